This is an optimization exercise on Yosys and OpenROAD, whose aim is small area, not a production implementation. RTL that was checked went through simulation tests only; none was proved equivalent to the original. The runs stand in the order in which they began. Some may have run side by side, so a run need not build on the results above it, and the first need not be the original design. Not every run is shown, and edits may drop behaviour that the tests do not exercise. No functional check of the RTL was part of runs 3 and 8. Power is estimated from default activity; no workload was simulated.

$ cat flow/run.sh
#!/bin/bash
# synth_recipe.tcl (not shown) runs the flow's synth.tcl, then flattens the netlist and writes it again
# the make line also repeats each setting of config.mk as NAME=value (left out here)
make -C /OpenROAD-flow-scripts/flow DESIGN_CONFIG=/design/flow/config.mk WORK_HOME=/design/flow/orfs CLKGATE_MAP_FILE= SYNTH_SCRIPT=/design/flow/synth_recipe.tcl finish
$ cat flow/config.mk
export PLATFORM = sky130hd
export DESIGN_NAME = SAL_ARBITER_RR_64TO1
export DESIGN_NICKNAME = SAL_ARBITER_RR_64TO1
export VERILOG_FILES = /design/flow/design.v
export SDC_FILE = /design/flow/constraint.sdc
export NUM_CORES = 4
export LEC_CHECK = 0
export CAP_MARGIN = 20
export CORE_AREA = 10 10 320 320
export DIE_AREA = 0 0 330 330
export SLEW_MARGIN = 20
$ cat flow/constraint.sdc
create_clock -name core_clock -period 5.5 [get_ports {clk}]
set_input_delay 1.1000 -clock core_clock [delete_from_list [all_inputs] [get_ports {clk}]]
set_output_delay 1.1000 -clock core_clock [all_outputs]
set_load 0.01 [all_outputs]
$ cat flow/design.v
module SAL_ARBITER_RR_4TO1
#(
    parameter   REQ_CNT                 = 4
  , parameter   REQ_CNT_LG2             = $clog2(REQ_CNT)
  , parameter   DATA_WIDTH              = 64
)
(
    input   wire                        clk
  , input   wire                        rst_n
  , input   wire    [REQ_CNT-1:0]       req_arr_i
  , input   wire    [REQ_CNT*DATA_WIDTH-1:0] data_arr_i   
  , output  logic   [REQ_CNT-1:0]       gnt_arr_o
  , output  logic                       req_o
  , output  logic   [DATA_WIDTH-1:0]    data_o   
  , input   wire                        gnt_i
);
    logic   [REQ_CNT_LG2-1:0]           prev_winner, prev_winner_n;
    logic   [REQ_CNT-1:0]               shift_valid;
    logic   [REQ_CNT-1:0]               shift_ready;
    logic   [REQ_CNT-1:0]               gnt_arr;
    always_ff @(posedge clk) begin
        if (!rst_n) begin
            prev_winner                 <= 'd3;
        end else begin
            prev_winner                 <= prev_winner_n;
        end
    end
    always_comb begin
        prev_winner_n                   = prev_winner;
        req_o                           = 'd0;
        data_o                          = 'd0;
        gnt_arr_o                       = 'h0;
        if (req_arr_i[0] & gnt_arr[0]) begin
            req_o                       = req_arr_i[0];
            data_o                      = data_arr_i[0*DATA_WIDTH +: DATA_WIDTH];
            if(gnt_i) begin
                prev_winner_n           = 2'd0;
                gnt_arr_o[0]            = 1'b1;
            end
        end else if (req_arr_i[1] & gnt_arr[1]) begin
            req_o                       = req_arr_i[1];
            data_o                      = data_arr_i[1*DATA_WIDTH +: DATA_WIDTH];
            if(gnt_i) begin
                prev_winner_n           = 2'd1;
                gnt_arr_o[1]            = 1'b1;
            end
        end else if (req_arr_i[2] & gnt_arr[2]) begin
            req_o                       = req_arr_i[2];
            data_o                      = data_arr_i[2*DATA_WIDTH +: DATA_WIDTH];
            if(gnt_i) begin
                prev_winner_n           = 2'd2;
                gnt_arr_o[2]            = 1'b1;
            end
        end else if (req_arr_i[3] & gnt_arr[3]) begin
            req_o                       = req_arr_i[3];
            data_o                      = data_arr_i[3*DATA_WIDTH +: DATA_WIDTH];
            if(gnt_i) begin
                prev_winner_n           = 2'd3;
                gnt_arr_o[3]            = 1'b1;
            end
        end
    end
    always_comb begin
        case(prev_winner)
            'd3: begin
                shift_valid             = {req_arr_i[3], req_arr_i[2], req_arr_i[1], req_arr_i[0]};
                gnt_arr                 = {shift_ready[3], shift_ready[2], shift_ready[1], shift_ready[0]};
            end
            'd0: begin
                shift_valid             = {req_arr_i[0], req_arr_i[3], req_arr_i[2], req_arr_i[1]};
                gnt_arr                 = {shift_ready[2], shift_ready[1], shift_ready[0], shift_ready[3]};
            end
            'd1: begin
                shift_valid             = {req_arr_i[1], req_arr_i[0], req_arr_i[3], req_arr_i[2]};
                gnt_arr                 = {shift_ready[1], shift_ready[0], shift_ready[3], shift_ready[2]};
            end
            'd2: begin
                shift_valid             = {req_arr_i[2], req_arr_i[1], req_arr_i[0], req_arr_i[3]};
                gnt_arr                 = {shift_ready[0], shift_ready[3], shift_ready[2], shift_ready[1]};
            end
        endcase
    end
    always_comb begin
        shift_ready                     = {REQ_CNT{1'b0}};
        if(shift_valid[0])              shift_ready[0] = 1'b1;
        else if(shift_valid[1])         shift_ready[1] = 1'b1;
        else if(shift_valid[2])         shift_ready[2] = 1'b1;
        else if(shift_valid[3])         shift_ready[3] = 1'b1;
    end
endmodule
module SAL_ARBITER_RR_64TO1
#(
    parameter   REQ_CNT                 = 64
  , parameter   REQ_CNT_LG2             = $clog2(REQ_CNT)
  , parameter	DATA_WIDTH	        = 12
)
(
    input   wire                        clk
  , input   wire                        rst_n
  , input   wire    [REQ_CNT-1:0]       req_arr_i
  , input   wire    [REQ_CNT*DATA_WIDTH-1:0] data_arr_i   
  , output  wire    [REQ_CNT-1:0]       gnt_arr_o
  , output  logic                       req_o
  , output  logic   [DATA_WIDTH-1:0]   	data_o 
  , input   wire                        gnt_i
);
    localparam	DEPTH1_REQ_CNT		= REQ_CNT >> 2;  
    localparam	DEPTH0_REQ_CNT		= REQ_CNT >> 4;  
    wire	[DEPTH1_REQ_CNT-1:0]	depth1_req_arr;
    wire	[DEPTH0_REQ_CNT-1:0]	depth0_req_arr;
    wire	[DEPTH1_REQ_CNT*DATA_WIDTH-1:0]	depth1_data_arr;
    wire	[DEPTH0_REQ_CNT*DATA_WIDTH-1:0]	depth0_data_arr;
    wire	[DEPTH1_REQ_CNT-1:0]	depth1_gnt_arr;
    wire	[DEPTH0_REQ_CNT-1:0]	depth0_gnt_arr;
    SAL_ARBITER_RR_4TO1
    #(
	.REQ_CNT                        (4)
      , .DATA_WIDTH			(DATA_WIDTH)
    ) 
    u_arbiter_depth0
    (
	.clk				(clk)
      , .rst_n				(rst_n)
      , .req_arr_i			(depth0_req_arr)
      , .data_arr_i			(depth0_data_arr)
      , .gnt_arr_o			(depth0_gnt_arr)
      , .req_o				(req_o)
      , .data_o				(data_o)
      , .gnt_i                          (gnt_i)
     );
    genvar j;
    generate
        for(j = 0; j < 4; j = j + 1) begin
            SAL_ARBITER_RR_4TO1 
            #(
                .REQ_CNT                (4)
              , .DATA_WIDTH		(DATA_WIDTH)
            ) 
            u_arbiter_depth1
            (
                .clk			(clk)
              , .rst_n			(rst_n)
              , .req_arr_i		(depth1_req_arr[(j*4)+:4])
              , .data_arr_i		(depth1_data_arr[(j*4*DATA_WIDTH) +: 4*DATA_WIDTH])
              , .gnt_arr_o		(depth1_gnt_arr[(j*4)+:4])
              , .req_o			(depth0_req_arr[j])
              , .data_o			(depth0_data_arr[j*DATA_WIDTH +: DATA_WIDTH])
              , .gnt_i                  (depth0_gnt_arr[j])
            );
        end
    endgenerate
    genvar i;
    generate
        for(i = 0; i < 16; i = i + 1) begin
            SAL_ARBITER_RR_4TO1 
            #(
                .REQ_CNT                (4)
              , .DATA_WIDTH		(DATA_WIDTH)
            ) 
            u_arbiter_depth2
            (
                .clk			(clk)
              , .rst_n			(rst_n)
              , .req_arr_i		(req_arr_i[(i*4)+:4])
              , .data_arr_i		(data_arr_i[(i*4*DATA_WIDTH) +: 4*DATA_WIDTH])
              , .gnt_arr_o		(gnt_arr_o[(i*4)+:4])
              , .req_o			(depth1_req_arr[i])
              , .data_o			(depth1_data_arr[i*DATA_WIDTH +: DATA_WIDTH])
              , .gnt_i                  (depth1_gnt_arr[i])
            );
        end
    endgenerate
endmodule
==> summary.txt, run 1 <==
Finish
  – Most frequent cells in the layout: clkdlybuf4s50_1, buf_4, a21oi_1
  – Final nets: 3564
  – Post-layout util: 25.5%
  – Most common cell after layout, fill and taps aside: clkdlybuf4s50_1
  – Layout fillers: 10478
  – Fin area: 24300 sq um
  – Share of cells above drive strength 1: between 10% and 20%
  – Area delta synth->final: 137%

Power and ir drop
  – Max VDD drop: 110 uV
  – P_leak: 9.32 nW
  – Int Power: 1.56 mW
  – Post-layout power: approximately 2.7 mW
  – Sw Pwr: between 1 and 1.5 mW
  – Pwr per Cell Area: 111 nW/um^2
  – Combinational Power Share: 73.9%
  – Sequential power share: 12.3%
  – Clock power share: 13.8%
  – Switching share of power: 42.1%

Placement
  – Final Wtd Congestion: 0.990
  – PortBufs: 911
  – Detailed placer's ending HPWL: 104000 um
  – Setup Slack @ Placement: -1.04 ns
  – Placed Area: 23400 sq um

STA
  – Worst hold slack: 0.552 ns
  – Hold Fails Final Rpt: 0
  – Worst Tran Pin Value: 0.965 ns
  – Clk_skew: around 0.015 ns
  – FMAX: 185 MHz
  – Tcrit/Tclk final: 98.1%
  – Final worst slack: roughly 0.10 ns
  – Period minus WS final: 5.40 ns
  – Final setup violating endpoints: 0
  – Final Max Tran Viols: 0
  – Slew headroom: 35.6%

Critical path
  – Required time of the critical path: 4.40 ns
  – Worst path top cell family by delay: simple AND/OR/NAND/NOR gates
  – Slowest cell delay on critical path: about 0.54 ns
  – WP depth: 13
  – Worst setup SP type: input pin
  – Cell mode on critical path: buf_4
  – CP Class: input pin to output pin
  – Crit. End Element: output pin
  – FF-to-FF path depth: 11
  – Max stage delay cell, worst path: or4_4
  – Worst Path Buf+Inv: 6
  – Data arrival time of the worst path: about 4.3 ns
  – Sequence of cells on the critical path: clkdlybuf4s50_1 -> or4_4 -> nor4_4 -> buf_4 -> nor2_1 -> a32oi_2 -> buf_12 -> buf_4 -> a21oi_1 -> nor4b_4 -> buf_4 -> or4_1 -> buf_4
  – CP max FO: 8

Global routing
  – Initial antenna violation count: 31
  – GRT overflow: 0
  – Number of global-route vias before repair: slightly below 20000
  – GRT Resource Usage Total: around a fifth
  – Largest net degree at the start of global routing: 43
  – First-pass GRT wire length: 156000 um

Detailed routing
  – DRC: 0
  – 1st-iter DRT viols: 2203
  – Vias: 19509
  – WL/cell: 29.5 um
  – Post-route ant nets: 0
  – Drt total wl: 118000 um
  – Vias per cell: 4.87
  – Initial DRT Pass Iterations: 9

Yosys
  – Synth Area per Inst: 6.52 sq um
  – Top cell type's share of synthesized area: 8.20%
  – Most area-consuming cells after synthesis: dfxtp_1, a221oi_1, o22ai_1
  – Number of synthesized flops with an enable pin: 0
  – Cell Area, Synth: 10300 sq um
  – Netlist cell types: 75
  – Yosys reg bits: 42
  – Syn Inst Count: 1574
  – Seq/Total Area, Yosys: 8.20%
  – Synth area leader: dfxtp_1
  – Post-synthesis async set-or-reset flop share: 0%
  – Yosys warns: 1
  – Post-synth top flop: dfxtp_1

Hold path
  – Hold Path Class: register to register
  – Hold Path Depth: 2

Floorplanning
  – Die Y: 330 um
  – FP Rows: between 100 and 150
  – Die area: between 100000 and 150000 sq um
  – IO Pins: 912
  – CORE AREA: approximately 95000 sq um
  – DIE WIDTH: 330 um
  – Starting density of the core: 10.8%

Clock network
  – Deepest clock path buffer count: 2
  – Insertion delay to the later sink of the worst-skew pair: 0.33 ns
  – Clock Pin Slew Worst Setup and Hold Paths: 0.07 ns
  – Clk root buf: clkbuf_16
  – TritonCTS Buffers: 5
  – TritonCTS clock tree: built
  – Clock sink total: 42
  – CTS H-tree lvls: 2

Job
  – Number of max-cap violations: 0

Status
  – Outcome: complete, no violations
## flip-flops by register name (all words and copies together) (netlist names)
register and count:
genblk1.u_arbiter_depth1.prev_winner 8, genblk2.u_arbiter_depth2.prev_winner 32, u_arbiter_depth0.prev_winner 2
## cell families after synthesis
kind of cell    share of synthesized area, %
compound gates                          57.2
buf+inv                                 7.54
flops                                   8.20
mux                                    0.683
simple gates                            26.4
## path summary, 6_finish.rpt
| path | start | to | slack [ns] |
|---|---|---|---|
| max | req_arr_i[50] | data_o[11] | 0.10 |
| min reg2reg | genblk2[11].u_arbiter_depth2.prev_winner[0]$_SDFFE_PN1P_ | genblk2[11].u_arbiter_depth2.prev_winner[0]$_SDFFE_PN1P_ | 0.55 |
| min | genblk2[11].u_arbiter_depth2.prev_winner[0]$_SDFFE_PN1P_ | genblk2[11].u_arbiter_depth2.prev_winner[0]$_SDFFE_PN1P_ | 0.55 |
| max reg2reg | u_arbiter_depth0.prev_winner[1]$_SDFFE_PN1P_ | genblk2[1].u_arbiter_depth2.prev_winner[1]$_SDFFE_PN1P_ | 2.76 |
## worst min-delay path, delay by kind of cell, from the launching register on
kind,cells,cell delay (ns)
and+or+nand+nor,1,0.07
AOI/OAI and AO/OA,1,0.08
DFF,1,0.35
## synth_stat cells, types with 7 or more instances
library cell,number
or3_1,21
o21a_1,25
and2_1,23
o211a_1,15
a21oi_1,134
nand2b_1,27
o22ai_1,109
or4_1,12
mux2i_1,7
o31ai_1,8
nand4_1,10
o22a_1,7
or2_2,23
nand2_1,118
a222oi_1,46
a221o_1,7
o21bai_1,19
a21o_1,15
a31oi_1,20
nor2_1,126
o221ai_1,33
a2bb2oi_1,8
o211ai_1,24
nor3b_1,13
o2bb2ai_1,8
nor2b_1,37
a221oi_1,81
o221a_2,7
o21ai_0,82
a211oi_1,19
a32oi_1,14
a22oi_1,17
inv_1,47
dfxtp_1,42
o311ai_0,14
clkbuf_1,141
o41ai_1,15
nor4_1,40
o311ai_1,8
o32ai_1,15
nor3_1,38
o21ai_1,7
## metal layers
metal / routed length (um) / global-route usage [%]
met1: 45400 / 24.1
met2: 55800 / 34.2
met3: 13300 / 6.81
met4: 3580 / 5.18
met5: 252 / 0
## area by class of cell
cell class	count	area [sq um]	share of cell area (%)
repair buffers	1301	12200	50.4
well taps	1265	1580	6.51
clock inverters	1	5.00	0.0206
flip-flops and latches	42	841	3.46
diodes	13	32.5	0.134
multi-input cells	1332	9270	38.1
clock buffers	7	143	0.587
inverters	47	176	0.726
## through the flow
| step | TNS (ns) | std cells |
|---|---|---|
| 3_5_place_dp | -31.14 | 3973 |
| 5_1_grt | -0.110 | 3997 |
| 3_3_place_gp | -31.40 | 3972 |
| 6_report | 0 | 4008 |
| 2_1_floorplan | 0 | 1574 |
| 4_1_cts | -0.176 | 3989 |
## repair_timing
| action | CTS | global route |
|---|---|---|
| endpoints found under the setup margin | 74 | 51 |
| hold buffers | 0 | 0 |
| gates resized for setup | 100 | 61 |
| buffers inserted | 10 | 5 |
| gates cloned | 1 | 1 |
| pin swaps | 20 | 13 |
## power by group through the flow
stage                     Sequential [mW]  Combinational [mW]  Clock (mW)
after floorplan                     0.326               0.533           0
after global placement              0.336                1.91           0
after detailed placement            0.336                1.91           0
after CTS                           0.330                1.97       0.404
after global routing                0.333                2.09       0.398
final                               0.331                1.99       0.370
==> inputs of run 2 (changes only) <==
==> flow/design.v (replaced) <==
module SAL_ARBITER_RR_4TO1
(
    input   wire    [3:0]               act_i    
  , input   wire    [1:0]               ptr_i    
  , output  logic   [3:0]               gnt_o    
);
    always_comb begin
        gnt_o = 4'b0000;
        case (ptr_i)
            2'd3: begin
                if      (act_i[0]) gnt_o[0] = 1'b1;
                else if (act_i[1]) gnt_o[1] = 1'b1;
                else if (act_i[2]) gnt_o[2] = 1'b1;
                else if (act_i[3]) gnt_o[3] = 1'b1;
            end
            2'd0: begin
                if      (act_i[1]) gnt_o[1] = 1'b1;
                else if (act_i[2]) gnt_o[2] = 1'b1;
                else if (act_i[3]) gnt_o[3] = 1'b1;
                else if (act_i[0]) gnt_o[0] = 1'b1;
            end
            2'd1: begin
                if      (act_i[2]) gnt_o[2] = 1'b1;
                else if (act_i[3]) gnt_o[3] = 1'b1;
                else if (act_i[0]) gnt_o[0] = 1'b1;
                else if (act_i[1]) gnt_o[1] = 1'b1;
            end
            default: begin
                if      (act_i[3]) gnt_o[3] = 1'b1;
                else if (act_i[0]) gnt_o[0] = 1'b1;
                else if (act_i[1]) gnt_o[1] = 1'b1;
                else if (act_i[2]) gnt_o[2] = 1'b1;
            end
        endcase
    end
endmodule
module SAL_ARBITER_RR_64TO1
#(
    parameter   REQ_CNT                 = 64
  , parameter   REQ_CNT_LG2             = $clog2(REQ_CNT)
  , parameter   DATA_WIDTH              = 12
)
(
    input   wire                        clk
  , input   wire                        rst_n
  , input   wire    [REQ_CNT-1:0]       req_arr_i
  , input   wire    [REQ_CNT*DATA_WIDTH-1:0] data_arr_i   
  , output  wire    [REQ_CNT-1:0]       gnt_arr_o
  , output  logic                       req_o
  , output  logic   [DATA_WIDTH-1:0]    data_o
  , input   wire                        gnt_i
);
    logic   [1:0]       leaf_ptr [16];
    logic   [1:0]       mid_ptr  [4];
    logic   [1:0]       root_ptr;
    logic   [15:0]      leaf_act;
    logic   [3:0]       mid_act;
    logic   [63:0]      leaf_pick;
    logic   [15:0]      mid_pick;
    logic   [3:0]       root_pick;
    logic   [15:0]      leaf_sel;        
    logic   [15:0]      leaf_gnt;        
    logic   [63:0]      sel;             
    logic   [3:0]       mid_gnt;
    genvar l, j;
    generate
        for (l = 0; l < 16; l = l + 1) begin : g_leaf
            assign leaf_act[l] = |req_arr_i[4*l +: 4];
            SAL_ARBITER_RR_4TO1 u_leaf (
                .act_i  (req_arr_i[4*l +: 4])
              , .ptr_i  (leaf_ptr[l])
              , .gnt_o  (leaf_pick[4*l +: 4])
            );
        end
        for (j = 0; j < 4; j = j + 1) begin : g_mid
            assign mid_act[j] = |leaf_act[4*j +: 4];
            SAL_ARBITER_RR_4TO1 u_mid (
                .act_i  (leaf_act[4*j +: 4])
              , .ptr_i  (mid_ptr[j])
              , .gnt_o  (mid_pick[4*j +: 4])
            );
        end
    endgenerate
    SAL_ARBITER_RR_4TO1 u_root (
        .act_i  (mid_act)
      , .ptr_i  (root_ptr)
      , .gnt_o  (root_pick)
    );
    assign req_o = |mid_act;
    always_comb begin
        for (int m = 0; m < 4; m++)
            mid_gnt[m] = root_pick[m] & gnt_i;
        for (int i = 0; i < 16; i++) begin
            leaf_sel[i] = mid_pick[i] & root_pick[i/4];
            leaf_gnt[i] = mid_pick[i] & mid_gnt[i/4];
        end
        for (int k = 0; k < 64; k++)
            sel[k] = leaf_pick[k] & leaf_sel[k/4];
    end
    assign gnt_arr_o = leaf_pick & {{4{leaf_gnt[15]}}, {4{leaf_gnt[14]}}, {4{leaf_gnt[13]}}, {4{leaf_gnt[12]}},
                                    {4{leaf_gnt[11]}}, {4{leaf_gnt[10]}}, {4{leaf_gnt[9]}},  {4{leaf_gnt[8]}},
                                    {4{leaf_gnt[7]}},  {4{leaf_gnt[6]}},  {4{leaf_gnt[5]}},  {4{leaf_gnt[4]}},
                                    {4{leaf_gnt[3]}},  {4{leaf_gnt[2]}},  {4{leaf_gnt[1]}},  {4{leaf_gnt[0]}}};
    always_comb begin
        data_o = '0;
        for (int k = 0; k < 64; k++)
            data_o = data_o | (data_arr_i[k*DATA_WIDTH +: DATA_WIDTH] & {DATA_WIDTH{sel[k]}});
    end
    function automatic [1:0] enc4(input [3:0] oh);
        enc4 = {oh[3] | oh[2], oh[3] | oh[1]};
    endfunction
    always_ff @(posedge clk) begin
        if (!rst_n) begin
            for (int i = 0; i < 16; i++) leaf_ptr[i] <= 2'd3;
            for (int m = 0; m < 4; m++)  mid_ptr[m]  <= 2'd3;
            root_ptr <= 2'd3;
        end else begin
            for (int i = 0; i < 16; i++)
                if (leaf_gnt[i]) leaf_ptr[i] <= enc4(leaf_pick[4*i +: 4]);
            for (int m = 0; m < 4; m++)
                if (mid_gnt[m])  mid_ptr[m]  <= enc4(mid_pick[4*m +: 4]);
            if (gnt_i & req_o) root_ptr <= enc4(root_pick);
        end
    end
endmodule
==> run 2 against run 1 <==
Against the previous run: now fails the layout checks on negative setup slack; first-iteration DRC count up 22%; maximum frequency shrank 8.1%; final cell count rose by 10%; register-to-register slack worse by 0.19 ns; flip-flop and latch count did not move; synthesized cell count down 1.7%; sequential power decreased by 1%; synthesized area up 2.8%; total power shrank 3.0%; core utilization grew 4.8 points; via count increased by 15%; critical path depth is 2 higher.
==> summary.txt, run 2 <==
Clock network
  – Deepest clock path buffer count: 2 (unchanged)
  – Clock Pin Slew Worst Setup and Hold Paths: 0.08 ns (about the same)
  – Clock sink total: 42 (unchanged)
  – Insertion delay to the later sink of the worst-skew pair: 0.35 ns (+0.02 ns)
  – CTS H-tree lvls: 2 (unchanged)
  – TritonCTS Buffers: 5 (unchanged)
  – Clk root buf: clkbuf_16
  – TritonCTS clock tree: built

Detailed routing
  – WL/cell: 39.5 um (+34%)
  – 1st-iter DRT viols: 2689 (+22%)
  – DRC: 0 (unchanged)
  – Vias per cell: 5.08 (+4.4%)
  – Initial DRT Pass Iterations: 10 (+1)
  – Post-route ant nets: 0 (unchanged)
  – Drt total wl: 175000 um (+48%)
  – Vias: 22442 (+15%)

STA
  – Hold Fails Final Rpt: 0 (unchanged)
  – Period minus WS final: 5.88 ns (+0.477 ns)
  – Worst Tran Pin Value: 0.825 ns (-0.140 ns)
  – RSZ-0062 raised after global routing: yes
  – Slew headroom: 44.5% (+8.9 points)
  – Final Max Tran Viols: 0 (unchanged)
  – Clk_skew: 0.0209 ns (+0.00569 ns)
  – FMAX: 170 MHz (-8.1%)
  – Tcrit/Tclk final: 107% (+8.7 points)
  – Final worst slack: -0.375 ns (-0.477 ns)
  – Final setup violating endpoints: 10 (+10)
  – Worst hold slack: 0.583 ns (+0.0312 ns)

Floorplanning
  – Starting density of the core: 11.1% (+0.30 points)
  – Die Y: 330 um (unchanged)
  – FP Rows: 113 (unchanged)
  – Die area: 109000 sq um (unchanged)
  – IO Pins: 912 (unchanged)
  – DIE WIDTH: 330 um (unchanged)
  – CORE AREA: 95200 sq um (unchanged)

Finish
  – Final nets: 3952 (+11%)
  – Most common cell after layout, fill and taps aside: clkdlybuf4s50_1
  – Post-layout util: 30.3% (+4.8 points)
  – Max reg flops: 32 (unchanged)
  – Share of cells above drive strength 1: 34.6% (+15 points)
  – Top Registers: leaf_ptr x32, mid_ptr x8, root_ptr x2
  – Layout fillers: 10400 (-0.74%)
  – Fin area: 28800 sq um (+19%)
  – Area delta synth->final: 173%
  – Register with the most flip-flops: leaf_ptr
  – Most frequent cells in the layout: clkdlybuf4s50_1, buf_4, a22oi_1

Power and ir drop
  – Pwr per Cell Area: 90.4 nW/um^2 (-18%)
  – Clock power share: 16.2% (+2.4 points)
  – Int Power: 1.54 mW (-1.2%)
  – Max VDD drop: 109 uV (-0.91%)
  – Sw Pwr: 1.07 mW (-5.5%)
  – Sequential power share: 12.5% (+0.2 points)
  – Switching share of power: 41.0% (-1.1 points)
  – Combinational Power Share: 71.3% (-2.6 points)
  – P_leak: 11.8 nW (+27%)

Yosys
  – Cell Area, Synth: 10500 sq um (+2.8%)
  – Yosys warns: 6 (+5)
  – Number of synthesized flops with an enable pin: 0 (unchanged)
  – Synth Area per Inst: 6.81 sq um (+4.5%)
  – Syn Inst Count: 1548 (-1.7%)
  – Most numerous cell in the Yosys netlist: a22oi_1
  – Netlist cell types: 89 (+19%)
  – Yosys reg bits: 42 (unchanged)
  – Post-synthesis async set-or-reset flop share: 0% (unchanged)
  – Synth area leader: a22oi_1
  – Seq/Total Area, Yosys: 7.98% (-0.22 points)
  – Top cell type's share of synthesized area: 9.54% (+1.3 points)
  – Most area-consuming cells after synthesis: a22oi_1, dfxtp_1, a22o_1
  – Post-synth top flop: dfxtp_1
  – Synth top cells by count: a22oi_1, nand2_1, nor2_1

Placement
  – Detailed placer's ending HPWL: 157000 um (+51%)
  – PortBufs: 911 (unchanged)
  – Final Wtd Congestion: 1.04 (+5.4%)
  – Placed Area: 26500 sq um (+13%)

Global routing
  – Largest net degree at the start of global routing: 30 (-30%)
  – Number of global-route vias before repair: 22527 (+17%)
  – Initial antenna violation count: 85 (+170%)
  – GRT overflow: 0 (unchanged)
  – First-pass GRT wire length: 221000 um (+42%)
  – GRT Resource Usage Total: 30.3% (+10 points)

Hold path
  – Hold EP: leaf_ptr[3][1]$_SDFFE_PN1P_
  – Hold Path Class: register to register
  – Hold_sp: leaf_ptr[3][1]$_SDFFE_PN1P_
  – Hold Path Depth: 2 (unchanged)

Status
  – Outcome: failed layout checks
  – SO Viols: negative setup slack

Critical path
  – FF-to-FF path depth: 15 (+4)
  – Sequence of cells on the critical path: buf_6 -> or4_4 -> nor4_4 -> buf_6 -> a2111o_1 -> buf_12 -> buf_6 -> nor2_4 -> buf_6 -> buf_6 -> a22oi_2 -> nand3_2 -> or4_4 -> or4_4 -> buf_6
  – Worst flop-to-flop path startpoint: root_ptr[1]$_SDFFE_PN1P_
  – Worst r2r dst: leaf_ptr[10][0]$_SDFFE_PN1P_
  – R2r setup slk: 2.57 ns (-0.19 ns)
  – CP Class: input pin to output pin
  – Worst setup SP type: input pin
  – Max stage delay cell, worst path: or4_4
  – Crit. End Element: output pin
  – CP max FO: 4 (-4)
  – Slowest cell delay on critical path: 0.59 ns (+0.05 ns)
  – Data arrival time of the worst path: 4.78 ns (+0.48 ns)
  – Required time of the critical path: 4.40 ns (about the same)
  – Cell mode on critical path: buf_6

Job
  – Number of max-cap violations: 0 (unchanged)
run 2: layer usage:
layer | global-route usage (%) | routed length (um) | vias to the layer above
met5 | 0 | 360 | -
met3 | 8.20 | 15900 | 318
met2 | 52.4 | 84400 | 1457
met4 | 11.4 | 7610 | 56
li1 | - | - | 9601
met1 | 35.2 | 66400 | 11010
run 2: layout make-up:
cell class | count | area, sq um | area share (%)
diodes | 35 | 87.6 | 0.304
clock buffers | 5 | 125 | 0.434
clock inverters | 3 | 40.0 | 0.139
inverters | 47 | 176 | 0.612
multi-input cells | 1351 | 10500 | 36.3
flip-flops and latches | 42 | 841 | 2.92
well taps | 1265 | 1580 | 5.49
repair buffers | 1670 | 15500 | 53.8
run 2: through the flow:
step                instances  power [mW]  setup slack, ns  TNS (ns)
CTS                      4368        2.58           -0.304    -0.912
finish                   4418        2.61           -0.375     -1.22
detailed placement       4294        2.03            -1.53    -34.67
global route             4405        2.67           -0.381     -1.81
global placement         4293        2.04            -1.55    -34.17
floorplan                1548       0.678            0.641         0
run 2: what timing repair did:
item | in CTS | in global routing
cloned | 2 | 0
buffers inserted | 73 | 22
endpoints found under the setup margin | 72 | 27
hold buffers | 0 | 0
pin swaps | 102 | 51
gates resized for setup | 418 | 135
run 2: worst max path at each step:
stage	from	end	slack, ns	cells after the start
finish	req_arr_i[47]	data_o[3]	-0.38	15
CTS	req_arr_i[46]	data_o[3]	-0.30	15
global placement	req_arr_i[32]	data_o[3]	-1.55	13
detailed placement	req_arr_i[32]	data_o[3]	-1.53	13
floorplan	req_arr_i[39]	data_o[11]	0.64	10
global route	req_arr_i[47]	data_o[3]	-0.38	15
run 2: power by group through the flow:
stage               Combinational [mW]  Sequential (mW)  Clock [mW]
finish                            1.86            0.327       0.422
global route                      1.91            0.328       0.438
CTS                               1.81            0.326       0.436
detailed placement                1.70            0.333           0
global placement                  1.71            0.332           0
floorplan                        0.354            0.325           0
run 2: cell families after synthesis:
logic type	synth area share, %
flops	7.98
mux	0.190
simple gates	37.3
buf+inv	6.41
compound gates	48.1
run 2: worst max-delay path: cells and delay by family:
family          cells  cell delay [ns]
compound gates      2             0.53
buf+inv             7             0.88
simple gates        6             2.25
==> inputs of run 3 (changes only) <==
==> flow/design.v (replaced) <==
module SAL_ARBITER_RR_4TO1
(
    input   wire    [3:0]               act_i
  , input   wire    [1:0]               ptr_i
  , output  logic   [3:0]               pick_o
);
    always_comb begin
        pick_o = 4'b0000;
        case (ptr_i)
            2'd3: begin
                if      (act_i[0]) pick_o[0] = 1'b1;
                else if (act_i[1]) pick_o[1] = 1'b1;
                else if (act_i[2]) pick_o[2] = 1'b1;
                else if (act_i[3]) pick_o[3] = 1'b1;
            end
            2'd0: begin
                if      (act_i[1]) pick_o[1] = 1'b1;
                else if (act_i[2]) pick_o[2] = 1'b1;
                else if (act_i[3]) pick_o[3] = 1'b1;
                else if (act_i[0]) pick_o[0] = 1'b1;
            end
            2'd1: begin
                if      (act_i[2]) pick_o[2] = 1'b1;
                else if (act_i[3]) pick_o[3] = 1'b1;
                else if (act_i[0]) pick_o[0] = 1'b1;
                else if (act_i[1]) pick_o[1] = 1'b1;
            end
            default: begin
                if      (act_i[3]) pick_o[3] = 1'b1;
                else if (act_i[0]) pick_o[0] = 1'b1;
                else if (act_i[1]) pick_o[1] = 1'b1;
                else if (act_i[2]) pick_o[2] = 1'b1;
            end
        endcase
    end
endmodule
module SAL_ARBITER_RR_PTR_NEXT
(
    input   wire                        rst_n
  , input   wire                        upd_i
  , input   wire    [3:0]               pick_i
  , input   wire    [1:0]               ptr_i
  , output  logic   [1:0]               ptr_o
);
    always_comb begin
        if (!rst_n)     ptr_o = 2'd3;
        else if (upd_i) ptr_o = {pick_i[3] | pick_i[2], pick_i[3] | pick_i[1]};
        else            ptr_o = ptr_i;
    end
endmodule
module SAL_ARBITER_RR_LEAF
(
    input   wire                        rst_n
  , input   wire    [3:0]               req_i
  , input   wire    [1:0]               ptr_i
  , input   wire                        sel_i
  , input   wire                        gnt_i
  , output  logic   [3:0]               sel_n_o
  , output  logic   [3:0]               gnt_o
  , output  logic   [1:0]               ptr_o
  , output  logic                       act_o
);
    logic   [3:0]   pick;
    SAL_ARBITER_RR_4TO1 u_pick (.act_i(req_i), .ptr_i(ptr_i), .pick_o(pick));
    assign act_o   = |req_i;
    assign sel_n_o = ~(pick & {4{sel_i}});
    assign gnt_o   = pick & {4{sel_i & gnt_i}};
    SAL_ARBITER_RR_PTR_NEXT u_ptr (.rst_n(rst_n), .upd_i(sel_i & gnt_i), .pick_i(pick), .ptr_i(ptr_i), .ptr_o(ptr_o));
endmodule
module SAL_ARBITER_RR_NODE
(
    input   wire                        rst_n
  , input   wire    [3:0]               act_i
  , input   wire    [1:0]               ptr_i
  , input   wire                        sel_i
  , input   wire                        gnt_i
  , output  logic   [3:0]               sel_o
  , output  logic   [1:0]               ptr_o
  , output  logic                       act_o
);
    logic   [3:0]   pick;
    SAL_ARBITER_RR_4TO1 u_pick (.act_i(act_i), .ptr_i(ptr_i), .pick_o(pick));
    assign act_o = |act_i;
    assign sel_o = pick & {4{sel_i}};
    SAL_ARBITER_RR_PTR_NEXT u_ptr (.rst_n(rst_n), .upd_i(sel_i & gnt_i & act_o), .pick_i(pick), .ptr_i(ptr_i), .ptr_o(ptr_o));
endmodule
module SAL_ARBITER_RR_DMUX
(
    input   wire    [63:0]              d_i
  , input   wire    [63:0]              sel_n_i
  , output  logic                       d_o
);
    assign d_o = &(d_i | sel_n_i);
endmodule
module SAL_ARBITER_RR_64TO1
#(
    parameter   REQ_CNT                 = 64
  , parameter   REQ_CNT_LG2             = $clog2(REQ_CNT)
  , parameter   DATA_WIDTH              = 12
)
(
    input   wire                        clk
  , input   wire                        rst_n
  , input   wire    [REQ_CNT-1:0]       req_arr_i
  , input   wire    [REQ_CNT*DATA_WIDTH-1:0] data_arr_i   
  , output  wire    [REQ_CNT-1:0]       gnt_arr_o
  , output  logic                       req_o
  , output  logic   [DATA_WIDTH-1:0]    data_o
  , input   wire                        gnt_i
);
    logic   [31:0]      leaf_ptr, leaf_ptr_n;    
    logic   [7:0]       mid_ptr, mid_ptr_n;      
    logic   [1:0]       root_ptr, root_ptr_n;
    logic   [15:0]      leaf_act;                
    logic   [3:0]       mid_act;                 
    logic   [3:0]       mid_sel;                 
    logic   [15:0]      leaf_sel;                
    logic   [63:0]      sel_n;                   
    SAL_ARBITER_RR_NODE u_root (
        .rst_n(rst_n), .act_i(mid_act), .ptr_i(root_ptr), .sel_i(1'b1), .gnt_i(gnt_i)
      , .sel_o(mid_sel), .ptr_o(root_ptr_n), .act_o(req_o)
    );
    genvar j, l, b;
    generate
        for (j = 0; j < 4; j = j + 1) begin : g_mid
            SAL_ARBITER_RR_NODE u_mid (
                .rst_n(rst_n), .act_i(leaf_act[4*j +: 4]), .ptr_i(mid_ptr[2*j +: 2])
              , .sel_i(mid_sel[j]), .gnt_i(gnt_i)
              , .sel_o(leaf_sel[4*j +: 4]), .ptr_o(mid_ptr_n[2*j +: 2]), .act_o(mid_act[j])
            );
        end
        for (l = 0; l < 16; l = l + 1) begin : g_leaf
            SAL_ARBITER_RR_LEAF u_leaf (
                .rst_n(rst_n), .req_i(req_arr_i[4*l +: 4]), .ptr_i(leaf_ptr[2*l +: 2])
              , .sel_i(leaf_sel[l]), .gnt_i(gnt_i)
              , .sel_n_o(sel_n[4*l +: 4]), .gnt_o(gnt_arr_o[4*l +: 4])
              , .ptr_o(leaf_ptr_n[2*l +: 2]), .act_o(leaf_act[l])
            );
        end
        for (b = 0; b < DATA_WIDTH; b = b + 1) begin : g_data
            logic [63:0] d;
            for (genvar k = 0; k < 64; k = k + 1) begin : g_k
                assign d[k] = data_arr_i[k*DATA_WIDTH + b];
            end
            SAL_ARBITER_RR_DMUX u_dmux (.d_i(d), .sel_n_i(sel_n), .d_o(data_o[b]));
        end
    endgenerate
    always_ff @(posedge clk) begin
        leaf_ptr <= leaf_ptr_n;
        mid_ptr  <= mid_ptr_n;
        root_ptr <= root_ptr_n;
    end
endmodule
==> flow/flow/run.sh (new file) <==
#!/bin/bash
# The standard layout, with every port buffered by the smallest buffer cell
# (buf_1) instead of the cell buffer_ports picks by default.
set -euo pipefail
export BUFFER_PORTS_ARGS="-buffer_cell sky130_fd_sc_hd__buf_1"
bash standard.sh > standard_flow.log 2>&1
==> flow/standard.sh (new file) <==
#!/bin/bash
# synth_recipe.tcl (not shown) runs the flow's synth.tcl, then flattens the netlist and writes it again
# the make line also repeats each setting of config.mk as NAME=value (left out here)
make -C /OpenROAD-flow-scripts/flow DESIGN_CONFIG=/design/flow/config.mk WORK_HOME=/design/flow/orfs CLKGATE_MAP_FILE= SYNTH_SCRIPT=/design/flow/synth_recipe.tcl "${@:-finish}"
--- a/flow/config.mk
+++ b/flow/config.mk
@@ -7,5 +7,6 @@
 export LEC_CHECK = 0
 export CAP_MARGIN = 20
-export CORE_AREA = 10 10 320 320
-export DIE_AREA = 0 0 330 330
+export CORE_AREA = 10 10 260 260
+export DIE_AREA = 0 0 270 270
 export SLEW_MARGIN = 20
+export SYNTH_HIERARCHICAL = 1
removed: flow/run.sh
==> run 3 against run 2 <==
Against the previous run: still fails the layout checks on negative setup slack; via count fell by 18%; first-iteration DRC count fell by 32%; non-clock buffer count shrank 403; combinational power shrank 59%; final cell count down 20%; die area decreased by 33%; final area down 37%; worst hold slack better by 0.0076 ns; synthesized area shrank 20%; critical endpoint is now data_o[11]; highest routed layer unchanged.
==> summary.txt, run 3 <==
STA
  – Clk_skew: 0.0130 ns (-0.00793 ns)
  – Worst hold slack: 0.591 ns (+0.00756 ns)
  – FMAX: 178 MHz (+4.5%)
  – RSZ-0062 raised after global routing: yes
  – Hold Fails Final Rpt: 0 (unchanged)
  – Final Max Tran Viols: 0 (unchanged)
  – Final setup violating endpoints: 12 (+2)
  – Slew headroom: 62.3% (+18 points)
  – Final worst slack: -0.125 ns (+0.251 ns)
  – Tcrit/Tclk final: 102% (-4.6 points)
  – Period minus WS final: 5.62 ns (-0.251 ns)
  – Worst Tran Pin Value: 0.566 ns (-0.259 ns)
  – Setup TNS: -0.826 ns (+0.391 ns)

Detailed routing
  – Vias per cell: 5.20 (+2.3%)
  – Post-route ant nets: 0 (unchanged)
  – Drt total wl: 113000 um (-35%)
  – WL/cell: 32.1 um (-19%)
  – 1st-iter DRT viols: 1821 (-32%)
  – Vias: 18295 (-18%)
  – Initial DRT Pass Iterations: 5 (-5)
  – DRC: 0 (unchanged)

Global routing
  – GRT overflow: 0 (unchanged)
  – First-pass GRT wire length: 148000 um (-33%)
  – Initial antenna violation count: 43 (-49%)
  – Largest net degree at the start of global routing: 43 (+43%)
  – Number of global-route vias before repair: 17916 (-20%)
  – GRT Resource Usage Total: 28.8% (-1.5 points)

Yosys
  – Cell Area, Synth: 8460 sq um (-20%)
  – Synth top cells by count: o22ai_1, nor2_1, nand2_1
  – Most numerous cell in the Yosys netlist: o22ai_1
  – Most area-consuming cells after synthesis: o22ai_1, nor2_1, dfxtp_1
  – Netlist cell types: 24 (-73%)
  – Syn Inst Count: 1382 (-11%)
  – Top cell type's share of synthesized area: 28.4% (+19 points)
  – Synth area leader: o22ai_1
  – Post-synth top flop: dfxtp_1
  – Seq/Total Area, Yosys: 9.94% (+2.0 points)
  – Number of synthesized flops with an enable pin: 0 (unchanged)
  – Yosys warns: 9 (+3)
  – Synth Area per Inst: 6.12 sq um (-10%)
  – Yosys reg bits: 42 (unchanged)
  – Post-synthesis async set-or-reset flop share: 0% (unchanged)

Clock network
  – Clock sink total: 42 (unchanged)
  – TritonCTS clock tree: built
  – Clk root buf: clkbuf_16
  – Deepest clock path buffer count: 2 (unchanged)
  – CTS H-tree lvls: 2 (unchanged)
  – Clock Pin Slew Worst Setup and Hold Paths: 0.08 ns (about the same)
  – Insertion delay to the later sink of the worst-skew pair: 0.33 ns (-0.02 ns)
  – TritonCTS Buffers: 5 (unchanged)
  – Hold_buf cts: 0 (unchanged)

Finish
  – Register with the most flip-flops: leaf_ptr
  – Max reg flops: 32 (unchanged)
  – Layout fillers: 6987 (-33%)
  – Share of cells above drive strength 1: 24.6% (-10 points)
  – Most common cell after layout, fill and taps aside: buf_1
  – Most frequent cells in the layout: buf_1, o22ai_1, nor2_1
  – Area delta synth->final: 113%
  – Final nets: 3495 (-12%)
  – Fin area: 18000 sq um (-37%)
  – Top Registers: leaf_ptr x32, mid_ptr x8, root_ptr x2

Hold path
  – Hold_sp: leaf_ptr[19]$_DFF_P_
  – Hold Path Depth: 2 (unchanged)
  – Hold EP: leaf_ptr[19]$_DFF_P_
  – Hold Path Class: register to register

Critical path
  – Worst path top cell family by delay: simple AND/OR/NAND/NOR gates
  – FF-to-FF path depth: 26 (+11)
  – Worst setup SP type: input pin
  – R2r setup slk: 1.46 ns (-1.11 ns)
  – Max stage delay cell, worst path: or4_4
  – Sequence of cells on the critical path: buf_6 -> or4_4 -> or4_4 -> buf_6 -> a211oi_2 -> o31a_1 -> and2_4 -> and2_4 -> buf_6 -> nand2_4 -> buf_8 -> o22ai_4 -> nor2_4 -> nand4_1 -> buf_6 -> nor4_2 -> buf_4
  – Cell mode on critical path: buf_6
  – Required time of the critical path: 4.40 ns (about the same)
  – Slowest cell delay on critical path: 0.63 ns (+0.04 ns)
  – Crit. End Element: output pin
  – Data arrival time of the worst path: 4.52 ns (-0.26 ns)
  – CP Class: input pin to output pin
  – CP max FO: 6 (+2)
  – Worst Path Buf+Inv: 6 (-1)
  – Worst r2r dst: root_ptr[0]$_DFF_P_
  – Worst flop-to-flop path startpoint: root_ptr[0]$_DFF_P_
  – CP startpoint: req_arr_i[13]

Placement
  – Final Wtd Congestion: 1.03 (-0.94%)
  – PortBufs: 911 (unchanged)
  – Detailed placer's ending HPWL: 99000 um (-37%)
  – Placed Area: 16000 sq um (-40%)

Floorplanning
  – DIE WIDTH: 270 um (-18%)
  – Die Y: 270 um (-18%)
  – Starting density of the core: 13.7% (+2.6 points)
  – IO Pins: 912 (unchanged)
  – Die area: 72900 sq um (-33%)
  – FP Rows: 91 (-19%)
  – CORE AREA: 61800 sq um (-35%)

Status
  – SO Viols: negative setup slack
  – Outcome: failed layout checks

Job
  – Number of max-cap violations: 0 (unchanged)

Power and ir drop
  – Max VDD drop: 104 uV (-4.5%)
  – P_leak: 7.21 nW (-39%)
  – Post-layout power: 1.43 mW (-45%)
  – Pwr per Cell Area: 79.4 nW/um^2 (-12%)
==> run 3: cell types whose count changed in the layout (fill, tap and decap cells not counted), sizes merged, moves of 39 or more <==
| cell | previous run | this run |
|---|---|---|
| nor2 | 106 | 273 |
| clkdlybuf4s50 | 815 | 0 |
| nand3 | 51 | 12 |
| a22o | 64 | 0 |
| a221oi | 43 | 0 |
| and3 | 56 | 111 |
| buf | 789 | 1261 |
| nor3 | 81 | 0 |
| a21oi | 86 | 21 |
| a22oi | 134 | 0 |
| o22ai | 22 | 384 |
==> run 3: per-stage QoR <==
step           std cells  setup slack [ns]  util, %
3_5_place_dp        3440            -0.935     25.8
5_1_grt             3511            -0.206     29.2
2_1_floorplan       1386             0.620        -
4_1_cts             3495            -0.156     28.0
6_report            3520            -0.125     29.2
3_3_place_gp        3440            -0.966     25.8
==> run 3: report_power, final <==
part	internal, mW	switching (mW)
combinational	0.356	0.409
sequential	0.309	0.0104
clock	0.170	0.177
==> run 3: what timing repair did <==
action	in CTS	in global routing
buffers inserted	48	7
cloned	4	3
resized for setup	207	127
setup endpoints to repair	21	13
pin swaps	65	67
==> run 3: worst min-delay path, cell delays in order (launching register included) <==
cell	delay (ns)
dfxtp_1	0.38
nor2_1	0.10
o21ai_1	0.07
==> run 3: logic make-up after synthesis <==
family | after synthesis | synth area share (%)
AO/OA/AOI/OAI | 573 | 43.9
buffers and inverters | 21 | 0.932
flip-flops | 42 | 9.94
other | 1 | 0.0443
AND/OR/NAND/NOR | 745 | 45.1
==> run 3: layout make-up <==
| class | instances | area, sq um | area share [%] |
|---|---|---|---|
| Clock buffer | 6 | 129 | 0.714 |
| Timing Repair Buffer | 1267 | 7190 | 39.9 |
| Inverter | 21 | 78.8 | 0.437 |
| Sequential cell | 42 | 841 | 4.66 |
| Tap cell | 837 | 1050 | 5.80 |
| Multi-Input combinational cell | 1323 | 8690 | 48.2 |
| Antenna cell | 22 | 55.1 | 0.305 |
| Clock inverter | 2 | 13.8 | 0.0763 |
==> run 3: routing by layer <==
| metal | global-route usage (%) | vias up | part of all wire (%) |
|---|---|---|---|
| met1 | 33.6 | 8654 | 37 |
| met4 | 11.3 | 10 | 4.1 |
| met3 | 7.17 | 217 | 10 |
| met5 | 0 | - | 0.058 |
| li1 | - | 8096 | - |
| met2 | 49.8 | 1318 | 49 |
==> run 3: worst max-delay path by stage <==
| stage | endpoint | slack (ns) | cells past startpoint |
|---|---|---|---|
| finish | data_o[11] | -0.12 | 17 |
| CTS | data_o[0] | -0.16 | 14 |
| global placement | data_o[2] | -0.97 | 14 |
| global route | data_o[11] | -0.21 | 17 |
| detailed placement | data_o[2] | -0.93 | 14 |
| floorplan | data_o[0] | 0.62 | 10 |
==> run 3: Yosys stat by module, one instance, submodules excluded <==
module,cell area [sq um],times used
SAL_ARBITER_RR_NODE,42.5,5
SAL_ARBITER_RR_64TO1,845,1
SAL_ARBITER_RR_LEAF,53.8,16
SAL_ARBITER_RR_4TO1,110,21
SAL_ARBITER_RR_PTR_NEXT,32.5,21
SAL_ARBITER_RR_DMUX,295,12
==> inputs of run 4 (changes only) <==
==> flow/design.v (replaced) <==
module SAL_RR_INV    (input wire a, output wire y); assign y = ~a; endmodule
module SAL_RR_NAND2  (input wire a, b, output wire y); assign y = ~(a & b); endmodule
module SAL_RR_NOR2   (input wire a, b, output wire y); assign y = ~(a | b); endmodule
module SAL_RR_NAND3  (input wire a, b, c, output wire y); assign y = ~(a & b & c); endmodule
module SAL_RR_AND2   (input wire a, b, output wire y); assign y = a & b; endmodule
module SAL_RR_AND3   (input wire a, b, c, output wire y); assign y = a & b & c; endmodule
module SAL_RR_NAND4  (input wire a, b, c, d, output wire y); assign y = ~(a & b & c & d); endmodule
module SAL_RR_NOR4   (input wire a, b, c, d, output wire y); assign y = ~(a | b | c | d); endmodule
module SAL_RR_OR4    (input wire a, b, c, d, output wire y); assign y = a | b | c | d; endmodule
module SAL_RR_O22AI  (input wire a1, a2, b1, b2, output wire y); assign y = ~((a1 | a2) & (b1 | b2)); endmodule
module SAL_RR_A222OI (input wire a1, a2, b1, b2, c1, c2, output wire y);
    assign y = ~((a1 & a2) | (b1 & b2) | (c1 & c2));
endmodule
module SAL_RR_A2111OI (input wire a1, a2, b1, c1, d1, output wire y);
    assign y = ~((a1 & a2) | b1 | c1 | d1);
endmodule
module SAL_RR_O2111AI (input wire a1, a2, b1, c1, d1, output wire y);
    assign y = ~((a1 | a2) & b1 & c1 & d1);
endmodule
module SAL_ARBITER_RR_4TO1
(
    input   wire    [3:0]               act_i
  , input   wire    [1:0]               b_i
  , input   wire    [1:0]               nb_i
  , output  wire    [3:0]               nblk_o
);
    wire    eq0, eq1, eq2, eq3, ne0, ne1, ne2, ne3;
    SAL_RR_NOR2  u_eq0 (.a(nb_i[1]), .b(b_i[0]),  .y(eq0));
    SAL_RR_NOR2  u_eq1 (.a(b_i[1]),  .b(b_i[0]),  .y(eq1));
    SAL_RR_NOR2  u_eq2 (.a(b_i[1]),  .b(nb_i[0]), .y(eq2));
    SAL_RR_NOR2  u_eq3 (.a(nb_i[1]), .b(nb_i[0]), .y(eq3));
    SAL_RR_NAND2 u_ne0 (.a(b_i[1]),  .b(nb_i[0]), .y(ne0));
    SAL_RR_NAND2 u_ne1 (.a(nb_i[1]), .b(nb_i[0]), .y(ne1));
    SAL_RR_NAND2 u_ne2 (.a(nb_i[1]), .b(b_i[0]),  .y(ne2));
    SAL_RR_NAND2 u_ne3 (.a(b_i[1]),  .b(b_i[0]),  .y(ne3));
    SAL_RR_A222OI u_blk0 (.a1(act_i[3]), .a2(ne3), .b1(act_i[2]), .b2(nb_i[0]), .c1(act_i[1]), .c2(eq0), .y(nblk_o[0]));
    SAL_RR_A222OI u_blk1 (.a1(act_i[0]), .a2(ne0), .b1(act_i[3]), .b2(nb_i[1]), .c1(act_i[2]), .c2(eq1), .y(nblk_o[1]));
    SAL_RR_A222OI u_blk2 (.a1(act_i[1]), .a2(ne1), .b1(act_i[0]), .b2(b_i[0]),  .c1(act_i[3]), .c2(eq2), .y(nblk_o[2]));
    SAL_RR_A222OI u_blk3 (.a1(act_i[2]), .a2(ne2), .b1(act_i[1]), .b2(b_i[1]),  .c1(act_i[0]), .c2(eq3), .y(nblk_o[3]));
endmodule
module SAL_ARBITER_RR_LEAF
(
    input   wire                        rst
  , input   wire    [3:0]               req_i
  , input   wire    [1:0]               nb_i
  , input   wire                        sel_i
  , input   wire                        upd_i
  , output  wire    [3:0]               sel_n_o
  , output  wire    [3:0]               gnt_o
  , output  wire    [1:0]               nb_o
  , output  wire                        act_o
  , output  wire                        ng_o
);
    wire    [1:0]   b;
    wire    [3:0]   nblk;
    wire            ng, n01, n23;
    SAL_RR_INV u_b1 (.a(nb_i[1]), .y(b[1]));
    SAL_RR_INV u_b0 (.a(nb_i[0]), .y(b[0]));
    SAL_ARBITER_RR_4TO1 u_blk (.act_i(req_i), .b_i(b), .nb_i(nb_i), .nblk_o(nblk));
    SAL_RR_NAND2 u_ng (.a(sel_i), .b(upd_i), .y(ng));
    assign ng_o = ng;
    genvar x;
    for (x = 0; x < 4; x = x + 1) begin : g_x
        SAL_RR_NAND3 u_sel (.a(req_i[x]), .b(sel_i), .c(nblk[x]), .y(sel_n_o[x]));
        SAL_RR_NOR2  u_gnt (.a(sel_n_o[x]), .b(ng), .y(gnt_o[x]));
    end
    SAL_RR_A2111OI u_nx1 (.a1(b[1]), .a2(ng), .b1(gnt_o[0]), .c1(gnt_o[3]), .d1(rst), .y(nb_o[1]));
    SAL_RR_A2111OI u_nx0 (.a1(b[0]), .a2(ng), .b1(gnt_o[2]), .c1(gnt_o[3]), .d1(rst), .y(nb_o[0]));
    SAL_RR_NOR2  u_n01 (.a(req_i[0]), .b(req_i[1]), .y(n01));
    SAL_RR_NOR2  u_n23 (.a(req_i[2]), .b(req_i[3]), .y(n23));
    SAL_RR_NAND2 u_act (.a(n01), .b(n23), .y(act_o));
endmodule
module SAL_ARBITER_RR_MID
(
    input   wire                        rst_n
  , input   wire    [3:0]               act_i
  , input   wire    [1:0]               b_i
  , input   wire                        sel_i
  , input   wire                        gnt_i
  , input   wire    [3:0]               ng_i
  , output  wire    [3:0]               sel_o
  , output  wire    [1:0]               b_o
  , output  wire                        act_o
  , output  wire                        upd_o
);
    wire    [1:0]   nb;
    wire    [3:0]   nblk;
    wire            n01, n23;
    SAL_RR_INV u_nb1 (.a(b_i[1]), .y(nb[1]));
    SAL_RR_INV u_nb0 (.a(b_i[0]), .y(nb[0]));
    SAL_ARBITER_RR_4TO1 u_blk (.act_i(act_i), .b_i(b_i), .nb_i(nb), .nblk_o(nblk));
    genvar x;
    for (x = 0; x < 4; x = x + 1) begin : g_x
        SAL_RR_AND2 u_sel (.a(act_i[x]), .b(nblk[x]), .y(sel_o[x]));
    end
    SAL_RR_AND2 u_upd (.a(sel_i), .b(gnt_i), .y(upd_o));
    SAL_RR_O2111AI u_nx1 (.a1(nb[1]), .a2(upd_o), .b1(rst_n), .c1(ng_i[0]), .d1(ng_i[3]), .y(b_o[1]));
    SAL_RR_O2111AI u_nx0 (.a1(nb[0]), .a2(upd_o), .b1(rst_n), .c1(ng_i[2]), .d1(ng_i[3]), .y(b_o[0]));
    SAL_RR_NOR2  u_n01 (.a(act_i[0]), .b(act_i[1]), .y(n01));
    SAL_RR_NOR2  u_n23 (.a(act_i[2]), .b(act_i[3]), .y(n23));
    SAL_RR_NAND2 u_act (.a(n01), .b(n23), .y(act_o));
endmodule
module SAL_ARBITER_RR_ROOT
(
    input   wire                        rst
  , input   wire    [3:0]               act_i
  , input   wire    [1:0]               nb_i
  , input   wire                        gnt_i
  , input   wire    [3:0]               upd_i
  , output  wire    [3:0]               sel_o
  , output  wire    [1:0]               nb_o
  , output  wire                        act_o
);
    wire    [1:0]   b;
    wire    [3:0]   nblk;
    wire            ng, n01, n23;
    SAL_RR_INV u_b1 (.a(nb_i[1]), .y(b[1]));
    SAL_RR_INV u_b0 (.a(nb_i[0]), .y(b[0]));
    SAL_ARBITER_RR_4TO1 u_blk (.act_i(act_i), .b_i(b), .nb_i(nb_i), .nblk_o(nblk));
    genvar x;
    for (x = 0; x < 4; x = x + 1) begin : g_x
        SAL_RR_AND2 u_sel (.a(act_i[x]), .b(nblk[x]), .y(sel_o[x]));
    end
    SAL_RR_NOR2  u_n01 (.a(act_i[0]), .b(act_i[1]), .y(n01));
    SAL_RR_NOR2  u_n23 (.a(act_i[2]), .b(act_i[3]), .y(n23));
    SAL_RR_NAND2 u_act (.a(n01), .b(n23), .y(act_o));
    SAL_RR_NAND2 u_ng (.a(act_o), .b(gnt_i), .y(ng));
    SAL_RR_A2111OI u_nx1 (.a1(b[1]), .a2(ng), .b1(upd_i[0]), .c1(upd_i[3]), .d1(rst), .y(nb_o[1]));
    SAL_RR_A2111OI u_nx0 (.a1(b[0]), .a2(ng), .b1(upd_i[2]), .c1(upd_i[3]), .d1(rst), .y(nb_o[0]));
endmodule
module SAL_ARBITER_RR_DMUX
(
    input   wire    [63:0]              d_i
  , input   wire    [63:0]              sel_n_i
  , input   wire    [3:0]               sel_i
  , output  wire                        d_o
);
    wire    [31:0]  u;
    wire    [7:0]   v;
    wire    [3:0]   w;
    genvar i;
    for (i = 0; i < 32; i = i + 1) begin : g_u
        SAL_RR_O22AI u_o (.a1(d_i[2*i]), .a2(sel_n_i[2*i]), .b1(d_i[2*i+1]), .b2(sel_n_i[2*i+1]), .y(u[i]));
    end
    for (i = 0; i < 8; i = i + 1) begin : g_v
        SAL_RR_NOR4 u_n (.a(u[4*i]), .b(u[4*i+1]), .c(u[4*i+2]), .d(u[4*i+3]), .y(v[i]));
    end
    for (i = 0; i < 4; i = i + 1) begin : g_w
        SAL_RR_NAND3 u_n (.a(sel_i[i]), .b(v[2*i]), .c(v[2*i+1]), .y(w[i]));
    end
    SAL_RR_NAND4 u_o (.a(w[0]), .b(w[1]), .c(w[2]), .d(w[3]), .y(d_o));
endmodule
module SAL_ARBITER_RR_64TO1
#(
    parameter   REQ_CNT                 = 64
  , parameter   REQ_CNT_LG2             = $clog2(REQ_CNT)
  , parameter   DATA_WIDTH              = 12
)
(
    input   wire                        clk
  , input   wire                        rst_n
  , input   wire    [REQ_CNT-1:0]       req_arr_i
  , input   wire    [REQ_CNT*DATA_WIDTH-1:0] data_arr_i   
  , output  wire    [REQ_CNT-1:0]       gnt_arr_o
  , output  logic                       req_o
  , output  logic   [DATA_WIDTH-1:0]    data_o
  , input   wire                        gnt_i
);
    logic   [31:0]      leaf_nb, leaf_nb_n;      
    logic   [7:0]       mid_b, mid_b_n;          
    logic   [1:0]       root_nb, root_nb_n;      
    wire                rst;
    wire    [15:0]      leaf_act;                
    wire    [3:0]       mid_act;                 
    wire    [3:0]       mid_sel;                 
    wire    [3:0]       mid_upd;                 
    wire    [15:0]      leaf_sel;                
    wire    [15:0]      leaf_ng;                 
    wire    [63:0]      sel_n;                   
    SAL_RR_INV u_rst (.a(rst_n), .y(rst));
    SAL_ARBITER_RR_ROOT u_root (
        .rst(rst), .act_i(mid_act), .nb_i(root_nb), .gnt_i(gnt_i), .upd_i(mid_upd)
      , .sel_o(mid_sel), .nb_o(root_nb_n), .act_o(req_o)
    );
    genvar j, l, b, k;
    generate
        for (j = 0; j < 4; j = j + 1) begin : g_mid
            SAL_ARBITER_RR_MID u_mid (
                .rst_n(rst_n), .act_i(leaf_act[4*j +: 4]), .b_i(mid_b[2*j +: 2])
              , .sel_i(mid_sel[j]), .gnt_i(gnt_i), .ng_i(leaf_ng[4*j +: 4])
              , .sel_o(leaf_sel[4*j +: 4]), .b_o(mid_b_n[2*j +: 2]), .act_o(mid_act[j])
              , .upd_o(mid_upd[j])
            );
        end
        for (l = 0; l < 16; l = l + 1) begin : g_leaf
            SAL_ARBITER_RR_LEAF u_leaf (
                .rst(rst), .req_i(req_arr_i[4*l +: 4]), .nb_i(leaf_nb[2*l +: 2])
              , .sel_i(leaf_sel[l]), .upd_i(mid_upd[l/4])
              , .sel_n_o(sel_n[4*l +: 4]), .gnt_o(gnt_arr_o[4*l +: 4])
              , .nb_o(leaf_nb_n[2*l +: 2]), .act_o(leaf_act[l]), .ng_o(leaf_ng[l])
            );
        end
        for (b = 0; b < DATA_WIDTH; b = b + 1) begin : g_data
            wire [63:0] d;
            for (k = 0; k < 64; k = k + 1) begin : g_k
                assign d[k] = data_arr_i[k*DATA_WIDTH + b];
            end
            SAL_ARBITER_RR_DMUX u_dmux (.d_i(d), .sel_n_i(sel_n), .sel_i(mid_sel), .d_o(data_o[b]));
        end
    endgenerate
    always_ff @(posedge clk) begin
        leaf_nb <= leaf_nb_n;
        mid_b   <= mid_b_n;
        root_nb <= root_nb_n;
    end
endmodule
==> flow/flow/run.sh (replaced) <==
#!/bin/bash
# The standard layout, with two changes:
#  - every combinational cell of the synthesized netlist starts at the
#    smallest-area variant of its type (downsize.tcl); timing repair in the
#    placement sizes up the ones the timing needs;
#  - every port is buffered by the smallest buffer cell (buf_1) instead of the
#    cell buffer_ports picks by default.
set -euo pipefail
export BUFFER_PORTS_ARGS="-buffer_cell sky130_fd_sc_hd__buf_1"
R=orfs/results/$FLOW_PLATFORM/SAL_ARBITER_RR_64TO1/base
bash standard.sh synth > synth.log 2>&1
ODB_IN=$R/1_synth.odb ODB_OUT=$R/1_synth.odb DONT_USE_CELLS="" \
  openroad -no_init -exit flow/downsize.tcl > downsize.log 2>&1
bash standard.sh > layout.log 2>&1
==> flow/flow/downsize.tcl (new file) <==
# Give every combinational cell of the synthesized netlist the smallest-area
# variant of its cell type (for example nor4_2 -> nor4_1); the placement's
# timing repair sizes up the ones the timing needs. Flip-flops are left as
# synthesis made them.
read_db $::env(ODB_IN)
set db [ord::get_db]
set smallest [dict create]
foreach lib [$db getLibs] {
  foreach m [$lib getMasters] {
    set n [$m getName]
    if {![regexp {^(sky130_fd_sc_hd__[a-z0-9]+)_([0-9]+)$} $n -> base drive]} { continue }
    set area [expr {[$m getWidth] * [$m getHeight]}]
    # the smallest area; among equal areas the strongest drive
    if {![dict exists $smallest $base] || $area < [lindex [dict get $smallest $base] 1]
        || ($area == [lindex [dict get $smallest $base] 1] && $drive > [lindex [dict get $smallest $base] 2])} {
      dict set smallest $base [list $m $area $drive]
    }
  }
}
set dont_use {}
foreach c $::env(DONT_USE_CELLS) { lappend dont_use $c }
set n 0
set swaps [dict create]
foreach inst [[[$db getChip] getBlock] getInsts] {
  set m [$inst getMaster]
  set name [$m getName]
  if {![regexp {^(sky130_fd_sc_hd__[a-z0-9]+)_([0-9]+)$} $name -> base drive]} { continue }
  if {[regexp {__(df|ed|sd|dl|clk|conb|tap|fill|decap|diode)} $name]} { continue }
  if {![dict exists $smallest $base]} { continue }
  set sm [lindex [dict get $smallest $base] 0]
  if {[$sm getName] eq $name || [lsearch -exact $dont_use [$sm getName]] >= 0} { continue }
  if {[$inst swapMaster $sm]} { incr n; dict incr swaps "$name -> [$sm getName]" }
}
puts "resized $n cells"
dict for {k v} $swaps { puts "  $v x $k" }
write_db $::env(ODB_OUT)
==> run 4 against run 3 <==
Against the previous run: the run now finishes clean; combinational power fell by 1%; first-iteration DRC count rose by 26%; core utilization fell by 8.5 points; clock power rose by 11%.
==> summary.txt, run 4 <==
Critical path
  – Worst Path Buf+Inv: 2 (-4)
  – Max stage delay cell, worst path: nor4_1
  – CP max FO: 13 (+7)
  – Slowest cell delay on critical path: 0.71 ns (+0.08 ns)
  – Required time of the critical path: 4.40 ns (about the same)
  – Data arrival time of the worst path: 4.19 ns (-0.33 ns)
  – Crit. End Element: output pin
  – Worst setup SP type: input pin
  – CP Class: input pin to output pin
  – Sequence of cells on the critical path: buf_1 -> nor2_1 -> nand2_1 -> a222oi_1 -> and2_1 -> nand3_1 -> o22ai_1 -> nor4_1 -> nand3_1 -> nand4_1 -> buf_1
  – Worst path top cell family by delay: simple AND/OR/NAND/NOR gates

Finish
  – Register area: 841 sq um (unchanged)
  – Register with the most flip-flops: leaf_nb
  – Most frequent cells in the layout: buf_1, o22ai_1, nor2_1
  – Fin area: 12800 sq um (-29%)
  – Final nets: 3016 (-14%)
  – Area delta synth->final: 78.1%
  – Layout fillers: 7262 (+3.9%)
  – Max reg flops: 32 (unchanged)
  – Post-route insts no fill: 3035 (-14%)
  – Top Registers: leaf_nb x32, mid_b x8, root_nb x2
  – Multi-input logic area: 6170 sq um (-29%)
  – Post-layout util: 20.7% (-8.5 points)
  – Share of cells above drive strength 1: 7.79% (-17 points)
  – Most common cell after layout, fill and taps aside: buf_1

Placement
  – Setup Slack @ Placement: 0.280 ns (+1.21 ns)
  – PortBufs: 911 (unchanged)
  – Placed Area: 12600 sq um (-21%)
  – Placed cells: 3011 (-12%)
  – Final Wtd Congestion: 1.10 (+6.2%)
  – Detailed placer's ending HPWL: 82400 um (-17%)

Floorplanning
  – IO Pins: 912 (unchanged)
  – Die area: 72900 sq um (unchanged)
  – Starting density of the core: 11.6% (-2.1 points)
  – CORE AREA: 61800 sq um (unchanged)
  – Die Y: 270 um (unchanged)
  – FP Rows: 91 (unchanged)
  – DIE WIDTH: 270 um (unchanged)

Power and ir drop
  – Int Power: 0.833 mW (-0.22%)
  – Sw Pwr: 0.630 mW (+5.5%)
  – Max VDD drop: 94.1 uV (-9.3%)
  – Pwr per Cell Area: 115 nW/um^2 (+44%)
  – Combinational Power Share: 51.6% (-1.8 points)
  – Clock power share: 26.4% (+2.1 points)
  – Sequential power share: 22.1% (-0.2 points)
  – Switching share of power: 43.0% (+1.4 points)
  – P_leak: 3.74 nW (-48%)

Yosys
  – Yosys warns: 7 (-2)
  – Cell Area, Synth: 7170 sq um (-15%)
  – Synth Area per Inst: 6.23 sq um (+1.8%)
  – Syn Inst Count: 1151 (-17%)

STA
  – Final worst slack: 0.210 ns (+0.335 ns)
  – Clk_skew: 0.00663 ns (-0.00633 ns)
  – Final Max Tran Viols: 0 (unchanged)
  – Slew headroom: 45.3% (-17 points)
  – Setup TNS: 0 ns (+0.826 ns)
  – Worst Tran Pin Value: 0.821 ns (+0.255 ns)
  – Final setup violating endpoints: 0 (-12)
  – RSZ-0062 raised after global routing: no
  – Tcrit/Tclk final: 96.2% (-6.1 points)
  – Hold Fails Final Rpt: 0 (unchanged)
  – FMAX: 189 MHz (+6.3%)
  – Period minus WS final: 5.29 ns (-0.335 ns)

Job
  – Number of max-cap violations: 0 (unchanged)

Status
  – Outcome: complete, no violations

Detailed routing
  – 1st-iter DRT viols: 2294 (+26%)
  – Drt total wl: 92600 um (-18%)
  – WL/cell: 30.5 um (-4.9%)
  – Vias per cell: 5.41 (+4.1%)
  – DRC: 0 (unchanged)
  – Vias: 16423 (-10%)
  – Initial DRT Pass Iterations: 8 (+3)
  – Post-route ant nets: 0 (unchanged)

Global routing
  – Largest net degree at the start of global routing: 35 (-19%)
  – GRT Resource Usage Total: 23.3% (-5.5 points)
  – GRT overflow: 0 (unchanged)
  – Initial antenna violation count: 21 (-51%)
  – First-pass GRT wire length: 123000 um (-17%)
  – Number of global-route vias before repair: 16064 (-10%)

Clock network
  – Clock Pin Slew Worst Setup and Hold Paths: 0.07 ns (about the same)
  – TritonCTS clock tree: built
  – TritonCTS Buffers: 5 (unchanged)
  – Hold_buf cts: 0 (unchanged)
  – Post-CTS sizing: 0 (-100%)
  – Insertion delay to the later sink of the worst-skew pair: 0.32 ns (about the same)
  – Clk root buf: clkbuf_16
  – CTS H-tree lvls: 2 (unchanged)
  – Postcts setup bufs: 0 (-100%)
  – Clock sink total: 42 (unchanged)
  – Deepest clock path buffer count: 2 (unchanged)

Hold path
  – Hold Path Class: register to register
==> run 4: routing by layer <==
layer	track usage [%]	wire [um]
met1	25.4	32600
met3	6.28	9960
met4	13.0	5160
met2	40.3	44800
met5	0	24
==> run 4: final cells by class <==
| cell class | instances | share of cell area, % |
|---|---|---|
| antenna | 17 | 0.333 |
| clock buffer | 6 | 1.09 |
| clock inverter | 1 | 0.235 |
| inverter | 43 | 1.26 |
| multi-input combinational | 1066 | 48.3 |
| sequential | 42 | 6.58 |
| tap | 837 | 8.20 |
| timing repair buffer | 1023 | 34.0 |
==> run 4: power groups by stage <==
stage / Combinational (mW) / Clock, mW / Sequential [mW]
after floorplan: 0.244 / 0 / 0.327
after global routing: 0.800 / 0.408 / 0.324
after CTS: 0.740 / 0.401 / 0.322
final: 0.755 / 0.386 / 0.323
after detailed placement: 0.737 / 0 / 0.329
after global placement: 0.741 / 0 / 0.329
==> run 4: path summary, 6_finish.rpt <==
path | startpoint | slack, ns | cells past startpoint | endpoint
worst max-delay path | req_arr_i[61] | 0.21 | 11 | data_o[7]
worst max register to register | mid_b[3]$_DFF_P_ | 2.87 | 8 | leaf_nb[14]$_DFF_P_
worst min-delay path | root_nb[1]$_DFF_P_ | 0.61 | 2 | root_nb[1]$_DFF_P_
worst min register to register | root_nb[1]$_DFF_P_ | 0.61 | 2 | root_nb[1]$_DFF_P_
==> run 4: through the flow <==
step	total power [mW]	hold WS, ns
after floorplan	0.571	0.564
after global placement	1.07	0.602
after detailed placement	1.07	0.597
after CTS	1.46	0.605
after global routing	1.53	0.650
final	1.46	0.613
==> run 4: worst reg2reg max path, delay by kind of cell, from the launching register on <==
kind,cells,cell delay [ns]
buffers and inverters,2,0.47
AO/OA/AOI/OAI,2,0.45
AND/OR/NAND/NOR,4,1.18
flip-flops,1,0.37
==> inputs of run 5 (changes only) <==
--- a/flow/flow/run.sh
+++ b/flow/flow/run.sh
@@ -1,11 +1,13 @@
 #!/bin/bash
-# The standard layout, with two changes:
+# The standard layout, with three changes:
 #  - every combinational cell of the synthesized netlist starts at the
 #    smallest-area variant of its type (downsize.tcl); timing repair in the
 #    placement sizes up the ones the timing needs;
 #  - every port is buffered by the smallest buffer cell (buf_1) instead of the
-#    cell buffer_ports picks by default.
+#    cell buffer_ports picks by default;
+#  - the ports are placed by requester, in order around the die (pins.tcl).
 set -euo pipefail
 export BUFFER_PORTS_ARGS="-buffer_cell sky130_fd_sc_hd__buf_1"
+export PRE_IO_PLACEMENT_TCL="$PWD/flow/pins.tcl"
 R=orfs/results/$FLOW_PLATFORM/SAL_ARBITER_RR_64TO1/base
 bash standard.sh synth > synth.log 2>&1
==> flow/flow/pins.tcl (new file) <==
# Pin placement constraints, read before place_pins (PRE_IO_PLACEMENT_TCL).
# Each requester's ports (its request, its 12 data bits and its grant) stay
# together and in order, and the requesters go around the die's edge in
# order: 0-19 on the bottom edge, 20-31 on the right, 32-51 on the top and
# 52-63 on the left. A leaf's and a middle node's requesters are then
# neighbours, and so is the logic that serves them.
set die [[ord::get_db_block] getDieArea]
set W [expr {[$die xMax] / 1000.0}]
set H [expr {[$die yMax] / 1000.0}]
set m 3.0
proc req_pins {k} {
  set names [list "req_arr_i\[$k\]"]
  for {set b 0} {$b < 12} {incr b} { lappend names "data_arr_i\[[expr {12*$k + $b}]\]" }
  lappend names "gnt_arr_o\[$k\]"
  return $names
}
# edge, first requester, number of requesters, edge length; the bottom and
# right edges run in increasing coordinates, the top and left in decreasing,
# so the order is continuous around the die.
foreach {edge first count len} [list bottom 0 20 $W right 20 12 $H top 32 20 $W left 52 12 $H] {
  set step [expr {($len - 2*$m) / $count}]
  for {set i 0} {$i < $count} {incr i} {
    set k [expr {$first + $i}]
    if {$edge eq "bottom" || $edge eq "right"} {
      set lo [expr {$m + $i*$step}]
    } else {
      set lo [expr {$len - $m - ($i+1)*$step}]
    }
    set hi [expr {$lo + $step}]
    set_io_pin_constraint -pin_names [req_pins $k] -region $edge:[format %.2f $lo]-[format %.2f $hi]
    set_io_pin_constraint -pin_names [req_pins $k] -group -order
  }
}
--- a/flow/config.mk
+++ b/flow/config.mk
@@ -8,5 +8,7 @@
 export CAP_MARGIN = 20
 export CORE_AREA = 10 10 260 260
+export CTS_BUF_LIST = sky130_fd_sc_hd__clkbuf_8
 export DIE_AREA = 0 0 270 270
+export GPL_TIMING_DRIVEN = 0
 export SLEW_MARGIN = 20
 export SYNTH_HIERARCHICAL = 1
==> run 5 against run 4 <==
Against the previous run: highest routed layer is now met4; clock power fell by 35%; critical path type unchanged; combinational power fell by 2%; die area did not move.
==> summary.txt, run 5 <==
Finish
  – Layout fillers: 7310 (+0.66%)
  – Post-route insts no fill: 2909 (-4.2%)
  – Final nets: 2904 (-3.7%)
  – Top Registers: leaf_nb x32, mid_b x8, root_nb x2
  – Area delta synth->final: 65.4%
  – Most frequent cells in the layout: buf_1, o22ai_1, nor2_1
  – Max reg flops: 32 (unchanged)
  – Fin area: 11900 sq um (-7.1%)
  – Register with the most flip-flops: leaf_nb
  – Register area: 841 sq um (unchanged)
  – Multi-input logic area: 6290 sq um (+2.0%)
  – Most common cell after layout, fill and taps aside: buf_1
  – Share of cells above drive strength 1: 3.57% (-4.2 points)
  – Post-layout util: 19.2% (-1.5 points)

Clock network
  – Deepest clock path buffer count: 2 (unchanged)
  – Insertion delay to the later sink of the worst-skew pair: 0.37 ns (+0.05 ns)
  – TritonCTS clock tree: built
  – TritonCTS Buffers: 5 (unchanged)
  – Hold_buf cts: 0 (unchanged)
  – Clock sink total: 42 (unchanged)
  – Clock Pin Slew Worst Setup and Hold Paths: 0.09 ns (+0.02 ns)
  – CTS H-tree lvls: 2 (unchanged)
  – Clk root buf: clkbuf_8

Global routing
  – Number of global-route vias before repair: 14161 (-12%)
  – First-pass GRT wire length: 96500 um (-22%)
  – GRT Resource Usage Total: 17.7% (-5.6 points)
  – Largest net degree at the start of global routing: 35 (unchanged)
  – GRT overflow: 0 (unchanged)
  – Initial antenna violation count: 1 (-95%)

Detailed routing
  – Vias per cell: 5.08 (-6.2%)
  – 1st-iter DRT viols: 2320 (+1.1%)
  – Drt total wl: 70800 um (-24%)
  – Met3 routed WL: 7670 um (-23%)
  – WL/cell: 24.3 um (-20%)
  – Top routing layer in use: met4
  – WL met2: 33500 um (-25%)
  – DRC: 0 (unchanged)
  – M1 wire length: 25800 um (-21%)
  – Vias: 14767 (-10%)
  – Post-route ant nets: 0 (unchanged)
  – Initial DRT Pass Iterations: 8 (unchanged)

Critical path
  – Data arrival time of the worst path: 4.34 ns (+0.15 ns)
  – Sequence of cells on the critical path: buf_1 -> nor2_1 -> nand2_1 -> a222oi_1 -> and2_1 -> nand3_1 -> o22ai_1 -> nor4_1 -> nand3_1 -> nand4_1 -> buf_1
  – Worst Path Buf+Inv: 2 (unchanged)
  – Max stage delay cell, worst path: nor4_1
  – Required time of the critical path: 4.40 ns (about the same)
  – Worst setup SP type: input pin
  – CP max FO: 13 (unchanged)
  – Crit. End Element: output pin
  – CP Class: input pin to output pin
  – Worst path top cell family by delay: simple AND/OR/NAND/NOR gates
  – Slowest cell delay on critical path: 0.85 ns (+0.14 ns)

STA
  – RSZ-0062 raised after global routing: no
  – Final setup violating endpoints: 0 (unchanged)
  – Worst Tran Pin Value: 1.04 ns (+0.220 ns)
  – Setup TNS: 0 ns (unchanged)
  – Period minus WS final: 5.44 ns (+0.152 ns)
  – Clk_skew: 0.0250 ns (+0.0184 ns)
  – Slew headroom: 30.0% (-15 points)
  – Final Max Tran Viols: 0 (unchanged)
  – Hold Fails Final Rpt: 0 (unchanged)
  – Tcrit/Tclk final: 98.9% (+2.8 points)
  – FMAX: 184 MHz (-2.8%)
  – Final worst slack: 0.0583 ns (-0.152 ns)
  – Worst hold slack: 0.617 ns (+0.00348 ns)

Placement
  – Final Wtd Congestion: 0.978 (-11%)
  – Detailed placer's ending HPWL: 61700 um (-25%)
  – PortBufs: 911 (unchanged)
  – Placed cells: 2899 (-3.7%)
  – Setup Slack @ Placement: -0.0605 ns (-0.340 ns)
  – Placed Area: 11600 sq um (-7.3%)

Yosys
  – Cell Area, Synth: 7170 sq um (unchanged)
  – Yosys warns: 7 (unchanged)
  – Synth Area per Inst: 6.23 sq um (unchanged)
  – Syn Inst Count: 1151 (unchanged)

Floorplanning
  – FP Rows: 91 (unchanged)
  – CORE AREA: 61800 sq um (unchanged)
  – Starting density of the core: 11.6% (unchanged)
  – IO Pins: 912 (unchanged)
  – Die Y: 270 um (unchanged)
  – Die area: 72900 sq um (unchanged)
  – DIE WIDTH: 270 um (unchanged)

Power and ir drop
  – Sequential power share: 24.5% (+2.4 points)
  – Pwr per Cell Area: 111 nW/um^2 (-3.3%)
  – Sw Pwr: 0.626 mW (-0.56%)
  – Combinational Power Share: 56.4% (+4.8 points)
  – Int Power: 0.689 mW (-17%)
  – Clock power share: 19.1% (-7.3 points)
  – P_leak: 3.21 nW (-14%)
  – Switching share of power: 47.6% (+4.6 points)
  – Post-layout power: 1.31 mW (-10%)
  – Max VDD drop: 77.6 uV (-17%)

Status
  – Outcome: complete, no violations

Hold path
  – Hold Path Class: register to register

Job
  – Number of max-cap violations: 0 (unchanged)
## run 5: worst paths after layout
check / startpoint / endpoint / slack, ns / cells past startpoint
setup / recovery: req_arr_i[61] / data_o[10] / 0.06 / 11
hold / removal: leaf_nb[5]$_DFF_P_ / leaf_nb[5]$_DFF_P_ / 0.62 / 2
setup reg to reg: root_nb[0]$_DFF_P_ / leaf_nb[30]$_DFF_P_ / 2.75 / 7
hold reg to reg: leaf_nb[5]$_DFF_P_ / leaf_nb[5]$_DFF_P_ / 0.62 / 2
## run 5: routing by layer
| layer | up-vias | global-route usage [%] |
|---|---|---|
| li1 | 6853 | - |
| met1 | 6671 | 19.9 |
| met2 | 1123 | 29.5 |
| met3 | 120 | 5.26 |
| met4 | 0 | 9.59 |
| met5 | - | 0 |
## run 5: cell type report
class,count,share of cell area (%)
multi-input cells,1066,53.1
repair buffers,911,28.8
well taps,837,8.83
flip-flops and latches,42,7.09
inverters,43,1.36
clock buffers,6,0.696
clock inverters,2,0.0738
diodes,2,0.0422
## run 5: timing repair
action,in CTS,in global routing
gates cloned,0,0
gates resized for setup,1,23
setup endpoints to repair,1,35
buffers inserted,0,0
pin swaps,0,1
endpoints found under the hold margin,0,0
## run 5: power by group through the flow
stage                     combinational [mW]  clock (mW)  sequential [mW]
after CTS                              0.710       0.287            0.322
after detailed placement               0.706           0            0.329
after global routing                   0.793       0.293            0.324
final                                  0.742       0.251            0.322
after global placement                 0.705           0            0.329
after floorplan                        0.244           0            0.327
## run 5: tightest hold or removal path: stages, from the launching register on
cell,delay (ns)
dfxtp_1,0.37
inv_2,0.11
a2111oi_0,0.09
==> inputs of run 6 (changes only) <==
--- a/flow/design.v
+++ b/flow/design.v
@@ -15,4 +15,6 @@
     assign y = ~((a1 & a2) | b1 | c1 | d1);
 endmodule
+module SAL_RR_A211O  (input wire a1, a2, b1, c1, output wire y); assign y = (a1 & a2) | b1 | c1; endmodule
+module SAL_RR_A22OI  (input wire a1, a2, b1, b2, output wire y); assign y = ~((a1 & a2) | (b1 & b2)); endmodule
 module SAL_RR_O2111AI (input wire a1, a2, b1, c1, d1, output wire y);
     assign y = ~((a1 | a2) & b1 & c1 & d1);
@@ -57,10 +59,13 @@
     SAL_RR_INV u_b1 (.a(nb_i[1]), .y(b[1]));
     SAL_RR_INV u_b0 (.a(nb_i[0]), .y(b[0]));
-    SAL_ARBITER_RR_4TO1 u_blk (.act_i(req_i), .b_i(b), .nb_i(nb_i), .nblk_o(nblk));
-    SAL_RR_NAND2 u_ng (.a(sel_i), .b(upd_i), .y(ng));
+    wire    [3:0]   L = {b[1], b[0], nb_i[1], nb_i[0]};
+    wire    [3:0]   t;
+    SAL_RR_NAND3 u_ng (.a(act_o), .b(sel_i), .c(upd_i), .y(ng));
     assign ng_o = ng;
     genvar x;
     for (x = 0; x < 4; x = x + 1) begin : g_x
-        SAL_RR_NAND3 u_sel (.a(req_i[x]), .b(sel_i), .c(nblk[x]), .y(sel_n_o[x]));
+        SAL_RR_A211O u_t    (.a1(req_i[(x+1)%4]), .a2(L[(x+3)%4]), .b1(req_i[(x+3)%4]), .c1(req_i[(x+2)%4]), .y(t[x]));
+        SAL_RR_A22OI u_nblk (.a1(L[x]), .a2(t[x]), .b1(req_i[(x+3)%4]), .b2(L[(x+1)%4]), .y(nblk[x]));
+        SAL_RR_NAND3 u_sel  (.a(req_i[x]), .b(sel_i), .c(nblk[x]), .y(sel_n_o[x]));
         SAL_RR_NOR2  u_gnt (.a(sel_n_o[x]), .b(ng), .y(gnt_o[x]));
     end
@@ -90,8 +95,5 @@
     SAL_RR_INV u_nb0 (.a(b_i[0]), .y(nb[0]));
     SAL_ARBITER_RR_4TO1 u_blk (.act_i(act_i), .b_i(b_i), .nb_i(nb), .nblk_o(nblk));
-    genvar x;
-    for (x = 0; x < 4; x = x + 1) begin : g_x
-        SAL_RR_AND2 u_sel (.a(act_i[x]), .b(nblk[x]), .y(sel_o[x]));
-    end
+    assign sel_o = nblk;
     SAL_RR_AND2 u_upd (.a(sel_i), .b(gnt_i), .y(upd_o));
     SAL_RR_O2111AI u_nx1 (.a1(nb[1]), .a2(upd_o), .b1(rst_n), .c1(ng_i[0]), .d1(ng_i[3]), .y(b_o[1]));
--- a/flow/config.mk
+++ b/flow/config.mk
@@ -11,4 +11,5 @@
 export DIE_AREA = 0 0 270 270
 export GPL_TIMING_DRIVEN = 0
+export SETUP_SLACK_MARGIN = 0.15
 export SLEW_MARGIN = 20
 export SYNTH_HIERARCHICAL = 1
==> run 6 against run 5 <==
Against the previous run: still clean on timing, DRC and antenna; worst hold slack worse by 0.056 ns; setup slack better by 0.16 ns; count of clock-buffer cells in the layout is 1 lower; routed wire length is 0.69% lower; clock skew is 0.0048 ns lower; critical path depth stayed put; maximum frequency is 3.0% higher; core utilization is 0.19 points higher; final cell count is 2.2% lower; total power is 0.87% higher; critical endpoint is now gnt_arr_o[59]; highest routed layer unchanged.
==> summary.txt, run 6 <==
Critical path
  – Required time of the critical path: 4.40 ns (about the same)
  – Max stage delay cell, worst path: a222oi_1
  – Sequence of cells on the critical path: buf_1 -> nor2_1 -> nand2_1 -> nor2_1 -> nand2_1 -> a222oi_1 -> and2_4 -> and2_2 -> nand3_1 -> nor2_2 -> buf_1
  – Worst Path Buf+Inv: 2 (unchanged)
  – Worst setup SP type: input pin
  – Crit. End Element: output pin
  – Slowest cell delay on critical path: 0.73 ns (-0.12 ns)
  – CP Class: input pin to output pin
  – Data arrival time of the worst path: 4.18 ns (-0.16 ns)
  – Worst path top cell family by delay: simple AND/OR/NAND/NOR gates
  – CP max FO: 13 (unchanged)

Power and ir drop
  – Clock power share: 18.2% (-0.9 points)
  – Switching share of power: 47.9% (+0.23 points)
  – Post-layout power: 1.33 mW (+0.87%)
  – P_leak: 3.28 nW (+2.0%)
  – Pwr per Cell Area: 111 nW/um^2 (-0.14%)
  – Combinational Power Share: 57.6% (+1.2 points)
  – Int Power: 0.691 mW (+0.43%)
  – Max VDD drop: 79.6 uV (+2.6%)
  – Sequential power share: 24.2% (-0.3 points)
  – Sw Pwr: 0.635 mW (+1.4%)

Clock network
  – Clock sink total: 42 (unchanged)
  – TritonCTS clock tree: built
  – Insertion delay to the later sink of the worst-skew pair: 0.37 ns (about the same)
  – Hold_buf cts: 0 (unchanged)
  – TritonCTS Buffers: 5 (unchanged)
  – Clk root buf: clkbuf_8
  – Deepest clock path buffer count: 2 (unchanged)
  – Clock Pin Slew Worst Setup and Hold Paths: 0.10 ns (about the same)
  – CTS H-tree lvls: 2 (unchanged)

Detailed routing
  – WL/cell: 24.7 um (+1.5%)
  – 1st-iter DRT viols: 1689 (-27%)
  – Vias per cell: 5.02 (-1.0%)
  – Vias: 14295 (-3.2%)
  – DRC: 0 (unchanged)
  – Post-route ant nets: 0 (unchanged)
  – Drt total wl: 70300 um (-0.69%)
  – Initial DRT Pass Iterations: 9 (+1)

Global routing
  – Largest net degree at the start of global routing: 35 (unchanged)
  – First-pass GRT wire length: 95300 um (-1.2%)
  – GRT overflow: 0 (unchanged)
  – Number of global-route vias before repair: 13991 (-1.2%)
  – Initial antenna violation count: 2 (+1)
  – GRT Resource Usage Total: 17.5% (-0.16 points)

Finish
  – Register with the most flip-flops: leaf_nb
  – Most common cell after layout, fill and taps aside: buf_1
  – Most frequent cells in the layout: buf_1, o22ai_1, nor2_1
  – Final nets: 2842 (-2.1%)
  – Post-route insts no fill: 2845 (-2.2%)
  – Top Registers: leaf_nb x32, mid_b x8, root_nb x2
  – Layout fillers: 7310 (unchanged)
  – Area delta synth->final: 70.9%
  – Max reg flops: 32 (unchanged)
  – Share of cells above drive strength 1: 6.23% (+2.7 points)
  – Multi-input logic area: 6300 sq um (about the same)
  – Register area: 841 sq um (unchanged)

STA
  – Period minus WS final: 5.28 ns (-0.158 ns)
  – Final setup violating endpoints: 0 (unchanged)
  – Final Max Tran Viols: 0 (unchanged)
  – Slew headroom: 27.0% (-3.0 points)
  – Worst Tran Pin Value: 1.09 ns (+0.0532 ns)
  – Hold Fails Final Rpt: 0 (unchanged)
  – FMAX: 189 MHz (+3.0%)
  – RSZ-0062 raised after global routing: yes
  – Clk_skew: 0.0202 ns (-0.00482 ns)
  – Tcrit/Tclk final: 96.1% (-2.9 points)

Placement
  – Detailed placer's ending HPWL: 61400 um (-0.44%)
  – Placed cells: 2819 (-2.8%)
  – Final Wtd Congestion: 0.998 (+2.1%)
  – PortBufs: 911 (unchanged)

Floorplanning
  – FP Rows: 91 (unchanged)
  – Die Y: 270 um (unchanged)
  – IO Pins: 912 (unchanged)
  – DIE WIDTH: 270 um (unchanged)
  – Starting density of the core: 11.3% (-0.26 points)
  – Die area: 72900 sq um (unchanged)
  – CORE AREA: 61800 sq um (unchanged)

Yosys
  – Synth Area per Inst: 6.55 sq um (+5.1%)
  – Cell Area, Synth: 7010 sq um (-2.2%)
  – Yosys warns: 7 (unchanged)
  – Syn Inst Count: 1071 (-7.0%)

Status
  – Outcome: complete, no violations

Job
  – Number of max-cap violations: 0 (unchanged)

Hold path
  – Hold Path Class: register to register
==> run 6: cell types whose count changed in the layout (fill, tap and decap cells not counted), moves of 21 or more <==
cell      previous run  this run
a222oi_1            84        20
and2_1              21         0
a211o_1              0        64
nor2_1             190       123
nand2_1            121        42
a22oi_1              0        64
==> run 6: cell type report <==
| type | count | area share, % |
|---|---|---|
| tap | 837 | 8.74 |
| inverter | 43 | 1.35 |
| multi-input combinational | 986 | 52.6 |
| clock buffer | 5 | 0.574 |
| clock inverter | 2 | 0.0627 |
| timing repair buffer | 929 | 29.7 |
| sequential | 42 | 7.02 |
| antenna | 1 | 0.0209 |
==> run 6: path summary, 6_finish.rpt <==
| kind | from | to | slack, ns | cells past startpoint |
|---|---|---|---|---|
| worst min register to register | leaf_nb[1]$_DFF_P_ | leaf_nb[1]$_DFF_P_ | 0.56 | 2 |
| worst max register to register | root_nb[0]$_DFF_P_ | leaf_nb[29]$_DFF_P_ | 2.72 | 7 |
| worst min-delay path | leaf_nb[1]$_DFF_P_ | leaf_nb[1]$_DFF_P_ | 0.56 | 2 |
| worst max-delay path | req_arr_i[35] | gnt_arr_o[59] | 0.22 | 11 |
==> run 6: repair_timing <==
item | 4_1_cts | 5_1_grt
buffers inserted | 6 | 12
endpoints found under the setup margin | 49 | 48
hold endpoints to repair | 0 | 0
resized for setup | 19 | 41
pin swaps | 7 | 10
==> run 6: layer usage <==
metal,vias up,track usage (%),routed length [um]
li1,6679,-,-
met4,0,9.73,3680
met5,-,0,0
met2,1026,29.0,33400
met1,6478,20.2,26300
met3,112,4.56,6980
==> run 6: power by group through the flow <==
stage | clock, mW | sequential, mW | combinational, mW
6_report | 0.241 | 0.321 | 0.765
2_1_floorplan | 0 | 0.326 | 0.244
3_5_place_dp | 0 | 0.328 | 0.706
5_1_grt | 0.283 | 0.322 | 0.821
3_3_place_gp | 0 | 0.328 | 0.706
4_1_cts | 0.285 | 0.321 | 0.721
==> run 6: per-stage QoR <==
stage          instance area (sq um)  hold WS (ns)  setup WS (ns)  util (%)  TNS (ns)
2_1_floorplan                   7010         0.521           1.47         -         0
3_3_place_gp                   11500         0.539         -0.182      18.6     -1.11
3_5_place_dp                   11500         0.546         -0.170      18.6     -1.16
4_1_cts                        11700         0.562         0.0749      18.9         0
5_1_grt                        12000         0.596         0.0699      19.4         0
6_report                       12000         0.561          0.217      19.4         0
==> run 6: tightest hold or removal path, delay by kind of cell, from the launching register on <==
kind,cells,cell delay (ns)
AO/OA/AOI/OAI,1,0.08
buffers and inverters,1,0.08
flip-flops,1,0.36
==> inputs of run 7 (changes only) <==
--- a/flow/flow/run.sh
+++ b/flow/flow/run.sh
@@ -6,8 +6,10 @@
 #  - every port is buffered by the smallest buffer cell (buf_1) instead of the
 #    cell buffer_ports picks by default;
-#  - the ports are placed by requester, in order around the die (pins.tcl).
+#  - the ports are placed by requester, in order around the die (pins.tcl),
+#    one routing track apart, so that the die can be small.
 set -euo pipefail
 export BUFFER_PORTS_ARGS="-buffer_cell sky130_fd_sc_hd__buf_1"
 export PRE_IO_PLACEMENT_TCL="$PWD/flow/pins.tcl"
+export PLACE_PINS_ARGS="-min_distance 1 -min_distance_in_tracks"
 R=orfs/results/$FLOW_PLATFORM/SAL_ARBITER_RR_64TO1/base
 bash standard.sh synth > synth.log 2>&1
--- a/flow/flow/pins.tcl
+++ b/flow/flow/pins.tcl
@@ -8,5 +8,5 @@
 set W [expr {[$die xMax] / 1000.0}]
 set H [expr {[$die yMax] / 1000.0}]
-set m 3.0
+set m 2.0
 proc req_pins {k} {
   set names [list "req_arr_i\[$k\]"]
--- a/flow/config.mk
+++ b/flow/config.mk
@@ -7,9 +7,8 @@
 export LEC_CHECK = 0
 export CAP_MARGIN = 20
-export CORE_AREA = 10 10 260 260
+export CORE_AREA = 10 10 170 170
 export CTS_BUF_LIST = sky130_fd_sc_hd__clkbuf_8
-export DIE_AREA = 0 0 270 270
+export DIE_AREA = 0 0 180 180
 export GPL_TIMING_DRIVEN = 0
-export SETUP_SLACK_MARGIN = 0.15
 export SLEW_MARGIN = 20
 export SYNTH_HIERARCHICAL = 1
==> run 7 against run 6 <==
Against the previous run: core utilization grew 24 points; synthesized area did not move; sequential power barely moved; largest cell class unchanged; highest routed layer unchanged.
==> summary.txt, run 7 <==
Floorplanning
  – CORE AREA: 25200 sq um (-59%)
  – IO Pins: 912 (unchanged)
  – DIE WIDTH: 180 um (-33%)
  – FP Rows: 58 (-36%)
  – Die area: 32400 sq um (-56%)
  – Starting density of the core: 27.8% (+17 points)
  – Die Y: 180 um (-33%)

Finish
  – Most frequent cells in the layout: buf_1, o22ai_1, nand3_1
  – Share of cells above drive strength 1: 2.51% (-3.7 points)
  – Top Registers: leaf_nb x32, mid_b x8, root_nb x2
  – Max reg flops: 32 (unchanged)
  – Final nets: 2824 (-0.63%)
  – Most common cell after layout, fill and taps aside: buf_1
  – Register with the most flip-flops: leaf_nb
  – Area delta synth->final: 56.5%

Critical path
  – Required time of the critical path: 4.40 ns (about the same)
  – R2r setup slk: 2.80 ns (+0.08 ns)
  – Worst r2r dst: leaf_nb[6]$_DFF_P_
  – Data arrival time of the worst path: 3.97 ns (-0.21 ns)
  – Crit. End Element: output pin
  – CP max FO: 13 (unchanged)
  – FF-to-FF path depth: 7 (unchanged)
  – Worst setup SP type: input pin
  – CP Class: input pin to output pin
  – Worst flop-to-flop path startpoint: root_nb[1]$_DFF_P_

Power and ir drop
  – Max VDD drop: 75.8 uV (-4.8%)
  – P_leak: 3.13 nW (-4.5%)
  – Pwr per Cell Area: 112 nW/um^2 (+0.89%)

Global routing
  – GRT Resource Usage Total: 37.1% (+20 points)
  – First-pass GRT wire length: 94200 um (-1.2%)
  – Largest net degree at the start of global routing: 35 (unchanged)
  – Number of global-route vias before repair: 14290 (+2.1%)
  – GRT overflow: 0 (unchanged)
  – Initial antenna violation count: 8 (+6)

Detailed routing
  – DRC: 0 (unchanged)
  – Initial DRT Pass Iterations: 8 (-1)
  – WL/cell: 28.5 um (+15%)
  – Vias per cell: 6.32 (+26%)
  – Post-route ant nets: 0 (unchanged)
  – 1st-iter DRT viols: 1655 (-2.0%)
  – Vias: 14722 (+3.0%)
  – Drt total wl: 66300 um (-5.7%)

Clock network
  – CTS H-tree lvls: 2 (unchanged)
  – Insertion delay to the later sink of the worst-skew pair: 0.30 ns (-0.07 ns)
  – Postcts setup bufs: 0 (-6)
  – Clk root buf: clkbuf_8
  – TritonCTS Buffers: 5 (unchanged)
  – Post-CTS sizing: 0 (-19)
  – TritonCTS clock tree: built
  – Clock sink total: 42 (unchanged)
  – Clock Pin Slew Worst Setup and Hold Paths: 0.09 ns (about the same)
  – Hold_buf cts: 0 (unchanged)
  – Deepest clock path buffer count: 2 (unchanged)

STA
  – Slew headroom: 47.1% (+20 points)
  – Final Max Tran Viols: 0 (unchanged)
  – RSZ-0062 raised after global routing: no
  – Final setup violating endpoints: 0 (unchanged)
  – Period minus WS final: 5.07 ns (-0.210 ns)
  – Hold Fails Final Rpt: 0 (unchanged)
  – Tcrit/Tclk final: 92.2% (-3.8 points)
  – Clk_skew: 0.00609 ns (-0.0141 ns)
  – Setup TNS: 0 ns (unchanged)
  – Worst Tran Pin Value: 0.793 ns (-0.301 ns)
  – Final worst slack: 0.427 ns (+0.210 ns)
  – FMAX: 197 MHz (+4.1%)

Yosys
  – Cell Area, Synth: 7010 sq um (unchanged)
  – Yosys warns: 7 (unchanged)
  – Syn Inst Count: 1071 (unchanged)
  – Synth Area per Inst: 6.55 sq um (unchanged)

Hold path
  – Hold Path Depth: 2 (unchanged)
  – Hold_sp: leaf_nb[22]$_DFF_P_
  – Hold EP: leaf_nb[22]$_DFF_P_
  – Hold Path Class: register to register

Placement
  – Setup Slack @ Placement: 0.515 ns (+0.686 ns)
  – Detailed placer's ending HPWL: 59000 um (-3.9%)
  – Final Wtd Congestion: 1.08 (+8.6%)
  – PortBufs: 911 (unchanged)

Status
  – Outcome: complete, no violations

Job
  – Number of max-cap violations: 0 (unchanged)
[run 7: final cells by class]
class                   instances  area (sq um)
flip-flops and latches         42           841
diodes                          8          20.0
clock inverters                 3          41.3
clock buffers                   5          68.8
multi-input cells             986          6010
repair buffers                911          3420
well taps                     330           413
inverters                      43           161
fillers                      2882         14200
[run 7: through the flow]
| stage | hold WS [ns] | instance area (sq um) | cells | utilization, % | total power, mW |
|---|---|---|---|---|---|
| after floorplan | 0.521 | 7010 | 1071 | - | 0.570 |
| after global placement | 0.540 | 10800 | 2312 | 43.1 | 0.953 |
| after detailed placement | 0.552 | 10800 | 2312 | 43.1 | 0.961 |
| after CTS | 0.564 | 11000 | 2320 | 43.5 | 1.21 |
| after global routing | 0.594 | 11000 | 2327 | 43.6 | 1.29 |
| final | 0.568 | 11000 | 2328 | 43.6 | 1.23 |
[run 7: layer usage]
layer,vias to the layer above,routed length [um],GRT usage (%)
li1,6630,-,-
met5,-,0,0
met4,0,3980,20.5
met3,237,7870,13.2
met1,6738,22800,39.0
met2,1117,31700,63.4
[run 7: where the power goes]
group / internal [mW] / switching, mW / total, mW
registers: 0.311 / 0.0100 / 0.321
clock network: 0.134 / 0.114 / 0.248
logic: 0.268 / 0.389 / 0.657
total: 0.713 / 0.513 / 1.23
[run 7: worst max-delay path by stage]
stage	to	cells after the start	start	slack (ns)
floorplan	gnt_arr_o[63]	9	req_arr_i[37]	1.47
global placement	data_o[2]	10	req_arr_i[45]	0.55
detailed placement	gnt_arr_o[35]	11	req_arr_i[23]	0.52
CTS	gnt_arr_o[35]	11	req_arr_i[23]	0.52
global route	gnt_arr_o[35]	11	req_arr_i[29]	0.02
finish	data_o[2]	10	req_arr_i[47]	0.43
[run 7: critical path, stage by stage]
cell and delay [ns]:
buf_1 0.15, nor2_1 0.13, nand2_1 0.13, a222oi_1 0.76, nand3_1 0.59, o22ai_1 0.43
nor4_1 0.16, nand3_1 0.18, nand4_1 0.13, buf_1 0.20
==> inputs of run 8 (changes only) <==
--- a/flow/design.v
+++ b/flow/design.v
@@ -17,4 +17,7 @@
 module SAL_RR_A211O  (input wire a1, a2, b1, c1, output wire y); assign y = (a1 & a2) | b1 | c1; endmodule
 module SAL_RR_A22OI  (input wire a1, a2, b1, b2, output wire y); assign y = ~((a1 & a2) | (b1 & b2)); endmodule
+module SAL_RR_NAND3B (input wire a_n, b, c, output wire y); assign y = ~(~a_n & b & c); endmodule
+module SAL_RR_O211AI (input wire a1, a2, b1, c1, output wire y); assign y = ~((a1 | a2) & b1 & c1); endmodule
+module SAL_RR_A2BB2OI (input wire a1_n, a2_n, b1, b2, output wire y); assign y = ~((~a1_n & ~a2_n) | (b1 & b2)); endmodule
 module SAL_RR_O2111AI (input wire a1, a2, b1, c1, d1, output wire y);
     assign y = ~((a1 | a2) & b1 & c1 & d1);
@@ -51,15 +54,15 @@
   , output  wire    [3:0]               gnt_o
   , output  wire    [1:0]               nb_o
-  , output  wire                        act_o
+  , output  wire                        act_n_o
   , output  wire                        ng_o
 );
     wire    [1:0]   b;
     wire    [3:0]   nblk;
-    wire            ng, n01, n23;
+    wire            ng;
     SAL_RR_INV u_b1 (.a(nb_i[1]), .y(b[1]));
     SAL_RR_INV u_b0 (.a(nb_i[0]), .y(b[0]));
     wire    [3:0]   L = {b[1], b[0], nb_i[1], nb_i[0]};
     wire    [3:0]   t;
-    SAL_RR_NAND3 u_ng (.a(act_o), .b(sel_i), .c(upd_i), .y(ng));
+    SAL_RR_NAND3B u_ng (.a_n(act_n_o), .b(sel_i), .c(upd_i), .y(ng));
     assign ng_o = ng;
     genvar x;
@@ -72,12 +75,10 @@
     SAL_RR_A2111OI u_nx1 (.a1(b[1]), .a2(ng), .b1(gnt_o[0]), .c1(gnt_o[3]), .d1(rst), .y(nb_o[1]));
     SAL_RR_A2111OI u_nx0 (.a1(b[0]), .a2(ng), .b1(gnt_o[2]), .c1(gnt_o[3]), .d1(rst), .y(nb_o[0]));
-    SAL_RR_NOR2  u_n01 (.a(req_i[0]), .b(req_i[1]), .y(n01));
-    SAL_RR_NOR2  u_n23 (.a(req_i[2]), .b(req_i[3]), .y(n23));
-    SAL_RR_NAND2 u_act (.a(n01), .b(n23), .y(act_o));
+    SAL_RR_NOR4  u_act (.a(req_i[0]), .b(req_i[1]), .c(req_i[2]), .d(req_i[3]), .y(act_n_o));
 endmodule
 module SAL_ARBITER_RR_MID
 (
     input   wire                        rst_n
-  , input   wire    [3:0]               act_i
+  , input   wire    [3:0]               act_n_i
   , input   wire    [1:0]               b_i
   , input   wire                        sel_i
@@ -90,16 +91,17 @@
 );
     wire    [1:0]   nb;
-    wire    [3:0]   nblk;
-    wire            n01, n23;
+    wire    [3:0]   t;
     SAL_RR_INV u_nb1 (.a(b_i[1]), .y(nb[1]));
     SAL_RR_INV u_nb0 (.a(b_i[0]), .y(nb[0]));
-    SAL_ARBITER_RR_4TO1 u_blk (.act_i(act_i), .b_i(b_i), .nb_i(nb), .nblk_o(nblk));
-    assign sel_o = nblk;
+    wire    [3:0]   L = {b_i[1], b_i[0], nb[1], nb[0]};
+    genvar x;
+    for (x = 0; x < 4; x = x + 1) begin : g_x
+        SAL_RR_O211AI  u_t    (.a1(act_n_i[(x+1)%4]), .a2(L[(x+1)%4]), .b1(act_n_i[(x+3)%4]), .c1(act_n_i[(x+2)%4]), .y(t[x]));
+        SAL_RR_A2BB2OI u_nblk (.a1_n(act_n_i[(x+3)%4]), .a2_n(L[(x+3)%4]), .b1(L[x]), .b2(t[x]), .y(sel_o[x]));
+    end
     SAL_RR_AND2 u_upd (.a(sel_i), .b(gnt_i), .y(upd_o));
     SAL_RR_O2111AI u_nx1 (.a1(nb[1]), .a2(upd_o), .b1(rst_n), .c1(ng_i[0]), .d1(ng_i[3]), .y(b_o[1]));
     SAL_RR_O2111AI u_nx0 (.a1(nb[0]), .a2(upd_o), .b1(rst_n), .c1(ng_i[2]), .d1(ng_i[3]), .y(b_o[0]));
-    SAL_RR_NOR2  u_n01 (.a(act_i[0]), .b(act_i[1]), .y(n01));
-    SAL_RR_NOR2  u_n23 (.a(act_i[2]), .b(act_i[3]), .y(n23));
-    SAL_RR_NAND2 u_act (.a(n01), .b(n23), .y(act_o));
+    SAL_RR_NAND4 u_act (.a(act_n_i[0]), .b(act_n_i[1]), .c(act_n_i[2]), .d(act_n_i[3]), .y(act_o));
 endmodule
 module SAL_ARBITER_RR_ROOT
@@ -173,5 +175,5 @@
     logic   [1:0]       root_nb, root_nb_n;      
     wire                rst;
-    wire    [15:0]      leaf_act;                
+    wire    [15:0]      leaf_act_n;              
     wire    [3:0]       mid_act;                 
     wire    [3:0]       mid_sel;                 
@@ -189,5 +191,5 @@
         for (j = 0; j < 4; j = j + 1) begin : g_mid
             SAL_ARBITER_RR_MID u_mid (
-                .rst_n(rst_n), .act_i(leaf_act[4*j +: 4]), .b_i(mid_b[2*j +: 2])
+                .rst_n(rst_n), .act_n_i(leaf_act_n[4*j +: 4]), .b_i(mid_b[2*j +: 2])
               , .sel_i(mid_sel[j]), .gnt_i(gnt_i), .ng_i(leaf_ng[4*j +: 4])
               , .sel_o(leaf_sel[4*j +: 4]), .b_o(mid_b_n[2*j +: 2]), .act_o(mid_act[j])
@@ -200,5 +202,5 @@
               , .sel_i(leaf_sel[l]), .upd_i(mid_upd[l/4])
               , .sel_n_o(sel_n[4*l +: 4]), .gnt_o(gnt_arr_o[4*l +: 4])
-              , .nb_o(leaf_nb_n[2*l +: 2]), .act_o(leaf_act[l]), .ng_o(leaf_ng[l])
+              , .nb_o(leaf_nb_n[2*l +: 2]), .act_n_o(leaf_act_n[l]), .ng_o(leaf_ng[l])
             );
         end
--- a/flow/flow/run.sh
+++ b/flow/flow/run.sh
@@ -1,4 +1,4 @@
 #!/bin/bash
-# The standard layout, with three changes:
+# The standard layout, with four changes:
 #  - every combinational cell of the synthesized netlist starts at the
 #    smallest-area variant of its type (downsize.tcl); timing repair in the
@@ -7,9 +7,11 @@
 #    cell buffer_ports picks by default;
 #  - the ports are placed by requester, in order around the die (pins.tcl),
-#    one routing track apart, so that the die can be small.
+#    one routing track apart, so that the die can be small;
+#  - the clock tree gets no dummy loads.
 set -euo pipefail
 export BUFFER_PORTS_ARGS="-buffer_cell sky130_fd_sc_hd__buf_1"
 export PRE_IO_PLACEMENT_TCL="$PWD/flow/pins.tcl"
 export PLACE_PINS_ARGS="-min_distance 1 -min_distance_in_tracks"
+export CTS_ARGS="-sink_clustering_enable -repair_clock_nets -buf_list sky130_fd_sc_hd__clkbuf_8 -dont_use_dummy_load"
 R=orfs/results/$FLOW_PLATFORM/SAL_ARBITER_RR_64TO1/base
 bash standard.sh synth > synth.log 2>&1
--- a/flow/config.mk
+++ b/flow/config.mk
@@ -8,5 +8,4 @@
 export CAP_MARGIN = 20
 export CORE_AREA = 10 10 170 170
-export CTS_BUF_LIST = sky130_fd_sc_hd__clkbuf_8
 export DIE_AREA = 0 0 180 180
 export GPL_TIMING_DRIVEN = 0
==> run 8 against run 7 <==
Against the previous run: sequential share of layout area fell by 0.075 points; synthesized cell count shrank 5.2%; clock skew grew 0.0025 ns; via count is 2.2% lower; setup slack lost 0.20 ns; count of clock-buffer cells in the layout unchanged; maximum frequency fell by 3.7%; critical path type unchanged; combinational power is 2% higher.
==> summary.txt, run 8 <==
Status
  – Outcome: complete, no violations

Floorplanning
  – Die area: 32400 sq um (unchanged)
  – CORE AREA: 25200 sq um (unchanged)
  – IO Pins: 912 (unchanged)
  – Die Y: 180 um (unchanged)
  – Starting density of the core: 27.5% (-0.32 points)
  – DIE WIDTH: 180 um (unchanged)
  – FP Rows: 58 (unchanged)

Finish
  – Top Registers: leaf_nb x32, mid_b x8, root_nb x2
  – Most common cell after layout, fill and taps aside: buf_1
  – Register with the most flip-flops: leaf_nb
  – Final nets: 2768 (-2.0%)
  – Area delta synth->final: 59.9%
  – Most frequent cells in the layout: buf_1, o22ai_1, nand3_1
  – Share of cells above drive strength 1: 3.52% (+1.0 points)
  – Post-layout util: 44.0% (+0.43 points)
  – Layout fillers: 2819 (-2.2%)
  – Max reg flops: 32 (unchanged)

Clock network
  – Deepest clock path buffer count: 2 (unchanged)
  – Clock Pin Slew Worst Setup and Hold Paths: 0.07 ns (-0.02 ns)
  – TritonCTS Buffers: 5 (unchanged)
  – TritonCTS clock tree: built
  – Insertion delay to the later sink of the worst-skew pair: 0.30 ns (about the same)
  – Clock sink total: 42 (unchanged)
  – Clk root buf: clkbuf_8
  – CTS H-tree lvls: 2 (unchanged)
  – Hold_buf cts: 0 (unchanged)

Placement
  – Final Wtd Congestion: 1.09 (+0.42%)
  – PortBufs: 911 (unchanged)
  – Detailed placer's ending HPWL: 58200 um (-1.4%)

Power and ir drop
  – P_leak: 3.05 nW (-2.6%)
  – Pwr per Cell Area: 106 nW/um^2 (-4.8%)
  – Max VDD drop: 78.0 uV (+2.8%)

Critical path
  – Cell mode on critical path: buf_1
  – Required time of the critical path: 4.40 ns (about the same)
  – CP startpoint: req_arr_i[8]
  – Slowest cell delay on critical path: 0.53 ns (-0.23 ns)
  – Worst setup SP type: input pin
  – Worst flop-to-flop path startpoint: root_nb[0]$_DFF_P_
  – Crit. End Element: output pin
  – R2r setup slk: 2.88 ns (+0.08 ns)
  – FF-to-FF path depth: 7 (unchanged)
  – Data arrival time of the worst path: 4.17 ns (+0.20 ns)
  – CP Capture Point: gnt_arr_o[31]
  – CP max FO: 13 (unchanged)
  – Worst r2r dst: leaf_nb[6]$_DFF_P_
  – Max stage delay cell, worst path: nor4_2
  – CP Class: input pin to output pin
  – Sequence of cells on the critical path: buf_1 -> nor4_2 -> nand4_1 -> a222oi_1 -> and2_2 -> and2_1 -> nand3b_1 -> nor2_1 -> buf_1

STA
  – RSZ-0062 raised after global routing: no
  – Period minus WS final: 5.27 ns (+0.196 ns)
  – Worst Tran Pin Value: 0.701 ns (-0.0924 ns)
  – Clk_skew: 0.00855 ns (+0.00246 ns)
  – Hold Fails Final Rpt: 0 (unchanged)
  – Worst hold slack: 0.557 ns (-0.0114 ns)
  – Slew headroom: 52.8% (+5.7 points)
  – Tcrit/Tclk final: 95.8% (+3.6 points)
  – FMAX: 190 MHz (-3.7%)
  – Final setup violating endpoints: 0 (unchanged)
  – Final Max Tran Viols: 0 (unchanged)

Yosys
  – Cell Area, Synth: 6930 sq um (-1.1%)
  – Synth Area per Inst: 6.83 sq um (+4.3%)
  – Yosys warns: 7 (unchanged)
  – Syn Inst Count: 1015 (-5.2%)

Global routing
  – Largest net degree at the start of global routing: 35 (unchanged)
  – Initial antenna violation count: 7 (-1)
  – Number of global-route vias before repair: 14148 (-0.99%)
  – First-pass GRT wire length: 92100 um (-2.1%)
  – GRT overflow: 0 (unchanged)
  – GRT Resource Usage Total: 36.5% (-0.61 points)

Detailed routing
  – Vias: 14394 (-2.2%)
  – DRC: 0 (unchanged)
  – Drt total wl: 65600 um (-1.1%)
  – Initial DRT Pass Iterations: 7 (-1)
  – Post-route ant nets: 0 (unchanged)
  – WL/cell: 28.9 um (+1.4%)
  – 1st-iter DRT viols: 1659 (+0.24%)
  – Vias per cell: 6.34 (+0.27%)

Job
  – Number of max-cap violations: 0 (unchanged)

Hold path
  – Hold Path Class: register to register
-- run 8: worst max-delay path, delay by kind of cell --
family	cells	cell delay (ns)
AOI/OAI and AO/OA	1	0.46
and+or+nand+nor	6	2.11
buffers and inverters	2	0.50
-- run 8: stage by stage --
step / setup WS, ns / std cells / cell area, sq um / power [mW] / TNS, ns
after global routing: 0.0111 / 2267 / 11100 / 1.25 / 0
after detailed placement: -0.273 / 2256 / 10800 / 0.959 / -6.12
after CTS: 0.0276 / 2261 / 10900 / 1.15 / 0
final: 0.231 / 2270 / 11100 / 1.18 / 0
after global placement: -0.128 / 2256 / 10800 / 0.948 / -1.43
after floorplan: 0.997 / 1015 / 6930 / 0.570 / 0
-- run 8: area by class of cell --
type / count / area (sq um) / share of cell area [%]
multi-input cells: 930 / 6160 / 55.5
repair buffers: 911 / 3420 / 30.9
flip-flops and latches: 42 / 841 / 7.59
well taps: 330 / 413 / 3.73
inverters: 43 / 161 / 1.46
clock buffers: 5 / 68.8 / 0.621
diodes: 9 / 22.5 / 0.203
-- run 8: worst min-delay path by stage --
stage,from,endpoint,slack [ns],depth (start not counted)
after CTS,leaf_nb[25]$_DFF_P_,leaf_nb[25]$_DFF_P_,0.56,2
after floorplan,leaf_nb[0]$_DFF_P_,leaf_nb[0]$_DFF_P_,0.52,2
after global placement,leaf_nb[25]$_DFF_P_,leaf_nb[25]$_DFF_P_,0.54,2
after detailed placement,leaf_nb[25]$_DFF_P_,leaf_nb[25]$_DFF_P_,0.55,2
after global routing,leaf_nb[25]$_DFF_P_,leaf_nb[25]$_DFF_P_,0.60,2
final,leaf_nb[25]$_DFF_P_,leaf_nb[25]$_DFF_P_,0.56,2
-- run 8: routing by layer --
layer  share of wire [%]  vias up  GRT usage [%]
met3                  12      248           14.8
met5                   0        -          0.767
met4                 6.4        0           21.9
li1                    -     6515              -
met2                  48     1128           61.5
met1                  34     6503           37.2
-- run 8: what timing repair did --
item                                    4_1_cts  5_1_grt
pin swaps                                     0        0
gates resized for setup                      16       18
buffers inserted                              0        0
endpoints found under the setup margin       60       61
-- run 8: report_power, final --
group          total [mW]  switching (mW)  internal, mW
Sequential          0.321         0.00969         0.311
Combinational       0.672           0.398         0.274
Clock               0.185           0.103        0.0820
Total                1.18           0.511         0.668
==> inputs of run 9 (changes only) <==
==> flow/design.v: back to that of run 6 <==
==> run 9 against run 8 <==
Against the previous run: still clean; final area shrank 1.4%; synthesized cell count grew 5.5%; die area is the same; worst hold slack gained 0.011 ns; setup slack gained 0.15 ns; total power shrank 1.4%; combinational power shrank 2%; core utilization shrank 0.61 points; final cell count grew 2.4%; first-iteration DRC count grew 3.7%; clock power is essentially flat; sequential power is essentially flat.
==> summary.txt, run 9 <==
Global routing
  – Busiest grt layer: met2
  – Met2 Use GR: 63.5% (+1.9 points)
  – GRT overflow: 0 (unchanged)
  – Number of global-route vias before repair: 14275 (+0.90%)
  – Largest net degree at the start of global routing: 35 (unchanged)
  – GRT Resource Usage Total: 37.1% (+0.63 points)
  – Initial antenna violation count: 8 (+1)
  – First-pass GRT wire length: 94200 um (+2.2%)
  – Grt met3 use: 13.2% (-1.6 points)
  – Grt met1 use: 39.1% (+1.9 points)

Finish
  – Register area: 841 sq um (unchanged)
  – Share of cells above drive strength 1: 2.42% (-1.1 points)
  – Top Registers: leaf_nb x32, mid_b x8, root_nb x2
  – Final nets: 2824 (+2.0%)
  – Max reg flops: 32 (unchanged)
  – Post-route insts no fill: 2324 (+2.4%)
  – Area delta synth->final: 55.9%
  – Register with the most flip-flops: leaf_nb
  – Most common cell after layout, fill and taps aside: buf_1
  – Multi-input logic area: 6010 sq um (-2.4%)
  – Most frequent cells in the layout: buf_1, o22ai_1, nand3_1
  – Post-layout util: 43.4% (-0.61 points)
  – Layout fillers: 2883 (+2.3%)
  – Fin area: 10900 sq um (-1.4%)

Detailed routing
  – Vias per cell: 6.33 (-0.21%)
  – Initial DRT Pass Iterations: 7 (unchanged)
  – Post-route ant nets: 0 (unchanged)
  – 1st-iter DRT viols: 1721 (+3.7%)
  – WL/cell: 28.5 um (-1.3%)
  – DRC: 0 (unchanged)
  – Vias: 14706 (+2.2%)
  – Drt total wl: 66300 um (+1.0%)

Yosys
  – Cell Area, Synth: 7010 sq um (+1.2%)
  – Synth Area per Inst: 6.55 sq um (-4.1%)
  – Syn Inst Count: 1071 (+5.5%)
  – Yosys warns: 7 (unchanged)

Floorplanning
  – Starting density of the core: 27.8% (+0.32 points)
  – Die area: 32400 sq um (unchanged)
  – DIE WIDTH: 180 um (unchanged)
  – CORE AREA: 25200 sq um (unchanged)
  – Die Y: 180 um (unchanged)
  – IO Pins: 912 (unchanged)
  – FP Rows: 58 (unchanged)

STA
  – Clk_skew: 0.0181 ns (+0.00955 ns)
  – Slew headroom: 45.4% (-7.4 points)
  – FMAX: 195 MHz (+2.9%)
  – Hold Fails Final Rpt: 0 (unchanged)
  – RSZ-0062 raised after global routing: no
  – Tcrit/Tclk final: 93.1% (-2.7 points)
  – Final Max Tran Viols: 0 (unchanged)
  – Setup TNS: 0 ns (unchanged)
  – Worst Tran Pin Value: 0.819 ns (+0.118 ns)
  – Period minus WS final: 5.12 ns (-0.148 ns)
  – Final setup violating endpoints: 0 (unchanged)

Critical path
  – Required time of the critical path: 4.40 ns (about the same)
  – Crit. End Element: output pin
  – Worst flop-to-flop path startpoint: root_nb[1]$_DFF_P_
  – Data arrival time of the worst path: 4.02 ns (-0.15 ns)
  – CP Class: input pin to output pin
  – Worst setup SP type: input pin
  – CP max FO: 13 (unchanged)
  – CP startpoint: req_arr_i[47]

Clock network
  – Insertion delay to the later sink of the worst-skew pair: 0.30 ns (about the same)
  – Post-CTS sizing: 0 (-16)
  – Hold_buf cts: 0 (unchanged)
  – TritonCTS clock tree: built
  – Clock sink total: 42 (unchanged)
  – CTS H-tree lvls: 2 (unchanged)
  – Postcts setup bufs: 0 (unchanged)
  – Clk root buf: clkbuf_8
  – Clock Pin Slew Worst Setup and Hold Paths: 0.09 ns (+0.02 ns)
  – TritonCTS Buffers: 5 (unchanged)
  – Deepest clock path buffer count: 2 (unchanged)

Power and ir drop
  – P_leak: 3.11 nW (+2.1%)
  – Pwr per Cell Area: 106 nW/um^2 (about the same)
  – Max VDD drop: 71.4 uV (-8.5%)

Hold path
  – Hold Path Class: register to register
  – Hold_sp: leaf_nb[20]$_DFF_P_

Placement
  – Final Wtd Congestion: 1.08 (-0.42%)
  – Placed Area: 10800 sq um (+0.74%)
  – PortBufs: 911 (unchanged)
  – Placed cells: 2312 (+2.5%)
  – Detailed placer's ending HPWL: 59000 um (+1.5%)

Status
  – Outcome: complete, no violations

Job
  – Number of max-cap violations: 0 (unchanged)
## run 9: cell types whose count changed in the layout (fill, tap and decap cells not counted), sizes merged, moves of 4 or more
| cell | change |
|---|---|
| nor2 | +56 |
| nand2 | +36 |
| a222oi | +16 |
| a2bb2oi | -16 |
| nand3 | +16 |
| nand3b | -16 |
| nor4 | -16 |
| o211ai | -16 |
| nand4 | -4 |
## run 9: cell type report
class                   count  share of cell area [%]
multi-input cells         986                    55.0
repair buffers            911                    31.3
flip-flops and latches     42                    7.69
well taps                 330                    3.78
inverters                  43                    1.48
clock buffers               5                   0.630
diodes                      7                   0.160
## run 9: final timing paths
| path | endpoint | slack, ns | cells after the start |
|---|---|---|---|
| setup / recovery | data_o[7] | 0.38 | 10 |
| setup reg to reg | leaf_nb[6]$_DFF_P_ | 2.83 | 7 |
| hold reg to reg | leaf_nb[20]$_DFF_P_ | 0.57 | 2 |
| hold / removal | leaf_nb[20]$_DFF_P_ | 0.57 | 2 |
## run 9: routing by layer
metal / vias to the layer above / wire length, um
met5: - / 13
met4: 2 / 3980
met3: 245 / 7600
met2: 1105 / 31700
met1: 6718 / 23000
li1: 6636 / -
## run 9: critical path: stages
cell and delay [ns]:
buf_1 0.15, nor2_1 0.13, nand2_1 0.14, a222oi_1 0.78, nand3_1 0.60, o22ai_1 0.48
nor4_1 0.14, nand3_1 0.16, nand4_1 0.12, buf_1 0.21
## run 9: power breakdown
group / switching [mW] / total (mW) / internal (mW)
sequential: 0.0100 / 0.321 / 0.311
clock: 0.101 / 0.183 / 0.0820
combinational: 0.390 / 0.658 / 0.268
total: 0.501 / 1.16 / 0.661
## run 9: metrics by stage
stage / hold slack, ns / setup WS (ns) / power (mW)
floorplan: 0.521 / 1.47 / 0.570
global placement: 0.540 / 0.550 / 0.953
detailed placement: 0.552 / 0.515 / 0.961
CTS: 0.563 / 0.518 / 1.15
global route: 0.592 / 0.00602 / 1.23
finish: 0.568 / 0.379 / 1.16
==> inputs of run 10 (changes only) <==
--- a/flow/design.v
+++ b/flow/design.v
@@ -91,15 +91,18 @@
     wire    [1:0]   nb;
     wire    [3:0]   nblk;
-    wire            n01, n23;
     SAL_RR_INV u_nb1 (.a(b_i[1]), .y(nb[1]));
     SAL_RR_INV u_nb0 (.a(b_i[0]), .y(nb[0]));
-    SAL_ARBITER_RR_4TO1 u_blk (.act_i(act_i), .b_i(b_i), .nb_i(nb), .nblk_o(nblk));
+    wire    [3:0]   L = {b_i[1], b_i[0], nb[1], nb[0]};
+    wire    [3:0]   t;
+    genvar x;
+    for (x = 0; x < 4; x = x + 1) begin : g_x
+        SAL_RR_A211O u_t    (.a1(act_i[(x+1)%4]), .a2(L[(x+3)%4]), .b1(act_i[(x+3)%4]), .c1(act_i[(x+2)%4]), .y(t[x]));
+        SAL_RR_A22OI u_nblk (.a1(L[x]), .a2(t[x]), .b1(act_i[(x+3)%4]), .b2(L[(x+1)%4]), .y(nblk[x]));
+    end
     assign sel_o = nblk;
     SAL_RR_AND2 u_upd (.a(sel_i), .b(gnt_i), .y(upd_o));
     SAL_RR_O2111AI u_nx1 (.a1(nb[1]), .a2(upd_o), .b1(rst_n), .c1(ng_i[0]), .d1(ng_i[3]), .y(b_o[1]));
     SAL_RR_O2111AI u_nx0 (.a1(nb[0]), .a2(upd_o), .b1(rst_n), .c1(ng_i[2]), .d1(ng_i[3]), .y(b_o[0]));
-    SAL_RR_NOR2  u_n01 (.a(act_i[0]), .b(act_i[1]), .y(n01));
-    SAL_RR_NOR2  u_n23 (.a(act_i[2]), .b(act_i[3]), .y(n23));
-    SAL_RR_NAND2 u_act (.a(n01), .b(n23), .y(act_o));
+    SAL_RR_OR4 u_act (.a(act_i[0]), .b(act_i[1]), .c(act_i[2]), .d(act_i[3]), .y(act_o));
 endmodule
 module SAL_ARBITER_RR_ROOT
@@ -116,5 +119,5 @@
     wire    [1:0]   b;
     wire    [3:0]   nblk;
-    wire            ng, n01, n23;
+    wire            ng;
     SAL_RR_INV u_b1 (.a(nb_i[1]), .y(b[1]));
     SAL_RR_INV u_b0 (.a(nb_i[0]), .y(b[0]));
@@ -124,7 +127,5 @@
         SAL_RR_AND2 u_sel (.a(act_i[x]), .b(nblk[x]), .y(sel_o[x]));
     end
-    SAL_RR_NOR2  u_n01 (.a(act_i[0]), .b(act_i[1]), .y(n01));
-    SAL_RR_NOR2  u_n23 (.a(act_i[2]), .b(act_i[3]), .y(n23));
-    SAL_RR_NAND2 u_act (.a(n01), .b(n23), .y(act_o));
+    SAL_RR_OR4 u_act (.a(act_i[0]), .b(act_i[1]), .c(act_i[2]), .d(act_i[3]), .y(act_o));
     SAL_RR_NAND2 u_ng (.a(act_o), .b(gnt_i), .y(ng));
     SAL_RR_A2111OI u_nx1 (.a1(b[1]), .a2(ng), .b1(upd_i[0]), .c1(upd_i[3]), .d1(rst), .y(nb_o[1]));
==> run 10 against run 9 <==
Against the previous run: clock skew up 0.0025 ns; flip-flop and latch count unchanged; maximum frequency decreased by 3.4%; non-clock buffer count stayed put; synthesized cell count fell by 2.4%; global-route usage shrank 1.4 points; sequential power about the same; clock power increased by 5%; final cell count decreased by 1.0%.
==> summary.txt, run 10 <==
Placement
  – Placed Area: 10800 sq um (-0.36%)
  – PortBufs: 911 (unchanged)
  – Detailed placer's ending HPWL: 56900 um (-3.6%)
  – Final Wtd Congestion: 1.08 (-0.69%)

Critical path
  – Max stage delay cell, worst path: or4_1
  – Required time of the critical path: 4.40 ns (about the same)
  – CP Class: input pin to output pin
  – Data arrival time of the worst path: 4.20 ns (+0.18 ns)
  – Worst setup SP type: input pin
  – R2r setup slk: 2.97 ns (+0.14 ns)
  – CP max FO: 13 (unchanged)
  – Crit. End Element: output pin
  – Slowest cell delay on critical path: 0.64 ns (-0.14 ns)
  – Sequence of cells on the critical path: buf_1 -> nor2_1 -> nand2_1 -> or4_1 -> a222oi_1 -> and2_2 -> and2_1 -> nand3_1 -> nor2_1 -> buf_1

Clock network
  – Clk root buf: clkbuf_8
  – TritonCTS Buffers: 5 (unchanged)
  – Insertion delay to the later sink of the worst-skew pair: 0.30 ns (about the same)
  – Deepest clock path buffer count: 2 (unchanged)
  – Clock Pin Slew Worst Setup and Hold Paths: 0.06 ns (-0.03 ns)
  – Clock sink total: 42 (unchanged)
  – CTS H-tree lvls: 2 (unchanged)
  – TritonCTS clock tree: built

Finish
  – Post-layout util: 43.3% (-0.11 points)
  – Share of cells above drive strength 1: 2.65% (+0.24 points)
  – Most frequent cells in the layout: buf_1, o22ai_1, nand3_1
  – Area delta synth->final: 56.4%
  – Most common cell after layout, fill and taps aside: buf_1
  – Final nets: 2798 (-0.92%)
  – Max reg flops: 32 (unchanged)
  – Register with the most flip-flops: leaf_nb
  – Top Registers: leaf_nb x32, mid_b x8, root_nb x2
  – Fin area: 10900 sq um (-0.26%)

Floorplanning
  – Die Y: 180 um (unchanged)
  – Starting density of the core: 27.7% (-0.15 points)
  – IO Pins: 912 (unchanged)
  – CORE AREA: 25200 sq um (unchanged)
  – FP Rows: 58 (unchanged)
  – DIE WIDTH: 180 um (unchanged)
  – Die area: 32400 sq um (unchanged)

Detailed routing
  – Vias: 14429 (-1.9%)
  – Post-route ant nets: 0 (unchanged)
  – Vias per cell: 6.27 (-0.86%)
  – 1st-iter DRT viols: 1794 (+4.2%)
  – WL/cell: 28.0 um (-1.9%)
  – DRC: 0 (unchanged)
  – Drt total wl: 64300 um (-2.9%)
  – Initial DRT Pass Iterations: 50 (+43)

STA
  – Setup TNS: 0 ns (unchanged)
  – Worst hold slack: 0.560 ns (-0.00783 ns)
  – Final setup violating endpoints: 0 (unchanged)
  – Worst Tran Pin Value: 0.798 ns (-0.0213 ns)
  – Tcrit/Tclk final: 96.4% (+3.3 points)
  – Clk_skew: 0.0206 ns (+0.00247 ns)
  – Slew headroom: 46.3% (+0.93 points)
  – Period minus WS final: 5.30 ns (+0.180 ns)
  – FMAX: 189 MHz (-3.4%)
  – Hold Fails Final Rpt: 0 (unchanged)
  – RSZ-0062 raised after global routing: no
  – Final Max Tran Viols: 0 (unchanged)

Global routing
  – Initial antenna violation count: 7 (-1)
  – Number of global-route vias before repair: 14085 (-1.3%)
  – Largest net degree at the start of global routing: 35 (unchanged)
  – First-pass GRT wire length: 90900 um (-3.5%)
  – GRT Resource Usage Total: 35.6% (-1.4 points)
  – GRT overflow: 0 (unchanged)

Yosys
  – Yosys warns: 7 (unchanged)
  – Synth Area per Inst: 6.67 sq um (+1.9%)
  – Cell Area, Synth: 6970 sq um (-0.55%)
  – Syn Inst Count: 1045 (-2.4%)

Power and ir drop
  – P_leak: 3.08 nW (-0.86%)
  – Post-layout power: 1.17 mW (+0.60%)
  – Max VDD drop: 87.5 uV (+23%)
  – Pwr per Cell Area: 107 nW/um^2 (+0.87%)

Job
  – Number of max-cap violations: 0 (unchanged)

Status
  – Outcome: complete, no violations

Hold path
  – Hold Path Class: register to register
## run 10: cell type report
| class | count | area (sq um) |
|---|---|---|
| Clock buffer | 5 | 68.8 |
| Multi-Input combinational cell | 960 | 5970 |
| Fill cell | 2878 | 14300 |
| Tap cell | 330 | 413 |
| Timing Repair Buffer | 911 | 3420 |
| Antenna cell | 9 | 22.5 |
| Inverter | 43 | 161 |
| Sequential cell | 42 | 841 |
## run 10: per-layer routing
layer	up-vias	part of all wire (%)	GRT usage, %
met4	2	5.9	20.4
met2	1142	48	60.7
met3	244	12	12.7
met5	-	0.016	0
li1	6560	-	-
met1	6481	34	37.4
## run 10: repair_timing
item                                    CTS  global route
endpoints found under the setup margin    0            19
resized for setup                         0             4
hold buffers                              0             0
hold endpoints to repair                  0             0
buffers inserted                          0             0
## run 10: metrics by stage
stage                     setup slack (ns)  cells
after global placement               0.178   2286
after detailed placement             0.126   2286
after CTS                            0.111   2291
after global routing               0.00168   2296
final                                0.199   2300
after floorplan                       1.08   1045
## run 10: worst paths after layout
kind	end	start	cells after the start
max	gnt_arr_o[63]	req_arr_i[39]	10
min	leaf_nb[31]$_DFF_P_	leaf_nb[31]$_DFF_P_	2
max reg2reg	leaf_nb[6]$_DFF_P_	root_nb[0]$_DFF_P_	7
min reg2reg	leaf_nb[31]$_DFF_P_	leaf_nb[31]$_DFF_P_	2
## run 10: power by group
part	internal, mW	total [mW]	switching (mW)	leakage, nW
combinational	0.269	0.656	0.387	2.71
clock	0.0823	0.192	0.110	0.0360
sequential	0.311	0.321	0.00919	0.340
## run 10: critical path: cells and delay by family
family | cells | cell delay (ns)
simple gates | 7 | 2.27
buf+inv | 2 | 0.42
compound gates | 1 | 0.41
==> inputs of run 11 (changes only) <==
--- a/flow/config.mk
+++ b/flow/config.mk
@@ -7,6 +7,6 @@
 export LEC_CHECK = 0
 export CAP_MARGIN = 20
-export CORE_AREA = 10 10 170 170
-export DIE_AREA = 0 0 180 180
+export CORE_AREA = 10 10 180 180
+export DIE_AREA = 0 0 190 190
 export GPL_TIMING_DRIVEN = 0
 export SLEW_MARGIN = 20
==> run 11 against run 10 <==
Against the previous run: still clean on timing, DRC and antenna; via count is 0.91% lower; first-iteration DRC count decreased by 18%; synthesized area is the same; core utilization down 5.0 points.
==> summary.txt, run 11 <==
Status
  – Outcome: complete, no violations

Clock network
  – TritonCTS Buffers: 5 (unchanged)
  – Hold_buf cts: 0 (unchanged)
  – Postcts setup bufs: 0 (unchanged)
  – Clock sink total: 42 (unchanged)
  – Deepest clock path buffer count: 2 (unchanged)
  – Clock Pin Slew Worst Setup and Hold Paths: 0.06 ns (about the same)
  – Clk root buf: clkbuf_8
  – CTS H-tree lvls: 2 (unchanged)
  – Insertion delay to the later sink of the worst-skew pair: 0.32 ns (+0.02 ns)
  – TritonCTS clock tree: built

STA
  – Worst Tran Pin Value: 0.735 ns (-0.0623 ns)
  – Slew headroom: 50.5% (+4.2 points)
  – Final setup violating endpoints: 0 (unchanged)
  – Period minus WS final: 5.25 ns (-0.0557 ns)
  – Final Max Tran Viols: 0 (unchanged)
  – Setup TNS: 0 ns (unchanged)
  – Worst hold slack: 0.560 ns (-0.000140 ns)
  – Tcrit/Tclk final: 95.4% (-1.0 points)
  – FMAX: 191 MHz (+1.1%)
  – Clk_skew: 0.0247 ns (+0.00414 ns)
  – Hold Fails Final Rpt: 0 (unchanged)
  – RSZ-0062 raised after global routing: no

Critical path
  – CP Class: input pin to output pin
  – Required time of the critical path: 4.40 ns (about the same)
  – Worst flop-to-flop path startpoint: root_nb[0]$_DFF_P_
  – Crit. End Element: output pin
  – Worst Path Buf+Inv: 2 (unchanged)
  – Worst r2r dst: leaf_nb[25]$_DFF_P_
  – R2r setup slk: 2.96 ns (about the same)
  – Worst path top cell family by delay: simple AND/OR/NAND/NOR gates
  – Data arrival time of the worst path: 4.15 ns (-0.05 ns)
  – Slowest cell delay on critical path: 0.64 ns (about the same)
  – Worst setup SP type: input pin
  – Max stage delay cell, worst path: or4_1
  – FF-to-FF path depth: 7 (unchanged)
  – CP max FO: 13 (unchanged)
  – Sequence of cells on the critical path: buf_1 -> nor2_1 -> nand2_1 -> or4_1 -> a222oi_1 -> and2_2 -> and2_1 -> nand3_1 -> nor2_1 -> buf_1

Hold path
  – Hold Path Depth: 2 (unchanged)
  – Hold_sp: leaf_nb[22]$_DFF_P_
  – Hold Path Class: register to register
  – Hold EP: leaf_nb[22]$_DFF_P_

Placement
  – Detailed placer's ending HPWL: 60400 um (+6.2%)
  – PortBufs: 911 (unchanged)
  – Final Wtd Congestion: 1.07 (-0.92%)

Job
  – Number of max-cap violations: 0 (unchanged)

Floorplanning
  – CORE AREA: 28600 sq um (+14%)
  – Starting density of the core: 24.4% (-3.3 points)
  – Die Y: 190 um (+5.6%)
  – IO Pins: 912 (unchanged)
  – Die area: 36100 sq um (+11%)
  – DIE WIDTH: 190 um (+5.6%)
  – FP Rows: 62 (+6.9%)

Detailed routing
  – Vias per cell: 6.08 (-3.0%)
  – Post-route ant nets: 0 (unchanged)
  – Met3 routed WL: 8090 um (+7.3%)
  – DRC: 0 (unchanged)
  – WL/cell: 28.9 um (+3.2%)
  – 1st-iter DRT viols: 1480 (-18%)
  – WL met2: 33200 um (+7.2%)
  – Top routing layer in use: met5
  – Drt total wl: 67800 um (+5.5%)
  – Initial DRT Pass Iterations: 24 (-52%)
  – M1 wire length: 23200 um (+5.1%)
  – Vias: 14298 (-0.91%)

Global routing
  – GRT Resource Usage Total: 33.6% (-2.0 points)
  – First-pass GRT wire length: 92800 um (+2.1%)
  – Initial antenna violation count: 9 (+2)
  – GRT overflow: 0 (unchanged)
  – Largest net degree at the start of global routing: 35 (unchanged)
  – Number of global-route vias before repair: 13875 (-1.5%)

Finish
  – Most frequent cells in the layout: buf_1, o22ai_1, nand3_1
  – Most common cell after layout, fill and taps aside: buf_1
  – Final nets: 2798 (unchanged)
  – Area delta synth->final: 57.3%
  – Max reg flops: 32 (unchanged)
  – Top Registers: leaf_nb x32, mid_b x8, root_nb x2
  – Register with the most flip-flops: leaf_nb
  – Share of cells above drive strength 1: 2.75% (+0.10 points)

Power and ir drop
  – Max VDD drop: 72.3 uV (-17%)
  – Pwr per Cell Area: 108 nW/um^2 (+0.50%)
  – P_leak: 3.08 nW (about the same)

Yosys
  – Syn Inst Count: 1045 (unchanged)
  – Cell Area, Synth: 6970 sq um (unchanged)
  – Yosys warns: 7 (unchanged)
  – Synth Area per Inst: 6.67 sq um (unchanged)
==> run 11: per-stage QoR <==
stage | utilization (%) | instance area, sq um | cells | power (mW) | setup slack [ns]
final | 38.3 | 11000 | 2350 | 1.18 | 0.255
after global routing | 38.3 | 11000 | 2350 | 1.25 | 0.0282
after CTS | 38.2 | 10900 | 2345 | 1.17 | 0.0840
after detailed placement | 38.0 | 10900 | 2340 | 0.973 | 0.0831
after global placement | 38.0 | 10900 | 2340 | 0.963 | 0.126
after floorplan | - | 6970 | 1045 | 0.571 | 1.08
==> run 11: area by class of cell <==
type	instances	area [sq um]
clock buffer	5	68.8
fill	3339	17700
tap	384	480
antenna	5	12.5
inverter	43	161
sequential	42	841
timing repair buffer	911	3420
multi-input combinational	960	5990
==> run 11: worst max path at each step <==
stage                       start             to  slack (ns)  cells after the start
finish               req_arr_i[1]  gnt_arr_o[51]        0.25                     10
global route        req_arr_i[37]  gnt_arr_o[51]        0.03                     10
CTS                  req_arr_i[1]  gnt_arr_o[31]        0.08                     10
detailed placement   req_arr_i[1]  gnt_arr_o[31]        0.08                     10
global placement     req_arr_i[1]  gnt_arr_o[63]        0.13                     10
floorplan           req_arr_i[37]  gnt_arr_o[63]        1.08                      8
==> run 11: per-layer routing <==
metal  up-vias  global-route usage [%]
met3       202                    13.2
met2      1071                    58.4
met1      6457                    35.0
met5         -                       0
li1       6564                       -
met4         4                    15.8
==> run 11: report_power, final <==
group          switching [mW]  internal, mW
clock                   0.110        0.0822
sequential            0.00964         0.311
combinational           0.400         0.269
==> run 11: timing repair <==
item,in CTS,in global routing
hold endpoints to repair,0,0
endpoints found under the setup margin,0,43
resized for setup,0,7
==> run 11: tightest hold or removal path, cell delays in order (launching register included) <==
cell and delay (ns):
dfxtp_1 0.34, inv_2 0.08, a2111oi_0 0.08

afterwards: timing with drivers on the ports:
Ports are ideal in the flow. The routed layouts listed here were re-timed in OpenROAD.
Step 1 sets driving cells, clkbuf_16 on the clock port and buf_2 on the other inputs (assumed; they add their load-dependent delay and slew).
Step 2, shift: input delay + t, output delay - t, t = (earliest + latest rising clock arrival at the registers) / 2. This alone moves slack from input paths to output paths.
a / b / c = ideal / step 1 / step 2; a / b = the first two.
| run | t (ns) | slack for setup (ns) | pins driven straight from the clock port |
|---|---|---|---|
| run 1 | 0.390 | 0.102 / 0.062 / 0.062 | 1 |
| run 2 | 0.402 | -0.375 / -0.423 / -0.423 | 1 |
| run 3 | 0.379 | -0.125 / -0.181 / -0.202 | 1 |
| run 4 | 0.365 | 0.210 / 0.176 / 0.176 | 1 |
| run 5 | 0.407 | 0.058 / 0.011 / 0.011 | 1 |
| run 6 | 0.407 | 0.217 / 0.183 / 0.183 | 1 |
| run 7 | 0.339 | 0.427 / 0.364 / 0.364 | 1 |
| run 8 | 0.333 | 0.231 / 0.179 / 0.179 | 1 |
| run 9 | 0.332 | 0.379 / 0.322 / 0.322 | 1 |
| run 10 | 0.334 | 0.199 / 0.141 / 0.141 | 1 |
| run 11 | 0.349 | 0.255 / 0.190 / 0.190 | 1 |
For run 3, which loses most, drivers alone change the setup slack by -0.056 ns; drivers and shift together by -0.077 ns.
